Background: an optimization exercise with open tools, aiming at small area. Do not read the settings as production practice. RTL that was checked went through simulation tests only; none was proved equivalent to the original. The runs stand in the order in which they began. Some may have run side by side, so a run need not build on the results above it, and the first need not be the original design. The series may have gaps, and a smaller design here may also do less where the tests do not look. Only the layout flow was run in runs 2 to 4; the RTL was not checked for function there.

===== flow/config.mk =====
export PLATFORM = sky130hd
export DESIGN_NAME = cpu16
export DESIGN_NICKNAME = cpu16
export VERILOG_FILES = /design/flow/design.v
export SDC_FILE = /design/flow/constraint.sdc
export NUM_CORES = 4
export LEC_CHECK = 0
export CAP_MARGIN = 20
export CORE_MARGIN = 2
export CORE_UTILIZATION = 40
export SLEW_MARGIN = 20

===== flow/constraint.sdc =====
create_clock -name core_clock -period 15.0 [get_ports {clk}]
set_input_delay 3.0000 -clock core_clock [delete_from_list [all_inputs] [get_ports {clk}]]
set_output_delay 3.0000 -clock core_clock [all_outputs]
set_load 0.01 [all_outputs]

===== flow/design.v =====
module Control (ins,controlcode);
	input[15:0] ins;
	output[20:0] controlcode;
	reg[20:0] controlcode;
	always@(*) 
		begin
			 case(ins[15:11])
				5'b00000:		controlcode<={5'b00000,	ins[7:0],8'b00000000};
				5'b00001:	   controlcode<={5'b00001,	ins[7:0],8'b00000000};
				5'b01000:		controlcode<={5'b01000,	ins[7:0],8'b00000000};
				5'b01001:		controlcode<={5'b01001,	ins[7:0],8'b00000000};
				5'b01010:		controlcode<={5'b01010,	ins[7:0],8'b00000000};
				5'b01011:		controlcode<={5'b01011,	ins[7:0],8'b00000000};
				5'b01100:		controlcode<={5'b01100,	ins[7:0],8'b00000000};
				5'b01101:		controlcode<={5'b01101,	ins[7:0],8'b00000000};
				5'b01110:		controlcode<={5'b01110,	ins[7:0],8'b00000000};
				5'b10000:		controlcode<={5'b10000,	ins[7:0],8'b00000000};
				5'b10100:	controlcode<={5'b10100,ins[7:4],8'b00000000,ins[3:0]};
				5'b10110:	controlcode<={5'b10110,8'b00000000,ins[7:0]};
				5'b10001:	controlcode<={5'b10001,	ins[7:0],8'b00000000};
				5'b10010:		controlcode<={5'b10010,	ins[7:0],8'b00000000};
				5'b10101:	controlcode<={5'b10101,ins[7:4],8'b00000000,ins[3:0]};
				5'b10111:	controlcode<={5'b10111,8'b00000000,ins[7:0]};
				5'b10011:	controlcode<={5'b10011,	ins[7:0],8'b00000000};
				5'b00100:		controlcode<={5'b00100,	ins[7:0],8'b00000000};
				5'b00110:	  	controlcode<={5'b00110,	ins[7:4],8'b00000000,ins[3:0]};
				5'b00101:	controlcode<={5'b00101,	8'b00000000,ins[7:0]};
				default:	controlcode<={ins[15:11],16'b0}; 
			 endcase
		end
endmodule
module regGroup(clk,regwr,r_addrA,r_addrB,w_addr,result,rdA,rdB,i_d1,i_d2);
	input clk;
	input regwr; 
	input[15:0] result; 
	input[3:0] w_addr;	 
	input[3:0] r_addrA;	 
	input[3:0] r_addrB;
	input[3:0] i_d1;		 
	input[3:0] i_d2;
	output[15:0] rdA;
	output[15:0] rdB;
	reg[15:0] regData[15:0];
	reg[15:0] regComA,regComB;
	assign rdA = regComA;
	assign rdB = regComB;
	always@(*) 
		begin
			if(i_d2 && !i_d1)begin
				regComA = regData[r_addrA];
				regComB = 16'b0;
				regComB[3:0] = i_d2;
			end
			else if(i_d1)begin
				regComA = 16'b0;
				regComB = 16'b0;
				regComA[3:0] = i_d1;
				regComB[3:0] = i_d2;
			end
			else begin
				regComA = regData[r_addrA];
				regComB = regData[r_addrB];
			end		
		end
	always@(posedge clk)
		begin
			if(regwr)
				regData[w_addr]<=result;
		end
endmodule
module ALU(
	input CLK,
	input rst,
	input [4:0] ALUControl,
	input [15:0] SrcA,
	input [15:0] SrcB,
	output reg[15:0] ALUResult,
	output reg[7:0] pc,
	output reg regwr
    );
	reg CF_temp;
	reg CF_next;
	always@(*) 
	begin
		ALUResult = 16'b0;
		regwr = 1'b0;
		CF_next = CF_temp;
		case(ALUControl)
			5'b00000:	   begin ALUResult = ( SrcA + 1 ); regwr = 1'b1; end
			5'b00001:		begin ALUResult = ( SrcA - 1 ); regwr = 1'b1; end
			5'b01000:		begin ALUResult = ( SrcA & SrcB );regwr = 1'b1; end
			5'b01001:		begin ALUResult = ( SrcA | SrcB );regwr = 1'b1; end
			5'b01010:		begin ALUResult = ( SrcA ^ SrcB );regwr = 1'b1; end
			5'b01011:		begin ALUResult = ( SrcA << SrcB );regwr = 1'b1; end
			5'b01100:		begin ALUResult = ( SrcA >> SrcB );regwr = 1'b1; end
			5'b01101:		begin ALUResult = ( SrcA <<< SrcB );regwr = 1'b1; end
			5'b01110:		begin ALUResult = ( SrcA >>> SrcB );regwr = 1'b1; end
			5'b10000:		begin {CF_next, ALUResult} = {1'b0, SrcA} + {1'b0, SrcB};regwr = 1'b1; end
			5'b10100:	begin {CF_next, ALUResult} = {1'b0, SrcA} + {1'b0, SrcB};regwr = 1'b1; end
			5'b10110:	begin {CF_next, ALUResult} = {1'b0, SrcA} + {1'b0, SrcB};regwr = 1'b0; end
			5'b10001:	begin ALUResult = ( SrcA + SrcB + CF_temp);regwr = 1'b1; end
			5'b10010:		begin ALUResult = ( SrcA - SrcB );regwr = 1'b1; end
			5'b10101:	begin ALUResult = ( SrcA - SrcB );regwr = 1'b1; end
			5'b10111:	begin ALUResult = ( SrcA - SrcB );regwr = 1'b0; end
			5'b10011:	begin ALUResult = ( SrcA - SrcB - CF_temp);regwr = 1'b1; end
			5'b00100:		begin ALUResult = ( SrcA - SrcB );regwr = 1'b0; end
			5'b00110:	   begin ALUResult = SrcB;regwr = 1'b1; end
			5'b00101:	begin ALUResult = 16'b0;regwr = 1'b0; end
			default:	begin ALUResult = 16'b0;regwr = 1'b0; end
		endcase
	end
	always@(posedge CLK)
	begin
		if(rst)
			CF_temp <= 1'b0;
		else
			CF_temp <= CF_next;
	end
	always@(posedge CLK)
	begin
		if(rst)
			pc <= 8'b0;
		else
		case(ALUControl)
			5'b00101:	pc <= {SrcA[3:0],SrcB[3:0]}; 
			default:	pc <= pc+1; 
		endcase
	end
endmodule
module cpu16(
	input clk,
	input rst,
	input [15:0] instr,
	output [7:0] pc,
	output wb_en,
	output [3:0] wb_addr,
	output [15:0] wb_data
    );
	wire [20:0] controlcode;
	wire [15:0] rdA, rdB, result;
	wire regwr;
	wire we = regwr & ~rst;
	Control u_control(
		.ins(instr),
		.controlcode(controlcode)
	);
	regGroup u_regs(
		.clk(clk),
		.regwr(we),
		.r_addrA(controlcode[15:12]),
		.r_addrB(controlcode[11:8]),
		.w_addr(controlcode[15:12]),
		.result(result),
		.rdA(rdA),
		.rdB(rdB),
		.i_d1(controlcode[7:4]),
		.i_d2(controlcode[3:0])
	);
	ALU u_alu(
		.CLK(clk),
		.rst(rst),
		.ALUControl(controlcode[20:16]),
		.SrcA(rdA),
		.SrcB(rdB),
		.ALUResult(result),
		.pc(pc),
		.regwr(regwr)
	);
	assign wb_en = we;
	assign wb_addr = controlcode[15:12];
	assign wb_data = result;
endmodule

===== flow/run.sh =====
#!/bin/bash
# synth_recipe.tcl (not shown) runs the flow's synth.tcl, then flattens the netlist and writes it again
# the make line also repeats each setting of config.mk as NAME=value (left out here)
make -C /OpenROAD-flow-scripts/flow DESIGN_CONFIG=/design/flow/config.mk WORK_HOME=/design/flow/orfs CLKGATE_MAP_FILE= SYNTH_SCRIPT=/design/flow/synth_recipe.tcl finish

==> results of run 1 <==
==> layer usage <==
metal / global-route usage [%] / up-vias / routed length (um)
met5: 0 / - / 18
met4: 19.35 / 2 / 6016
met3: 6.922 / 373 / 10120
met2: 50.69 / 1517 / 37130
met1: 42.46 / 9429 / 32300
li1: - / 8150 / -
==> metrics by stage <==
| stage | instances | hold slack [ns] | utilization [%] |
|---|---|---|---|
| finish | 2789 | 0.5098 | 45.27 |
| global route | 2789 | 0.5563 | 45.27 |
| CTS | 2788 | 0.5072 | 45.24 |
| detailed placement | 2733 | 0.4987 | 43.32 |
| global placement | 2733 | 0.4910 | 43.32 |
| floorplan | 2077 | 0.5109 | - |
==> how the worst max path moves through the flow <==
| stage | to | slack [ns] | cells past startpoint |
|---|---|---|---|
| CTS | wb_data[12] | 0.71 | 22 |
| finish | wb_data[12] | 0.65 | 22 |
| global placement | wb_data[12] | 0.98 | 22 |
| detailed placement | wb_data[12] | 0.73 | 22 |
| floorplan | wb_data[12] | 3.84 | 22 |
| global route | wb_data[12] | 0.53 | 20 |
==> worst max-delay path: stages <==
cell and delay (ns):
clkdlybuf4s50_1 0.86, and3_4 0.40, o21a_4 0.32, buf_4 0.29, nor2_1 0.71, o221ai_1 0.27, o211ai_1 0.54, nand2_1 0.41
inv_1 0.35, fa_1 0.27, nor2b_1 0.06, o21a_1 0.20, o21a_1 0.23, o41a_1 0.40, or4_1 0.51, o311ai_0 0.32
o221a_2 0.35, o21ai_0 0.12, a31oi_1 0.20, o311ai_0 0.18, or3_1 0.72, clkdlybuf4s50_1 0.60
==> flip-flops by register name, indices dropped and copies added (netlist names) <==
| name | flops |
|---|---|
| u_alu.CF_temp | 1 |
| u_regs.regData | 256 |
| u_alu.pc | 8 |
==> final cells by class <==
class / instances / area share (%)
multi-input combinational: 1596 / 49.87
sequential: 265 / 35.65
timing repair buffer: 141 / 5.307
tap: 664 / 3.765
clock buffer: 36 / 3.600
inverter: 68 / 1.157
clock inverter: 19 / 0.6520
==> Yosys cell counts (41+ instances only) <==
| cell | n | area share, % |
|---|---|---|
| edfxtp_1 | 256 | 39 |
| o21ai_0 | 83 | 2.1 |
| mux2i_1 | 108 | 5.5 |
| o22ai_1 | 74 | 2.3 |
| ha_1 | 64 | 4.1 |
| clkbuf_1 | 71 | 1.4 |
| nor2_1 | 218 | 4.2 |
| nor3_1 | 67 | 1.7 |
| nand3_1 | 45 | 1.1 |
| nand2_1 | 136 | 2.6 |
| inv_1 | 59 | 1.1 |
| a21oi_1 | 139 | 3.5 |
| a211oi_1 | 41 | 1.6 |
==> placed cells by master, fill, tap and decap left out, types with 23 or more instances in the layout <==
cell type        Yosys  final
edfxtp_1           256    256
o211ai_1            27     27
xnor2_1             27     27
or3_1               23     23
nor4_1              28     25
clkdlybuf4s50_1      0     41
mux2i_1            108    108
o31ai_1             39     39
o221ai_1            28     28
nor2_1             218    202
ha_1                64     64
buf_4               13     98
nor3_1              67     65
o22ai_1             74     74
a211oi_1            41     39
nand3_1             45     45
a21oi_1            139    139
inv_1               59     59
clkbuf_16            0     31
o21ai_0             83     82
nand2b_1            26     26
nand2_1            136    136
a31oi_1             31     31
==> cells by family (layout without fill, tap and decap cells) <==
| kind of cell | Yosys count | in the layout | share of synthesized area (%) |
|---|---|---|---|
| AND/OR/NAND/NOR | 654 | 654 | 16.14 |
| XOR/XNOR | 40 | 40 | 1.778 |
| AO/OA/AOI/OAI | 697 | 697 | 25.22 |
| multiplexers | 136 | 136 | 7.332 |
| buffers and inverters | 216 | 264 | 5.047 |
| adder cells (fa/ha/maj) | 69 | 69 | 4.571 |
| flip-flops | 265 | 265 | 39.92 |
==> impl_metrics.toml, run 1 <==
[clock_network]
clkTransAtPathRegs_ns = 0.06
clock_sinks = 265
htree_levels = 1
cts_resized = 0
clkLatencyLatePin_ns = 0.60
ctsHoldBuffers = 0
cts_setup_buffers = 0
cts_tree = "done"
clockRootBuffer = "clkbuf_16"
ctsLongestPathBuffers = 3
cts_buffers = 30

[run_status]
status = "finished clean"

[timing]
finalSetupViolations = 0
setup-tns-final_ns = 0
final.setup.worst_slack_ns = 0.6483
min_period_over_period_pct = 95.68
drv_slew = 0
fmax_mhz = 69.68
finalHoldViolCount = 0
slew_headroom_pct = 10.98
rsz0062_at_grt = "no"
clock_skew_ns = 0.04128
min_period_ns = 14.35
tightestPinTransition_ns = 1.333

[placed_design]
dp_hpwl_um = 59390
io_buffers = 43
preCtsSetupSlack_ns = 0.7277
gp_congestion = 0.9635
post_dp_cell_area_um2 = 21120

[finish]
fill_cells = 4642
diodes = 0
multi_input_area_um2 = 11000
nets = 2189
area_growth_pct = 11.97
final_area_um2 = 22070
drive_above_1_share_pct = 11.76
seq_area_um2 = 7868

[worst_setup_path]
cp-start-kind = "input port"
critPathRequiredTime_ns = 12.00
worstReg2RegStart = "u_regs.regData[1][0]"
crit_fanout = 27
reg2reg_depth = 19
r2r-end = "u_regs.regData[14][12]"
r2r_slack_ns = 8.28
critPathArrivalTime_ns = 11.35
crit_start = "instr[11]"
path_class = "in2out"
crit_path_end_kind = "output port"

[hold_path]
hp-start = "u_alu.pc[0]"
whs_endpoint = "u_alu.pc[0]"
whs_path_depth = 1
holdCritPathClass = "reg2reg"

[route]
wl_per_cell_um = 30.69
drtAntennaViolNets = 0
drtIter0Drc = 3009
vias_per_cell = 6.981
drcViolationCount = 0
wirelength_um = 85580
vias = 19470
drt_pass1_iterations = 6

[floorplan]
initial_core_util_pct = 40.43
coreArea_um2 = 48750
die_h_um = 226.0
ios = 47
fp-row-count = 81
dieArea_um2 = 51060
die_width_um = 226.0

[synthesis]
yosysSeqAreaShare_pct = 39.92
synth_nets = 2164
synth_seq_cells = 265
async_flop_share_pct = 0
ys_types = 117
synth_ff_type = "edfxtp_1"
synth_edf_count = 256
synth_warnings = 3
syn_area_um2 = 19710
netlist_instances = 2077
avgSynthCellArea_um2 = 9.489

[global_route]
antenna_found_initial = 1
grtUsageTotal_pct = 32.84
grt_pass1_vias = 18120
grt.overflow.total = 0
grt_max_degree = 51
grt_pass1_wl_um = 123100

[run]
cap_violations = 0
Power of run 1 is not shown: the default activity estimate is doubtful for this run.
==> run 2, diff against run 1 <==
==> flow/design.v (replaced) <==
module g_a22o(input a1, a2, b1, b2, output y);
	assign y = (a1 & a2) | (b1 & b2);
endmodule
module g_a222oi(input a1, a2, b1, b2, c1, c2, output y);
	assign y = ~((a1 & a2) | (b1 & b2) | (c1 & c2));
endmodule
module g_nand2(input a, b, output y);
	assign y = ~(a & b);
endmodule
module g_and3(input a, b, c, output y);
	assign y = a & b & c;
endmodule
module g_nand4(input a, b, c, d, output y);
	assign y = ~(a & b & c & d);
endmodule
module rdbit(input [15:0] d, input [15:0] s, output y);
	wire l0, l1, l2, l3, l4, l5, t;
	g_a222oi u0(d[0], s[0], d[1], s[1], d[2], s[2], l0);
	g_a222oi u1(d[3], s[3], d[4], s[4], d[5], s[5], l1);
	g_a222oi u2(d[6], s[6], d[7], s[7], d[8], s[8], l2);
	g_a222oi u3(d[9], s[9], d[10], s[10], d[11], s[11], l3);
	g_a222oi u4(d[12], s[12], d[13], s[13], d[14], s[14], l4);
	g_nand2 u5(d[15], s[15], l5);
	g_and3 u6(l0, l1, l2, t);
	g_nand4 u7(t, l3, l4, l5, y);
endmodule
module dec16(input [3:0] a, input en, output [15:0] y);
	assign y = en ? (16'b1 << a) : 16'b0;
endmodule
module fadd(input a, b, ci, output s, co);
	assign s = a ^ b ^ ci;
	assign co = (a & b) | (a & ci) | (b & ci);
endmodule
module shl16(input [15:0] a, input [3:0] n, output [15:0] y);
	assign y = a << n;
endmodule
module resbit(input sum, a, b, shl, shr, es, ca, cx, sl, sr, output y);
	assign y = (sum & es) | (a & b & ca) | ((a ^ b) & cx) | (shl & sl) | (shr & sr);
endmodule
module ctrl(
	input [4:0] op,
	input [3:0] x,
	input [3:0] y,
	input cf,
	input rst,
	output wr, ena, enb, immb, binv, cin, es, ca, cx, shl_op, shr_op,
	output cf_upd, cf_x0, jump
	);
	wire op_ins  = op == 5'b00000;
	wire op_des  = op == 5'b00001;
	wire op_and  = op == 5'b01000;
	wire op_or   = op == 5'b01001;
	wire op_xor  = op == 5'b01010;
	wire op_sll  = op == 5'b01011 || op == 5'b01101;
	wire op_srl  = op == 5'b01100 || op == 5'b01110;
	wire op_add  = op == 5'b10000 || op == 5'b10100;
	wire op_addc = op == 5'b10001;
	wire op_sub  = op == 5'b10010 || op == 5'b10101;
	wire op_subc = op == 5'b10011;
	wire op_addi2 = op == 5'b10110;
	wire op_mov  = op == 5'b00110;
	wire iform  = op == 5'b10100 || op == 5'b10101 || op == 5'b00110;
	wire iiform = op == 5'b10110 || op == 5'b10111 || op == 5'b00101;
	wire xnz = |x;
	wire ynz = |y;
	assign immb = (iform & ynz) | (iiform & (xnz | ynz));
	assign wr = (op_ins | op_des | op_and | op_or | op_xor | op_sll | op_srl |
	             op_add | op_addc | op_sub | op_subc | op_mov) & ~rst;
	assign ena = ~op_mov;
	assign enb = ~(immb | op_ins | op_des);
	assign binv = op_des | op_sub | op_subc;
	assign cin = op_ins | op_sub | (op_addc & cf) | (op_subc & ~cf);
	assign es = op_ins | op_des | op_add | op_addc | op_sub | op_subc | op_mov;
	assign ca = op_and | op_or;
	assign cx = op_xor | op_or;
	assign shl_op = op_sll;
	assign shr_op = op_srl;
	assign cf_upd = op_add | op_addi2;
	assign cf_x0 = op_addi2 & xnz;
	assign jump = op == 5'b00101;
endmodule
module cpu16(
	input clk,
	input rst,
	input [15:0] instr,
	output [7:0] pc,
	output wb_en,
	output [3:0] wb_addr,
	output [15:0] wb_data
    );
	wire [4:0] op = instr[15:11];
	wire [3:0] x = instr[7:4];
	wire [3:0] y = instr[3:0];
	reg [255:0] rf;
	reg [7:0] pc_q;
	reg cf;
	wire wr, ena, enb, immb, binv, cin, es, ca, cx, shl_op, shr_op;
	wire cf_upd, cf_x0, jump;
	ctrl u_ctrl(.op(op), .x(x), .y(y), .cf(cf), .rst(rst),
		.wr(wr), .ena(ena), .enb(enb), .immb(immb), .binv(binv), .cin(cin),
		.es(es), .ca(ca), .cx(cx), .shl_op(shl_op), .shr_op(shr_op),
		.cf_upd(cf_upd), .cf_x0(cf_x0), .jump(jump));
	wire [15:0] sa, sb, sw;
	dec16 u_deca(.a(x), .en(ena), .y(sa));
	dec16 u_decb(.a(y), .en(enb), .y(sb));
	dec16 u_decw(.a(x), .en(wr), .y(sw));
	wire [15:0] a, rb;
	genvar i, j;
	generate
		for (i = 0; i < 16; i = i + 1) begin : rd
			wire [15:0] col;
			for (j = 0; j < 16; j = j + 1) begin : c
				assign col[j] = rf[16*j + i];
			end
			rdbit ua(.d(col), .s(sa), .y(a[i]));
			rdbit ub(.d(col), .s(sb), .y(rb[i]));
		end
	endgenerate
	wire [15:0] b = {rb[15:4], rb[3:0] | (y & {4{immb}})};
	wire [15:0] bx = b ^ {16{binv}};
	wire [16:0] c;
	wire [15:0] sum;
	assign c[0] = cin;
	generate
		for (i = 0; i < 16; i = i + 1) begin : add
			fadd u(.a(a[i]), .b(bx[i]), .ci(c[i]), .s(sum[i]), .co(c[i+1]));
		end
	endgenerate
	wire big = |b[15:4];
	wire [15:0] arev;
	wire [15:0] shin, sh;
	generate
		for (i = 0; i < 16; i = i + 1) begin : rv
			assign arev[i] = a[15-i];
		end
	endgenerate
	assign shin = shr_op ? arev : a;
	shl16 u_shl(.a(shin), .n(b[3:0]), .y(sh));
	wire sl = shl_op & ~big;
	wire sr = shr_op & ~big;
	wire [15:0] result;
	generate
		for (i = 0; i < 16; i = i + 1) begin : res
			resbit u(.sum(sum[i]), .a(a[i]), .b(b[i]), .shl(sh[i]), .shr(sh[15-i]),
				.es(es), .ca(ca), .cx(cx), .sl(sl), .sr(sr), .y(result[i]));
		end
	endgenerate
	wire [255:0] rf_d;
	generate
		for (j = 0; j < 16; j = j + 1) begin : wrow
			wire nw = ~sw[j];
			for (i = 0; i < 16; i = i + 1) begin : wb
				g_a22o u(.a1(sw[j]), .a2(result[i]), .b1(nw), .b2(rf[16*j + i]), .y(rf_d[16*j + i]));
			end
		end
	endgenerate
	always @(posedge clk)
		rf <= rf_d;
	always @(posedge clk) begin
		if (rst)
			pc_q <= 8'b0;
		else if (jump)
			pc_q <= {(|x) ? x : a[3:0], b[3:0]};
		else
			pc_q <= pc_q + 8'd1;
	end
	always @(posedge clk) begin
		if (rst)
			cf <= 1'b0;
		else if (cf_upd)
			cf <= c[16] & ~cf_x0;
	end
	assign wb_en = wr;
	assign wb_addr = x;
	assign wb_data = result;
	assign pc = pc_q;
endmodule
--- a/flow/config.mk
+++ b/flow/config.mk
@@ -11 +11,2 @@
 export SLEW_MARGIN = 20
+export SYNTH_HIERARCHICAL = 1
==> impl_metrics.toml, run 2 <==
[global_route]
grt_max_degree = 26
grt.overflow.total = 0
grtUsageTotal_pct = 29.61
grt_pass1_vias = 12000
antenna_found_initial = 0
grt_pass1_wl_um = 75610

[clock_network]
cts_tree = "done"
htree_levels = 1
ctsLongestPathBuffers = 3
clkTransAtPathRegs_ns = 0.07
ctsHoldBuffers = 0
clock_sinks = 265
clockRootBuffer = "clkbuf_16"
clkLatencyLatePin_ns = 0.57
cts_buffers = 28

[finish]
drive_above_1_share_pct = 19.86
final_area_um2 = 15670
layout.cells.non_filler = 1782
reg_top3 = "rf (256), pc_q (8), cf (1)"
largest-register = "rf"
area_growth_pct = 22.93
final_common_cell = "dfxtp_1"
nets = 1413
final_cell_mix = "dfxtp_1 (265), a22o_1 (256), a222oi_1 (176)"
diodes = 0
largest_reg_flops = 256

[timing]
fmax_mhz = 67.52
min_period_ns = 14.81
slew_headroom_pct = 33.31
clock_skew_ns = 0.02565
drv_slew = 0
min_period_over_period_pct = 98.73
tightestPinTransition_ns = 0.9967
finalSetupViolations = 0
rsz0062_at_grt = "no"
finalHoldViolCount = 0
setup-tns-final_ns = 0

[floorplan]
dieArea_um2 = 33310
initial_core_util_pct = 40.50
fp-row-count = 65
ios = 47
die_width_um = 182.5
die_h_um = 182.5
coreArea_um2 = 31470

[synthesis]
ys_types = 51
syn_area_um2 = 12750
synthTopCellsByArea = "dfxtp_1 (42%), a22o_1 (18%), a222oi_1 (14%)"
synth_nets = 1218
async_flop_share_pct = 0
synth_warnings = 7
synth_seq_cells = 265
synth_edf_count = 0
avgSynthCellArea_um2 = 10.92
yosysTopAreaCell = "dfxtp_1"
synth_ff_type = "dfxtp_1"
yosysSeqAreaShare_pct = 41.62
yosys-top-cells-count = "dfxtp_1 (265), a22o_1 (256), a222oi_1 (176)"
synth.top_cell.area_share_pct = 41.62
netlist_instances = 1167
synth_most_common_cell = "dfxtp_1"

[route]
wirelength_um = 50830
wl_per_cell_um = 28.52
vias_per_cell = 7.155
drcViolationCount = 0
drt_pass1_iterations = 13
drtIter0Drc = 2479
drtAntennaViolNets = 0
vias = 12750

[placed_design]
io_buffers = 43
dp_cells = 1728
post_dp_cell_area_um2 = 14660
gp_congestion = 0.8919
dp_hpwl_um = 33270

[hold_path]
holdCritPathClass = "reg2reg"

[worst_setup_path]
critPathArrivalTime_ns = 11.81
max_stage_delay_ns = 0.45
cp-start-kind = "input port"
path_class = "in2out"
crit_path_end_kind = "output port"
critPathRequiredTime_ns = 12.00
crit_fanout = 4
slowest_stage = "or3b_4"
path_common_cell = "fa_2"

[run]
cap_violations = 0

[run_status]
status = "finished clean"
==> run 2: critical path, delay by kind of cell <==
| kind | cells | cell delay (ns) |
|---|---|---|
| fa+ha+maj | 16 | 5.75 |
| simple gates | 6 | 1.42 |
| compound gates | 6 | 1.02 |
| buf+inv | 2 | 0.47 |
| xor+xnor | 1 | 0.14 |
==> run 2: final timing paths <==
path	from	to	slack (ns)	cells after the start
worst min register to register	cf	cf	0.49	2
worst max register to register	rf[96]	rf[223]	6.58	25
worst max-delay path	instr[7]	wb_data[15]	0.19	31
worst min-delay path	cf	cf	0.49	2
==> run 2: what timing repair did <==
| action | in CTS | in global routing |
|---|---|---|
| buffers inserted | 2 | 3 |
| pin swaps | 7 | 13 |
| endpoints found under the setup margin | 3 | 2 |
| gates resized for setup | 26 | 21 |
==> run 2: layer usage <==
layer,global-route usage [%],share of wire (%)
met1,41.34,41
met2,44.90,43
met3,4.590,11
met4,13.84,4.8
met5,0,0
==> run 2: kinds of logic (layout without fill, tap and decap cells) <==
logic type                 count (synthesis)  after routing  share of synthesized area, %
and+or+nand+nor                          260            260                         11.07
muxes                                     52             52                         5.536
DFF                                      265            265                         41.62
AOI/OAI and AO/OA                        487            487                         34.28
xor gates and xnor gates                  22             22                         1.512
adders and majority gates                 33             33                         4.181
buffers and inverters                     48            261                         1.806
==> run 2: per-stage QoR <==
| stage | utilization, % | setup slack (ns) | hold slack [ns] |
|---|---|---|---|
| floorplan | - | 0.04175 | 0.4587 |
| global placement | 46.57 | -0.9682 | 0.4741 |
| detailed placement | 46.57 | -1.159 | 0.4791 |
| CTS | 49.47 | 0.002474 | 0.4963 |
| global route | 49.79 | 0.004076 | 0.5101 |
| finish | 49.79 | 0.1903 | 0.4883 |
==> run 2: area by class of cell <==
type                       count  area, um2
fill                        2804      15800
tap                          402      503.0
multi-input combinational    854       7360
timing repair buffer         189       1549
clock inverter                11      88.84
clock buffer                  37      774.5
sequential                   265       5305
inverter                      24      90.09
==> run 2: per-module statistics from Yosys, one instance, submodules excluded, excerpt <==
module / times used / flip-flops and latches / cell area, um2 / cells
cpu16: 1 / 265 / 6090 / 379
ctrl: 1 / 0 / 312.8 / 48
dec16: 3 / 0 / 120.1 / 23
fadd: 16 / 0 / 20.02 / 1
g_a222oi: 160 / 0 / 10.01 / 1
g_a22o: 256 / 0 / 8.758 / 1
g_and3: 32 / 0 / 6.256 / 1
g_nand2: 32 / 0 / 3.754 / 1
g_nand4: 32 / 0 / 6.256 / 1
resbit: 16 / 0 / 33.78 / 4
shl16: 1 / 0 / 759.5 / 79
Power of run 2 is not shown: the default activity estimate is doubtful for this run.
==> run 3, diff against run 2 <==
--- a/flow/config.mk
+++ b/flow/config.mk
@@ -9,3 +9,4 @@
 export CORE_MARGIN = 2
-export CORE_UTILIZATION = 40
+export CORE_UTILIZATION = 70
+export PLACE_DENSITY = 0.8
 export SLEW_MARGIN = 20
==> impl_metrics.toml, run 3 <==
[run_status]
status = "finished clean"

[route]
vias = 13470
vias_per_cell = 8.485
drtIter0Drc = 3189
drtAntennaViolNets = 0
drt_pass1_iterations = 15
wirelength_um = 49750
drcViolationCount = 0
wl_per_cell_um = 31.35

[global_route]
grtUsageTotal_pct = 48.80
grt_pass1_wl_um = 73890
grt_max_degree = 26
antenna_found_initial = 1
grt.overflow.total = 0
grt_pass1_vias = 12710

[synthesis]
synth_warnings = 7
synth_edf_count = 0
ys_types = 51
syn_area_um2 = 12750
yosysSeqAreaShare_pct = 41.62
synth_most_common_cell = "dfxtp_1"
synth.top_cell.area_share_pct = 41.62
yosys-top-cells-count = "dfxtp_1 (265), a22o_1 (256), a222oi_1 (176)"
synthTopCellsByArea = "dfxtp_1 (42%), a22o_1 (18%), a222oi_1 (14%)"
synth_seq_cells = 265
yosysTopAreaCell = "dfxtp_1"
netlist_instances = 1167
async_flop_share_pct = 0
synth_ff_type = "dfxtp_1"
synth_nets = 1218
avgSynthCellArea_um2 = 10.92

[timing]
tightestPinTransition_ns = 1.126
holdWs_ns = 0.5000
finalHoldViolCount = 0
min_period_ns = 14.75
setup-tns-final_ns = 0
clock_skew_ns = 0.01020
slew_headroom_pct = 24.92
min_period_over_period_pct = 98.31
finalSetupViolations = 0
rsz0062_at_grt = "no"
fmax_mhz = 67.81
drv_slew = 0

[finish]
fill_cells = 982
diodes = 0
largest-register = "rf"
fin_util_pct = 85.28
drive_above_1_share_pct = 18.41
final_cell_mix = "dfxtp_1 (265), a22o_1 (256), a222oi_1 (176)"
nets = 1389
final_common_cell = "dfxtp_1"
reg_top3 = "rf (256), pc_q (8), cf (1)"
area_growth_pct = 19.77
largest_reg_flops = 256
final_area_um2 = 15270

[worst_setup_path]
critPathArrivalTime_ns = 11.75
crit_path_end_kind = "output port"
path_class = "in2out"
slowest_stage = "a222oi_1"
crit_fanout = 3
cp-start-kind = "input port"
max_stage_delay_ns = 0.48
critPathRequiredTime_ns = 12.00
path_common_cell = "fa_2"

[clock_network]
clock_sinks = 265
htree_levels = 1
clkLatencyLatePin_ns = 0.54
clockRootBuffer = "clkbuf_16"
ctsLongestPathBuffers = 3
clkTransAtPathRegs_ns = 0.07
cts_buffers = 26
cts_tree = "done"
ctsHoldBuffers = 0

[floorplan]
ios = 47
coreArea_um2 = 17900
fp-row-count = 49
die_width_um = 138.9
initial_core_util_pct = 71.20
dieArea_um2 = 19310
die_h_um = 138.9

[hold_path]
holdCritPathClass = "reg2reg"

[placed_design]
post_dp_cell_area_um2 = 14200
gp_congestion = 0.9367
io_buffers = 43
dp_hpwl_um = 30370

[run]
cap_violations = 0
==> run 3: cell counts after synthesis <==
Identical to the previous run, type by type.
==> run 3: cell type report <==
type,count,area (um2),area share [%]
multi-input combinational,854,7343,48.10
sequential,265,5305,34.75
timing repair buffer,167,1338,8.761
clock buffer,36,738.2,4.835
tap,229,286.5,1.877
clock inverter,12,166.4,1.090
inverter,24,90.09,0.5901
==> run 3: metal layers <==
metal	vias up	share of wire (%)	global-route usage, %
met1	6327	34	63.97
met5	-	0.032	0
met4	2	7.7	28.92
met3	281	16	13.02
met2	1419	42	72.83
li1	5436	-	-
==> run 3: repair_timing <==
item | in CTS | in global routing
endpoints found under the setup margin | 3 | 3
pin swaps | 27 | 20
resized for setup | 51 | 6
setup buffers | 12 | 2
==> run 3: worst paths after layout <==
check / startpoint / endpoint / slack (ns) / cells past startpoint
max: instr[12] / wb_data[15] / 0.25 / 33
max reg2reg: rf[48] / rf[159] / 6.47 / 27
min reg2reg: cf / cf / 0.50 / 2
min: cf / cf / 0.50 / 2
==> run 3: cells by family after synthesis <==
logic type                 Yosys count  synth area share (%)
DFF                                265                 41.62
buffers and inverters               48                 1.806
adders and majority gates           33                 4.181
and+or+nand+nor                    260                 11.07
xor gates and xnor gates            22                 1.512
AOI/OAI and AO/OA                  487                 34.28
muxes                               52                 5.536
==> run 3: per-module statistics from Yosys (local to each module, per instance), a selection <==
| module | cells inside | cell area, um2 | copies in the design | flops+latches |
|---|---|---|---|---|
| g_a22o | 1 | 8.758 | 256 | 0 |
| g_a222oi | 1 | 10.01 | 160 | 0 |
| g_nand4 | 1 | 6.256 | 32 | 0 |
| shl16 | 79 | 759.5 | 1 | 0 |
| fadd | 1 | 20.02 | 16 | 0 |
| g_and3 | 1 | 6.256 | 32 | 0 |
| dec16 | 23 | 120.1 | 3 | 0 |
| resbit | 4 | 33.78 | 16 | 0 |
| g_nand2 | 1 | 3.754 | 32 | 0 |
| cpu16 | 379 | 6090 | 1 | 265 |
| ctrl | 48 | 312.8 | 1 | 0 |
==> run 3: metrics by stage <==
| stage | worst slack [ns] | instances |
|---|---|---|
| 3_3_place_gp | -0.7831 | 1525 |
| 4_1_cts | 0.002871 | 1585 |
| 2_1_floorplan | 0.04175 | 1167 |
| 6_report | 0.2536 | 1587 |
| 3_5_place_dp | -0.9594 | 1525 |
| 5_1_grt | 0.007532 | 1587 |
==> run 3: worst max-delay path: cells and delay by family <==
| kind | cells | cell delay, ns |
|---|---|---|
| fa+ha+maj | 16 | 5.82 |
| xor+xnor | 2 | 0.28 |
| simple gates | 4 | 0.48 |
| buf+inv | 5 | 0.71 |
| compound gates | 6 | 1.47 |
Power of run 3 is not shown: the default activity estimate is doubtful for this run.
==> run 4, diff against run 3 <==
==> flow/design.v (replaced) <==
module g_a22o(input a1, a2, b1, b2, output y);
	assign y = (a1 & a2) | (b1 & b2);
endmodule
module g_a222oi(input a1, a2, b1, b2, c1, c2, output y);
	assign y = ~((a1 & a2) | (b1 & b2) | (c1 & c2));
endmodule
module g_a22oi(input a1, a2, b1, b2, output y);
	assign y = ~((a1 & a2) | (b1 & b2));
endmodule
module g_o22a(input a1, a2, b1, b2, output y);
	assign y = (a1 | a2) & (b1 | b2);
endmodule
module g_a21oi(input a1, a2, b1, output y);
	assign y = ~((a1 & a2) | b1);
endmodule
module g_o21ai(input a1, a2, b1, output y);
	assign y = ~((a1 | a2) & b1);
endmodule
module g_nand2(input a, b, output y);
	assign y = ~(a & b);
endmodule
module g_nor2(input a, b, output y);
	assign y = ~(a | b);
endmodule
module g_and2(input a, b, output y);
	assign y = a & b;
endmodule
module g_xor2(input a, b, output y);
	assign y = a ^ b;
endmodule
module g_xnor2(input a, b, output y);
	assign y = ~(a ^ b);
endmodule
module g_and3(input a, b, c, output y);
	assign y = a & b & c;
endmodule
module g_nand3(input a, b, c, output y);
	assign y = ~(a & b & c);
endmodule
module g_nand4(input a, b, c, d, output y);
	assign y = ~(a & b & c & d);
endmodule
module g_mux2(input a0, a1, s, output y);
	assign y = s ? a1 : a0;
endmodule
module g_mux2i(input a0, a1, s, output y);
	assign y = ~(s ? a1 : a0);
endmodule
module g_inv(input a, output y);
	assign y = ~a;
endmodule
module rdbit(input [15:0] d, input [15:0] s, output y);
	wire l0, l1, l2, l3, l4, l5, t;
	g_a222oi u0(d[0], s[0], d[1], s[1], d[2], s[2], l0);
	g_a222oi u1(d[3], s[3], d[4], s[4], d[5], s[5], l1);
	g_a222oi u2(d[6], s[6], d[7], s[7], d[8], s[8], l2);
	g_a222oi u3(d[9], s[9], d[10], s[10], d[11], s[11], l3);
	g_a222oi u4(d[12], s[12], d[13], s[13], d[14], s[14], l4);
	g_nand2 u5(d[15], s[15], l5);
	g_and3 u6(l0, l1, l2, t);
	g_nand4 u7(t, l3, l4, l5, y);
endmodule
module dec16(input [3:0] a, input en, output [15:0] y);
	wire [3:0] an;
	wire [3:0] lo_n, hi_n;
	genvar k;
	generate
		for (k = 0; k < 4; k = k + 1) begin : iv
			g_inv u(a[k], an[k]);
		end
		for (k = 0; k < 4; k = k + 1) begin : pd
			g_nand3 ul(en, k[0] ? a[0] : an[0], k[1] ? a[1] : an[1], lo_n[k]);
			g_nand2 uh(k[0] ? a[2] : an[2], k[1] ? a[3] : an[3], hi_n[k]);
		end
		for (k = 0; k < 16; k = k + 1) begin : o
			g_nor2 u(lo_n[k % 4], hi_n[k / 4], y[k]);
		end
	endgenerate
endmodule
module decw(input [3:0] a, input en, output [15:0] y, output [15:0] yn);
	dec16 u(.a(a), .en(en), .y(y));
	genvar k;
	generate
		for (k = 0; k < 16; k = k + 1) begin : iv
			g_inv ui(y[k], yn[k]);
		end
	endgenerate
endmodule
module resmux(input l2, s, shl, shr, es, sl, sr, output y);
	wire l1 = ~((s & es) | (shl & sl) | (shr & sr));
	assign y = ~(l1 & l2);
endmodule
module alu2(input [1:0] a, input [1:0] bx, input c, input es, ca, cx, can, cxn,
	input [1:0] shl, input [1:0] shr, input sl, sr, output c2, output [1:0] res);
	wire p0, g0, cn1, s0, l20;
	wire pn1, gn1, s1, l21;
	g_xor2 u0(a[0], bx[0], p0);
	g_and2 u1(a[0], bx[0], g0);
	g_a21oi u2(p0, c, g0, cn1);
	g_xor2 u3(p0, c, s0);
	g_a22oi u4(g0, ca, p0, cx, l20);
	resmux u5(l20, s0, shl[0], shr[0], es, sl, sr, res[0]);
	g_xnor2 v0(a[1], bx[1], pn1);
	g_nand2 v1(a[1], bx[1], gn1);
	g_o21ai v2(pn1, cn1, gn1, c2);
	g_xor2 v3(pn1, cn1, s1);
	g_o22a v4(gn1, can, pn1, cxn, l21);
	resmux v5(l21, s1, shl[1], shr[1], es, sl, sr, res[1]);
endmodule
module shifter(input [15:0] a, input rev, revn, input [3:0] n, input [3:0] nn, output [15:0] y);
	wire [15:0] s0, s1, s2, s3;
	genvar i;
	generate
		for (i = 0; i < 16; i = i + 1) begin : st
			g_a22o ur(a[i], revn, a[15-i], rev, s0[i]);
			if (i >= 1) begin : a1
				g_a22o u(s0[i], nn[0], s0[i-1], n[0], s1[i]);
			end else begin : b1
				g_and2 u(s0[i], nn[0], s1[i]);
			end
			if (i >= 2) begin : a2
				g_a22o u(s1[i], nn[1], s1[i-2], n[1], s2[i]);
			end else begin : b2
				g_and2 u(s1[i], nn[1], s2[i]);
			end
			if (i >= 4) begin : a3
				g_a22o u(s2[i], nn[2], s2[i-4], n[2], s3[i]);
			end else begin : b3
				g_and2 u(s2[i], nn[2], s3[i]);
			end
			if (i >= 8) begin : a4
				g_a22o u(s3[i], nn[3], s3[i-8], n[3], y[i]);
			end else begin : b4
				g_and2 u(s3[i], nn[3], y[i]);
			end
		end
	endgenerate
endmodule
module ctrl(
	input [4:0] op,
	input [3:0] x,
	input [3:0] y,
	input cf,
	input rst,
	output wr, ena, enb, immb, binv, cin, es, ca, cx, can, cxn, shl_op, shr_op, rev, revn,
	output cf_upd, cf_mask, jump
	);
	wire o4 = op[4], o3 = op[3], o2 = op[2], o1 = op[1], o0 = op[0];
	wire xnz = |x;
	wire ynz = |y;
	assign wr = ~rst & ((~o4 & ~o3 & ((~o2 & ~o1) | (o2 & o1 & ~o0))) |
	                    (~o4 & o3 & ~(o2 & o1 & o0)) |
	                    (o4 & ~o3 & ~(o2 & o1)));
	assign ena = ~(~o4 & ~o3 & o1 & ~o0);
	wire imm_x = o4 ? o1 : o0;
	assign immb = ~o3 & o2 & (ynz | (imm_x & xnz));
	assign enb = ~immb & (o4 | o3 | o2);
	assign binv = o4 ? (o2 ? o0 : o1) : (o0 & ~o3 & ~o1);
	assign cin = o4 ? (o2 ? o0 : (o1 ^ (o0 & cf))) : (~o1 & ~o0);
	assign es = ~o3;
	assign ca = o3 & ~o2 & ~o1;
	assign cx = o3 & ~o2 & (o1 ^ o0);
	assign can = ~ca;
	assign cxn = ~cx;
	assign shl_op = o3 & o0 & (o2 | o1);
	assign shr_op = o3 & o2 & ~o0;
	assign rev = o2 & ~o0;
	assign revn = ~rev;
	assign cf_upd = o4 & ~o3 & ~o0 & (~o1 | o2);
	assign cf_mask = o1 & xnz;
	assign jump = ~o4 & ~o3 & o2 & ~o1 & o0;
endmodule
module cpu16(
	input clk,
	input rst,
	input [15:0] instr,
	output [7:0] pc,
	output wb_en,
	output [3:0] wb_addr,
	output [15:0] wb_data
    );
	wire [4:0] op = instr[15:11];
	wire [3:0] x = instr[7:4];
	wire [3:0] y = instr[3:0];
	reg [255:0] rf;
	reg [7:0] pc_q;
	reg cf;
	wire wr, ena, enb, immb, binv, cin, es, ca, cx, can, cxn, shl_op, shr_op, rev, revn;
	wire cf_upd, cf_mask, jump;
	ctrl u_ctrl(.op(op), .x(x), .y(y), .cf(cf), .rst(rst),
		.wr(wr), .ena(ena), .enb(enb), .immb(immb), .binv(binv), .cin(cin),
		.es(es), .ca(ca), .cx(cx), .can(can), .cxn(cxn),
		.shl_op(shl_op), .shr_op(shr_op), .rev(rev), .revn(revn),
		.cf_upd(cf_upd), .cf_mask(cf_mask), .jump(jump));
	wire [15:0] sa, sb, sw, swn;
	dec16 u_deca(.a(x), .en(ena), .y(sa));
	dec16 u_decb(.a(y), .en(enb), .y(sb));
	decw u_decw(.a(x), .en(wr), .y(sw), .yn(swn));
	wire [15:0] a, rb;
	genvar i, j;
	generate
		for (i = 0; i < 16; i = i + 1) begin : rd
			wire [15:0] col;
			for (j = 0; j < 16; j = j + 1) begin : c
				assign col[j] = rf[16*j + i];
			end
			rdbit ua(.d(col), .s(sa), .y(a[i]));
			rdbit ub(.d(col), .s(sb), .y(rb[i]));
		end
	endgenerate
	wire [15:0] b = {rb[15:4], rb[3:0] | (y & {4{immb}})};
	wire [15:0] bx = b ^ {16{binv}};
	wire big = |b[15:4];
	wire sl = shl_op & ~big;
	wire sr = shr_op & ~big;
	wire [15:0] sh;
	shifter u_sh(.a(a), .rev(rev), .revn(revn), .n(b[3:0]), .nn(~b[3:0]), .y(sh));
	wire [16:0] c;
	wire [15:0] result;
	assign c[0] = cin;
	generate
		for (i = 0; i < 16; i = i + 2) begin : alu
			alu2 u(.a(a[i+1:i]), .bx(bx[i+1:i]), .c(c[i]), .es(es), .ca(ca), .cx(cx),
				.can(can), .cxn(cxn), .shl(sh[i+1:i]), .shr({sh[14-i], sh[15-i]}),
				.sl(sl), .sr(sr), .c2(c[i+2]), .res(result[i+1:i]));
		end
	endgenerate
	wire [255:0] rf_d;
	generate
		for (j = 0; j < 16; j = j + 1) begin : wrow
			for (i = 0; i < 16; i = i + 1) begin : wb
				g_a22o u(.a1(sw[j]), .a2(result[i]), .b1(swn[j]), .b2(rf[16*j + i]), .y(rf_d[16*j + i]));
			end
		end
	endgenerate
	always @(posedge clk)
		rf <= rf_d;
	always @(posedge clk) begin
		if (rst)
			pc_q <= 8'b0;
		else if (jump)
			pc_q <= {(|x) ? x : a[3:0], b[3:0]};
		else
			pc_q <= pc_q + 8'd1;
	end
	always @(posedge clk) begin
		if (rst)
			cf <= 1'b0;
		else if (cf_upd)
			cf <= c[16] & ~cf_mask;
	end
	assign wb_en = wr;
	assign wb_addr = x;
	assign wb_data = result;
	assign pc = pc_q;
endmodule
--- a/flow/config.mk
+++ b/flow/config.mk
@@ -7,7 +7,8 @@
 export LEC_CHECK = 0
-export CAP_MARGIN = 20
+export CAP_MARGIN = 0
 export CORE_MARGIN = 2
-export CORE_UTILIZATION = 70
-export PLACE_DENSITY = 0.8
-export SLEW_MARGIN = 20
+export CORE_UTILIZATION = 60
+export CTS_BUF_LIST = sky130_fd_sc_hd__clkbuf_4
+export PLACE_DENSITY = 0.75
+export SLEW_MARGIN = 0
 export SYNTH_HIERARCHICAL = 1
==> impl_metrics.toml, run 4 <==
[run_status]
status = "finished clean"

[worst_setup_path]
crit_path_end_kind = "output port"
critPathRequiredTime_ns = 12.00
cp-start-kind = "input port"
path_class = "in2out"
critPathArrivalTime_ns = 10.61
slowest_stage = "clkdlybuf4s50_1"
max_stage_delay_ns = 0.63
crit_fanout = 19

[floorplan]
dieArea_um2 = 21870
initial_core_util_pct = 61.21
coreArea_um2 = 20300
fp-row-count = 52
ios = 47
die_width_um = 147.9
die_h_um = 147.9

[global_route]
grt_pass1_wl_um = 69770
grt_max_degree = 20
grt_pass1_vias = 11720
grt.overflow.total = 0
antenna_found_initial = 1
grtUsageTotal_pct = 41.59

[route]
drtAntennaViolNets = 0
drtIter0Drc = 2665
drt_pass1_iterations = 13
wirelength_um = 46810
vias = 13000
wl_per_cell_um = 27.73
drcViolationCount = 0
vias_per_cell = 7.700

[timing]
rsz0062_at_grt = "no"
slew_headroom_pct = 22.73
drv_slew = 0
setup-tns-final_ns = 0
tightestPinTransition_ns = 1.156
min_period_over_period_pct = 90.73
clock_skew_ns = 0.04915
finalSetupViolations = 0
finalHoldViolCount = 0
min_period_ns = 13.61
fmax_mhz = 73.48

[synthesis]
netlist_instances = 1207
yosysTopAreaCell = "dfxtp_1"
synth_simple_gate_area_share_pct = 11.17
synth_warnings = 7
synth_seq_cells = 265
synth_compound_area_share_pct = 40.23
synth_edf_count = 0
synthAdderAreaFrac_pct = 0.2014
yosysSeqAreaShare_pct = 42.70
yosys-top-cells-count = "a22o_1 (321), dfxtp_1 (265), a222oi_1 (160)"
synth_nets = 1227
synthTopCellsByArea = "dfxtp_1 (43%), a22o_1 (23%), a222oi_1 (13%)"
synth_mux_area_share_pct = 0.08056
synth_most_common_cell = "a22o_1"
synth_xor_area_share_pct = 3.666
synth_top_family_by_area = "compound AO/OA/AOI/OAI gates"
synth.top_cell.area_share_pct = 42.70
syn_area_um2 = 12420
synth_ff_type = "dfxtp_1"
avgSynthCellArea_um2 = 10.29
async_flop_share_pct = 0
ys_types = 44

[clock_network]
cts_resized = 0
cts_tree = "done"
htree_levels = 3
clock_sinks = 265
cts_buffers = 69
ctsHoldBuffers = 0
clkLatencyLatePin_ns = 0.67
ctsLongestPathBuffers = 3
clkTransAtPathRegs_ns = 0.05
cts_setup_buffers = 0
clockRootBuffer = "clkbuf_4"

[finish]
reg_top3 = "rf (256), pc_q (8), cf (1)"
area_growth_pct = 15.75
nets = 1393
final_cell_mix = "a22o_1 (321), dfxtp_1 (265), a222oi_1 (160)"
final_common_cell = "a22o_1"
largest-register = "rf"
largest_reg_flops = 256
drive_above_1_share_pct = 12.70

[run]
cap_violations = 0

[placed_design]
dp_hpwl_um = 30140
io_buffers = 43
gp_congestion = 1.073

[hold_path]
holdCritPathClass = "reg2reg"
-- run 4: cell count changes in the layout (fill, tap and decap cells not counted), sizes merged, moves of 15 or more --
cell	change
xor2	+21
clkbuf	+49
nand3	+26
fa	-16
and2	+23
mux2i	-20
a22o	+65
buf	-62
inv	+22
nor3	-16
mux2	-19
a222oi	-16
ha	-15
-- run 4: logic make-up after synthesis --
| logic type | count (synthesis) |
|---|---|
| flip-flops | 265 |
| AND/OR/NAND/NOR | 274 |
| multiplexers | 1 |
| AO/OA/AOI/OAI | 557 |
| buffers and inverters | 56 |
| XOR/XNOR | 52 |
| adder cells (fa/ha/maj) | 2 |
-- run 4: layout make-up --
type	count	area (um2)
multi-input combinational	886	6877
clock buffer	88	660.6
sequential	265	5305
inverter	43	163.9
tap	270	337.8
timing repair buffer	108	918.4
antenna	1	2.502
clock inverter	27	116.4
fill	1620	5918
-- run 4: metal layers --
layer / part of all wire (%) / global-route usage [%]
met1: 40 / 59.35
met2: 39 / 54.98
met3: 15 / 11.70
met4: 6.7 / 25.71
met5: 0 / 0
-- run 4: metrics by stage --
stage / setup slack [ns] / utilization (%) / instances / hold slack (ns) / area [um2]
after floorplan: 3.397 / - / 1207 / 0.4596 / 12420
after global placement: 1.780 / 67.01 / 1572 / 0.4737 / 13600
after detailed placement: 1.643 / 67.01 / 1572 / 0.4781 / 13600
after CTS: 1.615 / 70.83 / 1687 / 0.4903 / 14380
after global routing: 0.9646 / 70.85 / 1688 / 0.5106 / 14380
final: 1.391 / 70.85 / 1688 / 0.4914 / 14380
-- run 4: path summary, 6_finish.rpt --
check | startpoint | endpoint | slack [ns] | cells after the start
worst max-delay path | instr[4] | wb_data[15] | 1.39 | 34
worst min-delay path | cf | cf | 0.49 | 2
worst max register to register | rf[128] | rf[143] | 9.25 | 27
worst min register to register | cf | cf | 0.49 | 2
-- run 4: per-module statistics from Yosys (local to each module, per instance), excerpt --
module / cells / area (um2) / copies in the design / flip-flops and latches
g_a22o: 1 / 8.758 / 321 / 0
g_a222oi: 1 / 10.01 / 160 / 0
ctrl: 42 / 266.5 / 1 / 0
g_nand2: 1 / 3.754 / 52 / 0
g_nand4: 1 / 6.256 / 32 / 0
g_nand3: 1 / 5.005 / 12 / 0
g_and2: 1 / 6.256 / 23 / 0
resmux: 3 / 16.27 / 16 / 0
g_inv: 1 / 3.754 / 28 / 0
g_a22oi: 1 / 12.51 / 8 / 0
g_nor2: 1 / 3.754 / 48 / 0
g_a21oi: 1 / 8.758 / 8 / 0
g_xnor2: 1 / 8.758 / 8 / 0
-- run 4: worst max-delay path: cells and delay by family --
family,cells,cell delay [ns]
AO/OA/AOI/OAI,19,3.45
buffers and inverters,5,1.92
XOR/XNOR,3,0.72
AND/OR/NAND/NOR,7,1.49
Power of run 4 is not shown: the default activity estimate is doubtful for this run.
==> run 5, diff against run 4 <==
--- a/flow/design.v
+++ b/flow/design.v
@@ -62,5 +62,4 @@
 endmodule
-module dec16(input [3:0] a, input en, output [15:0] y);
+module predec(input [3:0] a, input en, output [3:0] lo, output [3:0] hi);
 	wire [3:0] an;
-	wire [3:0] lo_n, hi_n;
 	genvar k;
@@ -71,7 +70,16 @@
 		for (k = 0; k < 4; k = k + 1) begin : pd
-			g_nand3 ul(en, k[0] ? a[0] : an[0], k[1] ? a[1] : an[1], lo_n[k]);
-			g_nand2 uh(k[0] ? a[2] : an[2], k[1] ? a[3] : an[3], hi_n[k]);
-		end
+			g_and3 ul(en, k[0] ? a[0] : an[0], k[1] ? a[1] : an[1], lo[k]);
+			g_nor2 uh(k[0] ? an[2] : a[2], k[1] ? an[3] : a[3], hi[k]);
+		end
+	endgenerate
+endmodule
+module dec16(input [3:0] a, input en, output [15:0] y);
+	wire [3:0] lo, hi;
+	wire [15:0] yn;
+	predec u(.a(a), .en(en), .lo(lo), .hi(hi));
+	genvar k;
+	generate
 		for (k = 0; k < 16; k = k + 1) begin : o
-			g_nor2 u(lo_n[k % 4], hi_n[k / 4], y[k]);
+			g_nand2 un(lo[k % 4], hi[k / 4], yn[k]);
+			g_inv ui(yn[k], y[k]);
 		end
@@ -80,13 +88,23 @@
 module decw(input [3:0] a, input en, output [15:0] y, output [15:0] yn);
-	dec16 u(.a(a), .en(en), .y(y));
+	wire [3:0] lo, hi;
+	wire [15:0] t;
+	predec u(.a(a), .en(en), .lo(lo), .hi(hi));
 	genvar k;
 	generate
-		for (k = 0; k < 16; k = k + 1) begin : iv
-			g_inv ui(y[k], yn[k]);
-		end
-	endgenerate
-endmodule
-module resmux(input l2, s, shl, shr, es, sl, sr, output y);
+		for (k = 0; k < 16; k = k + 1) begin : o
+			g_nand2 un(lo[k % 4], hi[k / 4], t[k]);
+			g_inv ui(t[k], y[k]);
+			g_inv uj(y[k], yn[k]);
+		end
+	endgenerate
+endmodule
+module resmux(input l2, s, shl, shr, es, sl, sr, output yn);
+	wire l1;
+	g_a222oi u0(s, es, shl, sl, shr, sr, l1);
+	g_and2 u1(l1, l2, yn);
+endmodule
+module resmux_e(input g, p, s, shl, shr, es, ca, cx, sl, sr, output yn);
 	wire l1 = ~((s & es) | (shl & sl) | (shr & sr));
-	assign y = ~(l1 & l2);
+	wire l2 = ~((g & ca) | (p & cx));
+	assign yn = l1 & l2;
 endmodule
@@ -94,4 +112,5 @@
 	input [1:0] shl, input [1:0] shr, input sl, sr, output c2, output [1:0] res);
-	wire p0, g0, cn1, s0, l20;
+	wire p0, g0, cn1, s0;
 	wire pn1, gn1, s1, l21;
+	wire [1:0] rn;
 	g_xor2 u0(a[0], bx[0], p0);
@@ -100,4 +119,4 @@
 	g_xor2 u3(p0, c, s0);
-	g_a22oi u4(g0, ca, p0, cx, l20);
-	resmux u5(l20, s0, shl[0], shr[0], es, sl, sr, res[0]);
+	resmux_e u5(g0, p0, s0, shl[0], shr[0], es, ca, cx, sl, sr, rn[0]);
+	g_inv u6(rn[0], res[0]);
 	g_xnor2 v0(a[1], bx[1], pn1);
@@ -107,8 +126,14 @@
 	g_o22a v4(gn1, can, pn1, cxn, l21);
-	resmux v5(l21, s1, shl[1], shr[1], es, sl, sr, res[1]);
-endmodule
-module shifter(input [15:0] a, input rev, revn, input [3:0] n, input [3:0] nn, output [15:0] y);
+	resmux v5(l21, s1, shl[1], shr[1], es, sl, sr, rn[1]);
+	g_inv v6(rn[1], res[1]);
+endmodule
+module shifter(input [15:0] a, input rev, revn, input [3:0] nb, output [15:0] y);
 	wire [15:0] s0, s1, s2, s3;
+	wire [3:0] n, nn;
 	genvar i;
 	generate
+		for (i = 0; i < 4; i = i + 1) begin : sel
+			g_inv u0(nb[i], nn[i]);
+			g_inv u1(nn[i], n[i]);
+		end
 		for (i = 0; i < 16; i = i + 1) begin : st
@@ -216,3 +241,3 @@
 	wire [15:0] sh;
-	shifter u_sh(.a(a), .rev(rev), .revn(revn), .n(b[3:0]), .nn(~b[3:0]), .y(sh));
+	shifter u_sh(.a(a), .rev(rev), .revn(revn), .nb(b[3:0]), .y(sh));
 	wire [16:0] c;
--- a/flow/config.mk
+++ b/flow/config.mk
@@ -10,3 +10,5 @@
 export CORE_UTILIZATION = 60
-export CTS_BUF_LIST = sky130_fd_sc_hd__clkbuf_4
+export CTS_BUF_LIST = sky130_fd_sc_hd__clkbuf_8
+export CTS_CLUSTER_DIAMETER = 80
+export CTS_CLUSTER_SIZE = 16
 export PLACE_DENSITY = 0.75
==> impl_metrics.toml, run 5 <==
[timing]
min_period_over_period_pct = 91.26
clock_skew_ns = 0.03317
min_period_ns = 13.69
finalHoldViolCount = 0
drv_slew = 0
fmax_mhz = 73.05
tightestPinTransition_ns = 1.110
finalSetupViolations = 0
slew_headroom_pct = 25.71
rsz0062_at_grt = "no"
setup-tns-final_ns = 0

[finish]
seq_area_um2 = 5305
diodes = 0
final_cell_mix = "a22o_1 (321), dfxtp_1 (265), a222oi_1 (176)"
fill_cells = 1762
nets = 1358
multi_input_area_um2 = 6852
largest-register = "rf"
drive_above_1_share_pct = 3.731
largest_reg_flops = 256
area_growth_pct = 8.918
reg_top3 = "rf (256), pc_q (8), cf (1)"
final_common_cell = "a22o_1"

[synthesis]
synth_seq_cells = 265
yosys-top-cells-count = "a22o_1 (321), dfxtp_1 (265), a222oi_1 (176)"
yosysTopAreaCell = "dfxtp_1"
synth.top_cell.area_share_pct = 41.87
ys_types = 42
synth_ff_type = "dfxtp_1"
synth_nets = 1291
syn_area_um2 = 12670
synthTopCellsByArea = "dfxtp_1 (42%), a22o_1 (22%), a222oi_1 (14%)"
async_flop_share_pct = 0
netlist_instances = 1271
synth_warnings = 7
synth_most_common_cell = "a22o_1"
synth_edf_count = 0
yosysSeqAreaShare_pct = 41.87
avgSynthCellArea_um2 = 9.968

[clock_network]
ctsHoldBuffers = 0
cts_resized = 0
cts_setup_buffers = 0
clkTransAtPathRegs_ns = 0.09
htree_levels = 1
ctsLongestPathBuffers = 3
cts_tree = "done"
clockRootBuffer = "clkbuf_8"
clock_sinks = 265
clkLatencyLatePin_ns = 0.58
cts_buffers = 21

[worst_setup_path]
critPathArrivalTime_ns = 10.69
crit_path_end_kind = "output port"
critPathRequiredTime_ns = 12.00
crit_fanout = 16
cp-start-kind = "input port"
path_delay_family = "compound AO/OA/AOI/OAI gates"
path_class = "in2out"
slowest_stage = "clkdlybuf4s50_1"
path_buf_inv = 4
max_stage_delay_ns = 0.65

[run_status]
status = "finished clean"

[floorplan]
initial_core_util_pct = 60.65
coreArea_um2 = 20890
die_width_um = 149.3
dieArea_um2 = 22300
ios = 47
die_h_um = 149.3
fp-row-count = 53

[global_route]
grt_pass1_vias = 11270
grtUsageTotal_pct = 40.86
grt_max_degree = 20
antenna_found_initial = 6
grt.overflow.total = 0
grt_pass1_wl_um = 69430

[hold_path]
holdCritPathClass = "reg2reg"

[route]
wirelength_um = 46920
drcViolationCount = 0
drtAntennaViolNets = 0
vias_per_cell = 7.753
drtIter0Drc = 2468
vias = 12520
wl_per_cell_um = 29.05
drt_pass1_iterations = 12

[run]
cap_violations = 0

[placed_design]
dp_hpwl_um = 30270
gp_congestion = 1.061
io_buffers = 43
## run 5: changes by cell type after synthesis
cell,before,now
nand3_1,32,4
nand2_1,70,106
a22oi_1,16,0
and2_1,24,32
inv_1,42,114
a22oi_2,8,0
nor2_1,54,18
a222oi_1,160,176
and3_1,34,54
## run 5: routing by layer
metal | track usage, % | share of wire, % | vias up
met5 | 2.273 | 0.19 | -
met4 | 21.57 | 6.2 | 6
met3 | 10.24 | 14 | 132
met1 | 57.50 | 39 | 6004
li1 | - | - | 5436
met2 | 57.28 | 40 | 943
## run 5: final timing paths
kind | start | endpoint | slack [ns] | depth (start not counted)
worst max-delay path | instr[7] | wb_data[15] | 1.31 | 33
worst min-delay path | cf | cf | 0.50 | 2
worst max register to register | rf[97] | rf[15] | 8.86 | 26
worst min register to register | cf | cf | 0.50 | 2
## run 5: cell type report
class / count / share of cell area [%]
Clock buffer: 21 / 2.094
Clock inverter: 4 / 0.2901
Inverter: 115 / 3.146
Multi-Input combinational cell: 878 / 49.65
Sequential cell: 265 / 38.44
Tap cell: 275 / 2.493
Timing Repair Buffer: 57 / 3.881
## run 5: per-stage QoR
step	cell area [um2]	cells	setup WS (ns)	hold WS [ns]	util (%)
floorplan	12670	1271	3.797	0.4596	-
global placement	13470	1590	1.593	0.4742	64.49
detailed placement	13470	1590	1.504	0.4768	64.49
CTS	13800	1615	1.473	0.4971	66.06
global route	13800	1615	0.8681	0.5153	66.06
finish	13800	1615	1.310	0.4994	66.06
## run 5: kinds of logic (layout without fill, tap and decap cells)
logic type / after synthesis / in the layout / share of synthesized area [%]
AO/OA/AOI/OAI: 549 / 549 / 38.98
AND/OR/NAND/NOR: 274 / 274 / 11.23
flip-flops: 265 / 265 / 41.87
buffers and inverters: 128 / 197 / 4.049
XOR/XNOR: 52 / 52 / 3.595
adder cells (fa/ha/maj): 2 / 2 / 0.1975
multiplexers: 1 / 1 / 0.07901
## run 5: per-module statistics from Yosys (local to each module, per instance), excerpt
module / flops+latches / cells inside
cpu16: 265 / 345
ctrl: 0 / 42
g_a21oi: 0 / 1
g_a222oi: 0 / 1
g_a22o: 0 / 1
g_and2: 0 / 1
g_and3: 0 / 1
g_inv: 0 / 1
g_nand2: 0 / 1
g_nand4: 0 / 1
g_nor2: 0 / 1
g_o22a: 0 / 1
resmux_e: 0 / 4
## run 5: tightest hold or removal path, stage by stage, from the launching register on
cell and delay (ns):
dfxtp_1 0.34, nand2b_1 0.07, a21oi_1 0.05
Power of run 5 is not shown: the default activity estimate is doubtful for this run.
==> run 6, diff against run 5 <==
==> flow/flow/run.sh (new file) <==
#!/bin/bash
# Standard layout flow, with smaller port buffers and area recovery after
# global routing. Each tool's output is logged by standard.sh under orfs/logs.
set -e
cp standard.sh standard_sh.txt
export BUFFER_PORTS_ARGS="-buffer_cell sky130_fd_sc_hd__buf_1"
export RECOVER_POWER=100
bash standard.sh > standard_run.log 2>&1
==> flow/standard.sh (new file) <==
#!/bin/bash
# synth_recipe.tcl (not shown) runs the flow's synth.tcl, then flattens the netlist and writes it again
# the make line also repeats each setting of config.mk as NAME=value (left out here)
make -C /OpenROAD-flow-scripts/flow DESIGN_CONFIG=/design/flow/config.mk WORK_HOME=/design/flow/orfs CLKGATE_MAP_FILE= SYNTH_SCRIPT=/design/flow/synth_recipe.tcl "${@:-finish}"
removed: flow/run.sh
==> impl_metrics.toml, run 6 <==
[hold_path]
holdCritPathClass = "reg2reg"
hp-start = "rf[254]"

[timing]
slew_headroom_pct = 17.17
min_period_ns = 13.73
finalHoldViolCount = 0
min_period_over_period_pct = 91.54
setup-tns-final_ns = 0
fmax_mhz = 72.83
clock_skew_ns = 0.04680
drv_slew = 0
finalSetupViolations = 0
rsz0062_at_grt = "no"
tightestPinTransition_ns = 1.242

[synthesis]
synth.top_cell.area_share_pct = 41.87
synthTopCellsByArea = "dfxtp_1 (42%), a22o_1 (22%), a222oi_1 (14%)"
async_flop_share_pct = 0
synth_nets = 1291
yosys-top-cells-count = "a22o_1 (321), dfxtp_1 (265), a222oi_1 (176)"
yosysSeqAreaShare_pct = 41.87
netlist_instances = 1271
ys_types = 42
synth_warnings = 7
synth_edf_count = 0
avgSynthCellArea_um2 = 9.968
syn_area_um2 = 12670
synth_seq_cells = 265
yosysTopAreaCell = "dfxtp_1"
synth_ff_type = "dfxtp_1"
synth_most_common_cell = "a22o_1"

[floorplan]
fp-row-count = 53
initial_core_util_pct = 60.65
dieArea_um2 = 22300
ios = 47
coreArea_um2 = 20890
die_width_um = 149.3
die_h_um = 149.3

[route]
wirelength_um = 46280
wl_per_cell_um = 28.74
drtAntennaViolNets = 0
vias = 12550
drt_pass1_iterations = 13
drcViolationCount = 0
drtIter0Drc = 2511
vias_per_cell = 7.794

[run_status]
status = "finished clean"

[clock_network]
clockRootBuffer = "clkbuf_8"
cts_setup_buffers = 0
ctsLongestPathBuffers = 3
htree_levels = 1
cts_tree = "done"
clock_sinks = 265
clkLatencyLatePin_ns = 0.58
ctsHoldBuffers = 0
clkTransAtPathRegs_ns = 0.10
cts_resized = 0
cts_buffers = 20

[global_route]
grt.overflow.total = 0
grt_pass1_vias = 11270
grt_max_degree = 20
grt_pass1_wl_um = 68660
antenna_found_initial = 1
grtUsageTotal_pct = 40.43

[worst_setup_path]
worstReg2RegStart = "rf[97]"
path_class = "in2out"
path_common_cell = "o21ai_0"
crit_path_end_kind = "output port"
crit_fanout = 17
crit_start = "instr[6]"
max_stage_delay_ns = 0.71
critPathArrivalTime_ns = 10.73
r2r_slack_ns = 8.00
cp-start-kind = "input port"
critPathRequiredTime_ns = 12.00
slowest_stage = "a222oi_1"

[finish]
largest-register = "rf"
final_common_cell = "a22o_1"
final_cell_mix = "a22o_1 (321), dfxtp_1 (265), a222oi_1 (176)"
area_growth_pct = 6.143
fill_cells = 1812
seq_area_um2 = 5305
multi_input_area_um2 = 6837
reg_top3 = "rf (256), pc_q (8), cf (1)"
largest_reg_flops = 256
diodes = 0
nets = 1355
fin_util_pct = 64.38
drive_above_1_share_pct = 2.622

[placed_design]
gp_congestion = 1.053
io_buffers = 43
dp_hpwl_um = 29850

[run]
cap_violations = 0
-- run 6: changes by cell type in the layout (fill, tap and decap cells not counted), moves of 2 or more --
cell and delta:
o21ai_0 +6, buf_4 -8, o21ai_1 -6, clkdlybuf4s50_1 -43
clkinvlp_4 -2, and2_1 -11, buf_1 +37, a21oi_2 -3
a21oi_1 +3, clkbuf_1 +12, and2_0 +11
-- run 6: metal layers --
layer	wire length (um)	vias up	GRT usage, %
met5	14	-	0
met4	2719	2	19.05
met3	6646	119	11.19
met2	18870	982	57.95
met1	18020	6010	56.29
li1	-	5435	-
-- run 6: kinds of logic (layout without fill, tap and decap cells) --
| group | count (synthesis) | count (layout) | share of synthesized area, % |
|---|---|---|---|
| AO/OA/AOI/OAI | 549 | 549 | 38.98 |
| XOR/XNOR | 52 | 52 | 3.595 |
| AND/OR/NAND/NOR | 274 | 274 | 11.23 |
| flip-flops | 265 | 265 | 41.87 |
| multiplexers | 1 | 1 | 0.07901 |
| buffers and inverters | 128 | 192 | 4.049 |
| adder cells (fa/ha/maj) | 2 | 2 | 0.1975 |
-- run 6: modules after synthesis (local to each module, per instance), excerpt --
| module | cell area, um2 | copies in the design | flops+latches | cells inside |
|---|---|---|---|---|
| g_and3 | 6.256 | 44 | 0 | 1 |
| g_a222oi | 10.01 | 168 | 0 | 1 |
| ctrl | 266.5 | 1 | 0 | 42 |
| g_a21oi | 8.758 | 8 | 0 | 1 |
| g_xnor2 | 8.758 | 8 | 0 | 1 |
| g_xor2 | 8.758 | 24 | 0 | 1 |
| g_nand4 | 6.256 | 32 | 0 | 1 |
| g_nand2 | 3.754 | 88 | 0 | 1 |
| g_nor2 | 3.754 | 12 | 0 | 1 |
| g_inv | 3.754 | 100 | 0 | 1 |
| g_o21ai | 5.005 | 8 | 0 | 1 |
| g_a22o | 8.758 | 321 | 0 | 1 |
-- run 6: stage by stage --
stage          hold WS, ns  cell area [um2]  setup WS [ns]  std cells
6_report            0.5048            13450          1.269       1610
5_1_grt             0.5243            13450         0.7290       1610
4_1_cts             0.5049            13490          2.119       1610
3_5_place_dp        0.4769            13190          2.127       1588
3_3_place_gp        0.4739            13190          2.249       1588
2_1_floorplan       0.4596            12670          3.797       1271
-- run 6: path summary, 6_finish.rpt --
check / cells after the start / end
setup / recovery: 33 / wb_data[15]
hold / removal: 1 / rf[254]
setup reg to reg: 25 / rf[110]
hold reg to reg: 1 / rf[254]
-- run 6: final cells by class --
type	count	area share, %
clock buffers	20	2.047
clock inverters	2	0.1861
inverters	115	3.219
multi-input cells	878	50.84
flip-flops and latches	265	39.45
well taps	275	2.559
repair buffers	55	1.703
-- run 6: critical path: cells and delay by family --
| kind | cells | cell delay [ns] |
|---|---|---|
| AO/OA/AOI/OAI | 19 | 4.81 |
| buffers and inverters | 5 | 1.13 |
| XOR/XNOR | 3 | 0.54 |
| AND/OR/NAND/NOR | 6 | 1.20 |
Power of run 6 is not shown: the default activity estimate is doubtful for this run.
==> run 7, diff against run 6 <==
--- a/flow/design.v
+++ b/flow/design.v
@@ -75,2 +75,26 @@
 endmodule
+module predec2(input [3:0] a, input en0, en1, output [3:0] lo0, output [3:0] lo1, output [3:0] hi);
+	wire [3:0] an;
+	genvar k;
+	generate
+		for (k = 0; k < 4; k = k + 1) begin : iv
+			g_inv u(a[k], an[k]);
+		end
+		for (k = 0; k < 4; k = k + 1) begin : pd
+			g_and3 ul0(en0, k[0] ? a[0] : an[0], k[1] ? a[1] : an[1], lo0[k]);
+			g_and3 ul1(en1, k[0] ? a[0] : an[0], k[1] ? a[1] : an[1], lo1[k]);
+			g_nor2 uh(k[0] ? an[2] : a[2], k[1] ? an[3] : a[3], hi[k]);
+		end
+	endgenerate
+endmodule
+module sel16(input [3:0] lo, input [3:0] hi, output [15:0] y);
+	wire [15:0] yn;
+	genvar k;
+	generate
+		for (k = 0; k < 16; k = k + 1) begin : o
+			g_nand2 un(lo[k % 4], hi[k / 4], yn[k]);
+			g_inv ui(yn[k], y[k]);
+		end
+	endgenerate
+endmodule
 module dec16(input [3:0] a, input en, output [15:0] y);
@@ -87,6 +111,4 @@
 endmodule
-module decw(input [3:0] a, input en, output [15:0] y, output [15:0] yn);
-	wire [3:0] lo, hi;
+module selw(input [3:0] lo, input [3:0] hi, output [15:0] y, output [15:0] yn);
 	wire [15:0] t;
-	predec u(.a(a), .en(en), .lo(lo), .hi(hi));
 	genvar k;
@@ -169,24 +191,33 @@
 	input rst,
-	output wr, ena, enb, immb, binv, cin, es, ca, cx, can, cxn, shl_op, shr_op, rev, revn,
-	output cf_upd, cf_mask, jump
+	output wr, addr_en, ena, aimm, enb, immb, binv, cin, es, ca, cx, can, cxn,
+	output shl_op, shr_op, rev, revn, cf_upd, jump
 	);
 	wire o4 = op[4], o3 = op[3], o2 = op[2], o1 = op[1], o0 = op[0];
+	wire x02, x10, x21, x1c;
+	g_xor2 ux0(o0, o2, x02);
+	g_xor2 ux1(o1, o0, x10);
+	g_xor2 ux2(o2, o1, x21);
+	g_xor2 ux3(o1, o0 & cf, x1c);
 	wire xnz = |x;
 	wire ynz = |y;
-	assign wr = ~rst & ((~o4 & ~o3 & ((~o2 & ~o1) | (o2 & o1 & ~o0))) |
-	                    (~o4 & o3 & ~(o2 & o1 & o0)) |
-	                    (o4 & ~o3 & ~(o2 & o1)));
-	assign ena = ~(~o4 & ~o3 & o1 & ~o0);
+	wire wrop = (~o4 & ~o3 & ((~o2 & ~o1) | (o2 & o1 & ~o0))) |
+	            (~o4 & o3 & ~(o2 & o1 & o0)) |
+	            (o4 & ~o3 & ~(o2 & o1));
+	assign wr = wrop & ~rst;
+	assign addr_en = wrop | (~o4 & ~o3 & o2 & ~o1 & ~o0);
+	wire iiform = ~o3 & o2 & (o4 ? o1 : (~o1 & o0));
+	assign aimm = iiform & xnz;
+	assign ena = ~(aimm | (~o4 & ~o3 & o1 & ~o0));
 	wire imm_x = o4 ? o1 : o0;
-	assign immb = ~o3 & o2 & (ynz | (imm_x & xnz));
+	assign immb = ~o3 & o2 & (o4 | o1 | o0) & (ynz | (imm_x & xnz));
 	assign enb = ~immb & (o4 | o3 | o2);
-	assign binv = o4 ? (o2 ? o0 : o1) : (o0 & ~o3 & ~o1);
-	assign cin = o4 ? (o2 ? o0 : (o1 ^ (o0 & cf))) : (~o1 & ~o0);
-	assign es = ~o3;
-	assign ca = o3 & ~o2 & ~o1;
-	assign cx = o3 & ~o2 & (o1 ^ o0);
+	assign binv = o4 ? (o2 ? o0 : o1) : (~o3 & ~o1 & x02);
+	assign cin = o4 ? (o2 ? o0 : x1c) : (~o1 & ~o0);
+	assign es = ~o3 & (o4 | (~o1 & ~(o2 & o0)) | (o2 & o1 & ~o0));
+	assign ca = ~o4 & o3 & ~o2 & ~o1;
+	assign cx = ~o4 & o3 & ~o2 & x10;
 	assign can = ~ca;
 	assign cxn = ~cx;
-	assign shl_op = o3 & o0 & (o2 | o1);
-	assign shr_op = o3 & o2 & ~o0;
+	assign shl_op = ~o4 & o3 & o0 & x21;
+	assign shr_op = ~o4 & o3 & o2 & ~o0;
 	assign rev = o2 & ~o0;
@@ -194,3 +225,2 @@
 	assign cf_upd = o4 & ~o3 & ~o0 & (~o1 | o2);
-	assign cf_mask = o1 & xnz;
 	assign jump = ~o4 & ~o3 & o2 & ~o1 & o0;
@@ -212,14 +242,16 @@
 	reg cf;
-	wire wr, ena, enb, immb, binv, cin, es, ca, cx, can, cxn, shl_op, shr_op, rev, revn;
-	wire cf_upd, cf_mask, jump;
+	wire wr, addr_en, ena, aimm, enb, immb, binv, cin, es, ca, cx, can, cxn;
+	wire shl_op, shr_op, rev, revn, cf_upd, jump;
 	ctrl u_ctrl(.op(op), .x(x), .y(y), .cf(cf), .rst(rst),
-		.wr(wr), .ena(ena), .enb(enb), .immb(immb), .binv(binv), .cin(cin),
+		.wr(wr), .addr_en(addr_en), .ena(ena), .aimm(aimm), .enb(enb), .immb(immb), .binv(binv), .cin(cin),
 		.es(es), .ca(ca), .cx(cx), .can(can), .cxn(cxn),
 		.shl_op(shl_op), .shr_op(shr_op), .rev(rev), .revn(revn),
-		.cf_upd(cf_upd), .cf_mask(cf_mask), .jump(jump));
+		.cf_upd(cf_upd), .jump(jump));
 	wire [15:0] sa, sb, sw, swn;
-	dec16 u_deca(.a(x), .en(ena), .y(sa));
+	wire [3:0] lo_a, lo_w, hi_x;
+	predec2 u_pdx(.a(x), .en0(ena), .en1(wr), .lo0(lo_a), .lo1(lo_w), .hi(hi_x));
+	sel16 u_sela(.lo(lo_a), .hi(hi_x), .y(sa));
+	selw u_selw(.lo(lo_w), .hi(hi_x), .y(sw), .yn(swn));
 	dec16 u_decb(.a(y), .en(enb), .y(sb));
-	decw u_decw(.a(x), .en(wr), .y(sw), .yn(swn));
-	wire [15:0] a, rb;
+	wire [15:0] ra, rb;
 	genvar i, j;
@@ -231,3 +263,3 @@
 			end
-			rdbit ua(.d(col), .s(sa), .y(a[i]));
+			rdbit ua(.d(col), .s(sa), .y(ra[i]));
 			rdbit ub(.d(col), .s(sb), .y(rb[i]));
@@ -235,2 +267,3 @@
 	endgenerate
+	wire [15:0] a = {ra[15:4], ra[3:0] | (x & {4{aimm}})};
 	wire [15:0] b = {rb[15:4], rb[3:0] | (y & {4{immb}})};
@@ -266,3 +299,3 @@
 		else if (jump)
-			pc_q <= {(|x) ? x : a[3:0], b[3:0]};
+			pc_q <= {a[3:0], b[3:0]};
 		else
@@ -274,6 +307,6 @@
 		else if (cf_upd)
-			cf <= c[16] & ~cf_mask;
+			cf <= c[16];
 	end
 	assign wb_en = wr;
-	assign wb_addr = x;
+	assign wb_addr = x & {4{addr_en}};
 	assign wb_data = result;
==> impl_metrics.toml, run 7 <==
[run_status]
status = "finished clean"

[synthesis]
async_flop_share_pct = 0
yosys-top-cells-count = "a22o_1 (321), dfxtp_1 (265), a222oi_1 (176)"
synthTopCellsByArea = "dfxtp_1 (42%), a22o_1 (22%), a222oi_1 (14%)"
synth_ff_type = "dfxtp_1"
avgSynthCellArea_um2 = 9.972
synth_warnings = 7
yosysSeqAreaShare_pct = 41.69
syn_area_um2 = 12720
ys_types = 45
netlist_instances = 1276
synth.top_cell.area_share_pct = 41.69
synth_nets = 1295
synth_edf_count = 0
synth_most_common_cell = "a22o_1"
synth_seq_cells = 265
yosysTopAreaCell = "dfxtp_1"

[worst_setup_path]
crit_start = "instr[12]"
cp-start-kind = "input port"
path_delay_family = "compound AO/OA/AOI/OAI gates"
path_buf_inv = 5
crit_path_end_kind = "output port"
slowest_stage = "clkbuf_1"
crit_fanout = 17
max_stage_delay_ns = 0.89
critPathRequiredTime_ns = 12.00
worstReg2RegStart = "rf[0]"
path_class = "in2out"
r2r_slack_ns = 8.18
reg2reg_depth = 26
r2r-end = "rf[207]"
path_common_cell = "a21oi_1"
critPathArrivalTime_ns = 11.13

[timing]
clock_skew_ns = 0.05194
slew_headroom_pct = 16.45
drv_slew = 0
tightestPinTransition_ns = 1.253
rsz0062_at_grt = "no"
setup-tns-final_ns = 0
final.setup.worst_slack_ns = 0.8698
fmax_mhz = 70.77
min_period_ns = 14.13
finalSetupViolations = 0
min_period_over_period_pct = 94.20
finalHoldViolCount = 0

[placed_design]
dp_hpwl_um = 29900
dp_cells = 1600
gp_congestion = 1.070
io_buffers = 43
preCtsSetupSlack_ns = 1.619

[clock_network]
clock_sinks = 265
clkTransAtPathRegs_ns = 0.10
cts_buffers = 20
cts_setup_buffers = 0
ctsLongestPathBuffers = 3
cts_resized = 0
htree_levels = 1
clockRootBuffer = "clkbuf_8"
cts_tree = "done"
clkLatencyLatePin_ns = 0.58
ctsHoldBuffers = 0

[floorplan]
coreArea_um2 = 20890
die_width_um = 149.6
ios = 47
fp-row-count = 53
die_h_um = 149.6
initial_core_util_pct = 60.92
dieArea_um2 = 22390

[route]
drt_pass1_iterations = 11
drtAntennaViolNets = 0
wirelength_um = 46010
wl_per_cell_um = 28.35
vias = 12660
drcViolationCount = 0
drtIter0Drc = 2374
vias_per_cell = 7.800

[finish]
layout.cells.non_filler = 1623
final_cell_mix = "a22o_1 (321), dfxtp_1 (265), a222oi_1 (176)"
diodes = 0
largest_reg_flops = 256
area_growth_pct = 6.421
fill_cells = 1804
largest-register = "rf"
nets = 1366
final_common_cell = "a22o_1"
drive_above_1_share_pct = 2.893
reg_top3 = "rf (256), pc_q (8), cf (1)"

[global_route]
grt_pass1_wl_um = 67470
antenna_found_initial = 0
grt_max_degree = 19
grtUsageTotal_pct = 39.49
grt_pass1_vias = 11040
grt.overflow.total = 0

[run]
cap_violations = 0

[hold_path]
hp-start = "rf[202]"
whs_path_depth = 1
whs_endpoint = "rf[202]"
holdCritPathClass = "reg2reg"
[run 7: changes by cell type after synthesis, moves of 3 or more]
cell / delta
and2_1: +6
nor4b_1: -5
xor2_1: +5
o21bai_1: +3
a21oi_1: +3
buf_2: -3
a311oi_1: -3
inv_1: -3
[run 7: how the worst max path moves through the flow]
stage,end,cells past startpoint
4_1_cts,wb_data[15],33
3_3_place_gp,wb_data[15],33
2_1_floorplan,wb_data[15],31
5_1_grt,wb_data[15],33
3_5_place_dp,wb_data[15],33
6_report,wb_data[13],32
[run 7: metrics by stage]
| stage | utilization (%) | area [um2] | hold WS (ns) |
|---|---|---|---|
| floorplan | - | 12720 | 0.4522 |
| global placement | 63.61 | 13290 | 0.4667 |
| detailed placement | 63.61 | 13290 | 0.4757 |
| CTS | 65.07 | 13590 | 0.5051 |
| global route | 64.83 | 13540 | 0.5230 |
| finish | 64.83 | 13540 | 0.5093 |
[run 7: final cells by class]
cell class              count  area [um2]  share of cell area (%)
repair buffers             57       236.5                   1.746
inverters                 111       416.7                   3.077
flip-flops and latches    265        5305                   39.18
clock buffers              21       289.0                   2.134
multi-input cells         892        6934                   51.21
clock inverters             2       16.27                  0.1201
well taps                 275       344.1                   2.541
[run 7: kinds of logic (layout without fill, tap and decap cells)]
logic type,Yosys count,after routing,share of synthesized area [%]
multiplexers,2,2,0.1573
XOR/XNOR,56,56,3.854
AO/OA/AOI/OAI,559,559,39.39
adder cells (fa/ha/maj),1,1,0.09831
flip-flops,265,265,41.69
AND/OR/NAND/NOR,274,274,11.15
buffers and inverters,119,191,3.658
[run 7: worst register-to-register path, stage by stage, from the launching register on]
cell	delay, ns
dfxtp_1	0.33
a222oi_1	0.55
and3_1	0.33
nand4_1	0.12
a21oi_1	0.38
xnor2_1	0.21
xor2_1	0.29
a21oi_1	0.16
o21ai_0	0.31
a21oi_1	0.16
o21ai_0	0.37
a21oi_2	0.12
o21ai_0	0.32
a21oi_1	0.17
o21ai_1	0.27
a21oi_2	0.11
o21ai_1	0.25
a21oi_2	0.11
o21ai_1	0.24
a21oi_1	0.14
o21ai_1	0.25
a21oi_2	0.10
xor2_1	0.18
a222oi_1	0.38
and2_1	0.18
inv_1	0.34
a22o_1	0.36
[run 7: modules after synthesis, one instance, submodules excluded, a selection]
| module | flip-flops and latches | cells | copies in the design | area (um2) |
|---|---|---|---|---|
| cpu16 | 265 | 346 | 1 | 5826 |
| ctrl | 0 | 50 | 1 | 330.3 |
| g_a21oi | 0 | 1 | 8 | 8.758 |
| g_a222oi | 0 | 1 | 168 | 10.01 |
| g_a22o | 0 | 1 | 321 | 8.758 |
| g_and2 | 0 | 1 | 31 | 6.256 |
| g_inv | 0 | 1 | 96 | 3.754 |
| g_nand2 | 0 | 1 | 88 | 3.754 |
| g_nand4 | 0 | 1 | 32 | 6.256 |
| g_nor2 | 0 | 1 | 8 | 3.754 |
| g_o21ai | 0 | 1 | 8 | 5.005 |
| g_o22a | 0 | 1 | 8 | 8.758 |
| g_xnor2 | 0 | 1 | 8 | 8.758 |
| g_xor2 | 0 | 1 | 28 | 8.758 |
| resmux_e | 0 | 4 | 8 | 23.77 |
[run 7: routing by layer]
| layer | part of all wire, % | GRT usage [%] | wire (um) |
|---|---|---|---|
| met1 | 40 | 59.53 | 18620 |
| met2 | 39 | 52.89 | 18130 |
| met3 | 15 | 9.299 | 6975 |
| met4 | 4.9 | 17.38 | 2276 |
| met5 | 0 | 0 | 0 |
Power of run 7 is not shown: the default activity estimate is doubtful for this run.
==> run 8, diff against run 7 <==
--- a/flow/config.mk
+++ b/flow/config.mk
@@ -9,3 +9,3 @@
 export CORE_MARGIN = 2
-export CORE_UTILIZATION = 60
+export CORE_UTILIZATION = 66
 export CTS_BUF_LIST = sky130_fd_sc_hd__clkbuf_8
@@ -13,3 +13,3 @@
 export CTS_CLUSTER_SIZE = 16
-export PLACE_DENSITY = 0.75
+export PLACE_DENSITY = 0.8
 export SLEW_MARGIN = 0
==> impl_metrics.toml, run 8 <==
[run_status]
status = "finished clean"

[global_route]
grt.overflow.total = 0
grt_pass1_vias = 11080
grt_max_degree = 19
grt_pass1_wl_um = 66540
grtUsageTotal_pct = 42.59
antenna_found_initial = 1
grt_busiest_layer = "met1"
grtUsageMet3_pct = 10.97
met2_usage_pct = 59.19
use_met1_pct = 62.03

[finish]
multi_input_area_um2 = 6930
final_common_cell = "a22o_1"
drive_above_1_share_pct = 2.530
reg_top3 = "rf (256), pc_q (8), cf (1)"
nets = 1362
area_growth_pct = 6.136
fill_cells = 1496
final_area_um2 = 13510
final_cell_mix = "a22o_1 (321), dfxtp_1 (265), a222oi_1 (176)"
largest_reg_flops = 256
seq_area_um2 = 5305
largest-register = "rf"

[timing]
drv_slew = 0
final.setup.worst_slack_ns = 1.063
setup-tns-final_ns = 0
clock_skew_ns = 0.04487
fmax_mhz = 71.75
tightestPinTransition_ns = 1.308
min_period_ns = 13.94
min_period_over_period_pct = 92.92
rsz0062_at_grt = "no"
holdWs_ns = 0.5107
finalSetupViolations = 0
finalHoldViolCount = 0
slew_headroom_pct = 12.78

[worst_setup_path]
critPathRequiredTime_ns = 12.00
cp-start-kind = "input port"
critPathArrivalTime_ns = 10.94
max_stage_delay_ns = 0.86
crit_path_end_kind = "output port"
path_common_cell = "a21oi_1"
path_class = "in2out"
crit_fanout = 17
r2r_slack_ns = 8.19
slowest_stage = "clkbuf_1"

[floorplan]
coreArea_um2 = 18830
initial_core_util_pct = 67.57
fp-row-count = 50
dieArea_um2 = 20410
die_h_um = 142.9
die_width_um = 142.9
ios = 47

[synthesis]
synth_seq_cells = 265
async_flop_share_pct = 0
synth_ff_type = "dfxtp_1"
synth_nets = 1295
synth_most_common_cell = "a22o_1"
synthTopCellsByArea = "dfxtp_1 (42%), a22o_1 (22%), a222oi_1 (14%)"
yosysSeqAreaShare_pct = 41.69
yosys-top-cells-count = "a22o_1 (321), dfxtp_1 (265), a222oi_1 (176)"
syn_area_um2 = 12720
avgSynthCellArea_um2 = 9.972
yosysTopAreaCell = "dfxtp_1"
synth_edf_count = 0
netlist_instances = 1276
synth.top_cell.area_share_pct = 41.69
synth_warnings = 7
ys_types = 45

[route]
drtIter0Drc = 2727
wirelength_um = 45010
drcViolationCount = 0
wl_per_cell_um = 28.04
vias = 12700
drtAntennaViolNets = 0
vias_per_cell = 7.915
drt_pass1_iterations = 13

[clock_network]
clock_sinks = 265
ctsHoldBuffers = 0
clockRootBuffer = "clkbuf_8"
clkLatencyLatePin_ns = 0.57
cts_buffers = 20
ctsLongestPathBuffers = 3
cts_resized = 0
clkTransAtPathRegs_ns = 0.10
cts_setup_buffers = 0
htree_levels = 1
cts_tree = "done"

[placed_design]
io_buffers = 43
gp_congestion = 0.9825
post_dp_cell_area_um2 = 13240
preCtsSetupSlack_ns = 1.883
dp_hpwl_um = 29530

[run]
cap_violations = 0

[hold_path]
holdCritPathClass = "reg2reg"
==> run 8: layout make-up <==
| class | count | share of cell area, % |
|---|---|---|
| inverter | 111 | 3.085 |
| timing repair buffer | 53 | 1.529 |
| antenna | 1 | 0.01853 |
| multi-input combinational | 892 | 51.32 |
| clock buffer | 20 | 2.038 |
| sequential | 265 | 39.28 |
| tap | 260 | 2.409 |
| clock inverter | 3 | 0.3243 |
==> run 8: through the flow <==
step           cells  util (%)
2_1_floorplan   1276         -
3_3_place_gp    1581     70.30
3_5_place_dp    1581     70.30
4_1_cts         1604     71.99
5_1_grt         1604     71.71
6_report        1605     71.72
==> run 8: cell families (layout without fill, tap and decap cells) <==
| group | after synthesis | count (layout) | synth area share [%] |
|---|---|---|---|
| buffers and inverters | 119 | 187 | 3.658 |
| AOI/OAI and AO/OA | 559 | 559 | 39.39 |
| DFF | 265 | 265 | 41.69 |
| xor gates and xnor gates | 56 | 56 | 3.854 |
| other | 0 | 1 | 0 |
| muxes | 2 | 2 | 0.1573 |
| adders and majority gates | 1 | 1 | 0.09831 |
| and+or+nand+nor | 274 | 274 | 11.15 |
==> run 8: modules after synthesis (local to each module, per instance), a selection <==
| module | cell area, um2 | times used |
|---|---|---|
| g_inv | 3.754 | 96 |
| g_and2 | 6.256 | 31 |
| cpu16 | 5826 | 1 |
| g_a222oi | 10.01 | 168 |
| g_and3 | 6.256 | 44 |
| resmux_e | 23.77 | 8 |
| g_nand4 | 6.256 | 32 |
| g_a22o | 8.758 | 321 |
| g_xor2 | 8.758 | 28 |
| g_a21oi | 8.758 | 8 |
| g_nand2 | 3.754 | 88 |
| g_xnor2 | 8.758 | 8 |
| g_nor2 | 3.754 | 8 |
| g_o21ai | 5.005 | 8 |
==> run 8: worst paths after layout <==
path,depth (start not counted),start,to
worst max-delay path,31,instr[12],wb_data[13]
worst min-delay path,1,rf[120],rf[120]
worst max register to register,25,rf[97],rf[254]
worst min register to register,1,rf[120],rf[120]
==> run 8: layer usage <==
layer | vias to the layer above | wire length, um
met4 | 0 | 2514
li1 | 5459 | -
met1 | 6059 | 17720
met5 | - | 0
met2 | 1056 | 17770
met3 | 130 | 7008
==> run 8: worst max-delay path, delay by kind of cell <==
kind	cells	cell delay, ns
xor+xnor	3	0.57
simple gates	5	1.08
mux	1	0.16
buf+inv	5	1.94
compound gates	17	4.12
Power of run 8 is not shown: the default activity estimate is doubtful for this run.
==> run 9, diff against run 8 <==
==> flow/run.sh (new file) <==
#!/bin/bash
# synth_recipe.tcl (not shown) runs the flow's synth.tcl, then flattens the netlist and writes it again
# the make line also repeats each setting of config.mk as NAME=value (left out here)
make -C /OpenROAD-flow-scripts/flow DESIGN_CONFIG=/design/flow/config.mk WORK_HOME=/design/flow/orfs CLKGATE_MAP_FILE= SYNTH_SCRIPT=/design/flow/synth_recipe.tcl finish
--- a/flow/config.mk
+++ b/flow/config.mk
@@ -9,3 +9,3 @@
 export CORE_MARGIN = 2
-export CORE_UTILIZATION = 66
+export CORE_UTILIZATION = 60
 export CTS_BUF_LIST = sky130_fd_sc_hd__clkbuf_8
@@ -13,3 +13,3 @@
 export CTS_CLUSTER_SIZE = 16
-export PLACE_DENSITY = 0.8
+export PLACE_DENSITY = 0.75
 export SLEW_MARGIN = 0
removed: flow/flow/run.sh
removed: flow/standard.sh
==> impl_metrics.toml, run 9 <==
[run_status]
status = "finished clean"

[clock_network]
clkLatencyLatePin_ns = 0.58
ctsHoldBuffers = 0
cts_tree = "done"
cts_resized = 0
clock_sinks = 265
clkTransAtPathRegs_ns = 0.09
htree_levels = 1
ctsLongestPathBuffers = 3
clockRootBuffer = "clkbuf_8"
cts_buffers = 20
cts_setup_buffers = 0

[global_route]
grtUsageTotal_pct = 40.99
use_met1_pct = 59.00
antenna_found_initial = 3
grt_max_degree = 19
grt_pass1_vias = 11340
grtUsageMet3_pct = 9.360
met2_usage_pct = 56.70
grt_pass1_wl_um = 69950
grt_busiest_layer = "met1"
grt.overflow.total = 0

[floorplan]
ios = 47
coreArea_um2 = 20890
die_h_um = 149.6
initial_core_util_pct = 60.92
die_width_um = 149.6
fp-row-count = 53
dieArea_um2 = 22390

[route]
wirelength_um = 47210
drtIter0Drc = 2432
vias = 12690
drtAntennaViolNets = 0
drcViolationCount = 0
vias_per_cell = 7.754
drt_pass1_iterations = 13
wl_per_cell_um = 28.84

[worst_setup_path]
crit_fanout = 17
path_buf_inv = 5
critPathRequiredTime_ns = 12.00
max_stage_delay_ns = 0.89
path_class = "in2out"
cp-start-kind = "input port"
crit_path_end_kind = "output port"
critPathArrivalTime_ns = 11.39
slowest_stage = "clkdlybuf4s50_1"
path_delay_family = "compound AO/OA/AOI/OAI gates"

[finish]
reg_top3 = "rf (256), pc_q (8), cf (1)"
largest-register = "rf"
largest_reg_flops = 256
nets = 1381
area_growth_pct = 9.774
diodes = 0
final_common_cell = "a22o_1"
drive_above_1_share_pct = 4.846
final_cell_mix = "a22o_1 (321), dfxtp_1 (265), a222oi_1 (176)"
fill_cells = 1794

[timing]
finalSetupViolations = 0
finalHoldViolCount = 0
setup-tns-final_ns = 0
min_period_ns = 14.39
tightestPinTransition_ns = 1.079
fmax_mhz = 69.51
slew_headroom_pct = 27.78
drv_slew = 0
min_period_over_period_pct = 95.91
rsz0062_at_grt = "no"
clock_skew_ns = 0.04030

[synthesis]
synth_warnings = 7
synth_edf_count = 0
synthTopCellsByArea = "dfxtp_1 (42%), a22o_1 (22%), a222oi_1 (14%)"
yosysSeqAreaShare_pct = 41.69
avgSynthCellArea_um2 = 9.972
synth_nets = 1295
synth_seq_cells = 265
yosysTopAreaCell = "dfxtp_1"
syn_area_um2 = 12720
synth.top_cell.area_share_pct = 41.69
ys_types = 45
synth_ff_type = "dfxtp_1"
async_flop_share_pct = 0
netlist_instances = 1276
yosys-top-cells-count = "a22o_1 (321), dfxtp_1 (265), a222oi_1 (176)"
synth_most_common_cell = "a22o_1"

[placed_design]
gp_congestion = 1.080
io_buffers = 43
dp_hpwl_um = 30760

[run]
cap_violations = 0

[hold_path]
holdCritPathClass = "reg2reg"
[run 9: metal layers]
metal	vias to the layer above	routed length [um]
li1	5500	-
met1	6130	18930
met2	930	19110
met3	131	6227
met4	2	2918
met5	-	13
[run 9: cell type report]
type | count | area, um2 | share of cell area (%)
Multi-Input combinational cell | 892 | 6954 | 49.79
Clock inverter | 2 | 25.02 | 0.1791
Tap cell | 275 | 344.1 | 2.463
Timing Repair Buffer | 72 | 648.1 | 4.640
Inverter | 111 | 416.7 | 2.983
Clock buffer | 20 | 275.3 | 1.971
Sequential cell | 265 | 5305 | 37.98
[run 9: worst paths after layout]
kind              from     endpoint  slack [ns]  cells after the start
max          instr[12]  wb_data[15]        0.61                     34
min            rf[250]      rf[250]        0.51                      1
max reg2reg     rf[97]      rf[127]        8.72                     25
min reg2reg    rf[250]      rf[250]        0.51                      1
[run 9: per-module statistics from Yosys (local to each module, per instance), a selection]
module	cells	flip-flops and latches	cell area, um2
ctrl	50	0	330.3
g_a222oi	1	0	10.01
g_a21oi	1	0	8.758
g_o22a	1	0	8.758
g_xnor2	1	0	8.758
g_xor2	1	0	8.758
g_nand4	1	0	6.256
g_inv	1	0	3.754
g_nor2	1	0	3.754
g_nand2	1	0	3.754
[run 9: cells by family (layout without fill, tap and decap cells)]
kind of cell | Yosys count | in the layout | synth area share [%]
adder cells (fa/ha/maj) | 1 | 1 | 0.09831
XOR/XNOR | 56 | 56 | 3.854
AO/OA/AOI/OAI | 559 | 559 | 39.39
flip-flops | 265 | 265 | 41.69
multiplexers | 2 | 2 | 0.1573
buffers and inverters | 119 | 205 | 3.658
AND/OR/NAND/NOR | 274 | 274 | 11.15
[run 9: worst reg2reg max path: cells and delay by family (launching register included)]
family | cells | cell delay (ns)
and+or+nand+nor | 3 | 0.66
AOI/OAI and AO/OA | 18 | 4.32
xor gates and xnor gates | 3 | 0.56
DFF | 1 | 0.34
buffers and inverters | 1 | 0.31
[run 9: metrics by stage]
| step | utilization, % | area [um2] | hold slack, ns | cells | setup slack, ns |
|---|---|---|---|---|---|
| detailed placement | 65.43 | 13670 | 0.4767 | 1615 | 0.9430 |
| floorplan | - | 12720 | 0.4522 | 1276 | 3.822 |
| global route | 66.87 | 13970 | 0.5221 | 1637 | 0.1603 |
| CTS | 66.87 | 13970 | 0.5065 | 1637 | 0.9213 |
| finish | 66.87 | 13970 | 0.5077 | 1637 | 0.6131 |
| global placement | 65.43 | 13670 | 0.4742 | 1615 | 1.107 |
Power of run 9 is not shown: the default activity estimate is doubtful for this run.
==> run 10, diff against run 9 <==
==> flow/flow/run.sh (new file) <==
#!/bin/bash
# Standard layout flow, with smaller port buffers and area recovery after
# global routing. Each tool's output is logged by standard.sh under orfs/logs.
set -e
cp standard.sh standard_sh.txt
export BUFFER_PORTS_ARGS="-buffer_cell sky130_fd_sc_hd__buf_1"
export RECOVER_POWER=100
bash standard.sh > standard_run.log 2>&1
==> flow/standard.sh (new file) <==
#!/bin/bash
# synth_recipe.tcl (not shown) runs the flow's synth.tcl, then flattens the netlist and writes it again
# the make line also repeats each setting of config.mk as NAME=value (left out here)
make -C /OpenROAD-flow-scripts/flow DESIGN_CONFIG=/design/flow/config.mk WORK_HOME=/design/flow/orfs CLKGATE_MAP_FILE= SYNTH_SCRIPT=/design/flow/synth_recipe.tcl "${@:-finish}"
--- a/flow/config.mk
+++ b/flow/config.mk
@@ -9,7 +9,7 @@
 export CORE_MARGIN = 2
-export CORE_UTILIZATION = 60
+export CORE_UTILIZATION = 66
 export CTS_BUF_LIST = sky130_fd_sc_hd__clkbuf_8
 export CTS_CLUSTER_DIAMETER = 80
-export CTS_CLUSTER_SIZE = 16
-export PLACE_DENSITY = 0.75
+export CTS_CLUSTER_SIZE = 18
+export PLACE_DENSITY = 0.8
 export SLEW_MARGIN = 0
removed: flow/run.sh
==> impl_metrics.toml, run 10 <==
[synthesis]
synth_most_common_cell = "a22o_1"
yosys-top-cells-count = "a22o_1 (321), dfxtp_1 (265), a222oi_1 (176)"
syn_area_um2 = 12720
synth_compound_area_share_pct = 39.39
synth_ff_type = "dfxtp_1"
synth_seq_cells = 265
synth_mux_area_share_pct = 0.1573
synthTopCellsByArea = "dfxtp_1 (42%), a22o_1 (22%), a222oi_1 (14%)"
synth.top_cell.area_share_pct = 41.69
synth_edf_count = 0
synth_nets = 1295
synth_xor_area_share_pct = 3.854
synthAdderAreaFrac_pct = 0.09833
synth_top_family_by_area = "compound AO/OA/AOI/OAI gates"
yosysSeqAreaShare_pct = 41.69
netlist_instances = 1276
synth_simple_gate_area_share_pct = 11.15
avgSynthCellArea_um2 = 9.972
synth_warnings = 7
ys_types = 45
async_flop_share_pct = 0
yosysTopAreaCell = "dfxtp_1"

[route]
drt_pass1_iterations = 15
drtIter0Drc = 2723
wl_per_cell_um = 28.16
vias_per_cell = 7.989
wirelength_um = 45120
drcViolationCount = 0
drtAntennaViolNets = 0
vias = 12800

[worst_setup_path]
worstReg2RegStart = "rf[0]"
critPathRequiredTime_ns = 12.00
crit_fanout = 17
path_class = "in2out"
reg2reg_depth = 26
crit_path_end_kind = "output port"
slowest_stage = "clkbuf_1"
cp-start-kind = "input port"
critPathArrivalTime_ns = 10.85
max_stage_delay_ns = 0.85
path_common_cell = "a21oi_1"
crit_start = "instr[12]"

[hold_path]
holdCritPathClass = "reg2reg"
whs_path_depth = 1
hp-start = "rf[45]"

[clock_network]
ctsLongestPathBuffers = 3
clkLatencyLatePin_ns = 0.58
clockRootBuffer = "clkbuf_8"
htree_levels = 1
cts_resized = 0
cts_setup_buffers = 0
cts_buffers = 18
ctsHoldBuffers = 0
cts_tree = "done"
clkTransAtPathRegs_ns = 0.11
clock_sinks = 265

[floorplan]
fp-row-count = 50
die_width_um = 142.9
initial_core_util_pct = 67.57
dieArea_um2 = 20410
die_h_um = 142.9
coreArea_um2 = 18830
ios = 47

[finish]
drive_above_1_share_pct = 2.385
fin_util_pct = 71.48
layout.cells.non_filler = 1602
area_growth_pct = 5.772
multi_input_area_um2 = 6930
reg_top3 = "rf (256), pc_q (8), cf (1)"
largest-register = "rf"
largest_reg_flops = 256
fill_cells = 1501
final_cell_mix = "a22o_1 (321), dfxtp_1 (265), a222oi_1 (176)"
final_common_cell = "a22o_1"
diodes = 0
seq_area_um2 = 5305
nets = 1360

[timing]
min_period_over_period_pct = 92.34
setup-tns-final_ns = 0
drv_slew = 0
fmax_mhz = 72.20
clock_skew_ns = 0.04683
rsz0062_at_grt = "no"
min_period_ns = 13.85
slew_headroom_pct = 13.08
tightestPinTransition_ns = 1.304
finalSetupViolations = 0
finalHoldViolCount = 0

[placed_design]
gp_congestion = 0.9825
io_buffers = 43
dp_hpwl_um = 29530
dp_cells = 1581

[run]
cap_violations = 0

[run_status]
status = "finished clean"

[global_route]
grt_pass1_wl_um = 66610
grtUsageTotal_pct = 42.59
antenna_found_initial = 0
grt_pass1_vias = 11080
grt_max_degree = 19
grt.overflow.total = 0
## run 10: stage by stage
step	cell area [um2]	hold WS, ns	setup WS [ns]
4_1_cts	13510	0.5100	1.861
3_3_place_gp	13240	0.4739	1.990
5_1_grt	13460	0.5234	0.5841
6_report	13460	0.5103	1.149
3_5_place_dp	13240	0.4769	1.883
2_1_floorplan	12720	0.4522	3.822
## run 10: worst paths after layout
kind	endpoint	slack [ns]
worst min register to register	rf[45]	0.51
worst min-delay path	rf[45]	0.51
worst max-delay path	wb_data[13]	1.15
worst max register to register	rf[110]	8.27
## run 10: cell families after synthesis
logic type,count (synthesis)
muxes,2
adders and majority gates,1
and+or+nand+nor,274
AOI/OAI and AO/OA,559
xor gates and xnor gates,56
buffers and inverters,119
DFF,265
## run 10: per-module statistics from Yosys, one instance, submodules excluded, excerpt
module	cells inside	copies in the design	flip-flops and latches	area, um2
cpu16	346	1	265	5826
ctrl	50	1	0	330.3
g_a21oi	1	8	0	8.758
g_a222oi	1	168	0	10.01
g_a22o	1	321	0	8.758
g_and2	1	31	0	6.256
g_and3	1	44	0	6.256
g_inv	1	96	0	3.754
g_nand2	1	88	0	3.754
g_nand4	1	32	0	6.256
g_nor2	1	8	0	3.754
g_o21ai	1	8	0	5.005
g_o22a	1	8	0	8.758
g_xnor2	1	8	0	8.758
g_xor2	1	28	0	8.758
resmux_e	4	8	0	23.77
## run 10: layer usage
metal	vias up	global-route usage [%]	part of all wire (%)
met5	-	0	0
met4	0	18.39	5.3
met3	132	9.490	16
met2	1098	60.10	40
met1	6111	62.31	39
li1	5458	-	-
## run 10: critical path: cells and delay by family
family,cells,cell delay [ns]
xor gates and xnor gates,3,0.57
buffers and inverters,5,1.95
and+or+nand+nor,5,1.08
AOI/OAI and AO/OA,17,4.05
muxes,1,0.16
## run 10: area by class of cell
cell class | instances | area share (%)
multi-input cells | 892 | 51.49
flip-flops and latches | 265 | 39.42
inverters | 111 | 3.096
well taps | 260 | 2.417
clock buffers | 19 | 1.943
repair buffers | 53 | 1.534
clock inverters | 2 | 0.1023
Power of run 10 is not shown: the default activity estimate is doubtful for this run.
==> run 11, diff against run 10 <==
--- a/flow/config.mk
+++ b/flow/config.mk
@@ -13,2 +13,3 @@
 export CTS_CLUSTER_SIZE = 18
+export GPL_TIMING_DRIVEN = 0
 export PLACE_DENSITY = 0.8
==> impl_metrics.toml, run 11 <==
[run_status]
status = "finished clean"

[finish]
final_cell_mix = "a22o_1 (321), dfxtp_1 (265), a222oi_1 (176)"
nets = 1358
final_area_um2 = 13490
diodes = 0
largest-register = "rf"
drive_above_1_share_pct = 2.687
fin_util_pct = 71.61
area_growth_pct = 5.978
largest_reg_flops = 256
reg_top3 = "rf (256), pc_q (8), cf (1)"
fill_cells = 1469
final_common_cell = "a22o_1"

[clock_network]
cts_setup_buffers = 0
clkTransAtPathRegs_ns = 0.11
cts_resized = 0
htree_levels = 1
clkLatencyLatePin_ns = 0.56
ctsHoldBuffers = 0
ctsLongestPathBuffers = 3
clockRootBuffer = "clkbuf_8"
clock_sinks = 265
cts_tree = "done"
cts_buffers = 18

[timing]
tightestPinTransition_ns = 1.323
min_period_over_period_pct = 93.16
finalSetupViolations = 0
clock_skew_ns = 0.03207
final.setup.worst_slack_ns = 1.026
drv_slew = 0
slew_headroom_pct = 11.82
setup-tns-final_ns = 0
rsz0062_at_grt = "no"
fmax_mhz = 71.56
min_period_ns = 13.97
finalHoldViolCount = 0

[route]
wl_per_cell_um = 28.52
drtIter0Drc = 2808
vias = 12650
drt_pass1_iterations = 15
vias_per_cell = 7.904
drcViolationCount = 0
wirelength_um = 45630
drtAntennaViolNets = 0

[synthesis]
synth_ff_type = "dfxtp_1"
synth_most_common_cell = "a22o_1"
synth_warnings = 7
synth_edf_count = 0
yosysTopAreaCell = "dfxtp_1"
synth_nets = 1295
async_flop_share_pct = 0
synth.top_cell.area_share_pct = 41.69
syn_area_um2 = 12720
synthTopCellsByArea = "dfxtp_1 (42%), a22o_1 (22%), a222oi_1 (14%)"
avgSynthCellArea_um2 = 9.972
yosys-top-cells-count = "a22o_1 (321), dfxtp_1 (265), a222oi_1 (176)"
yosysSeqAreaShare_pct = 41.69
netlist_instances = 1276
synth_seq_cells = 265
ys_types = 45

[floorplan]
fp-row-count = 50
dieArea_um2 = 20410
ios = 47
initial_core_util_pct = 67.57
die_h_um = 142.9
die_width_um = 142.9
coreArea_um2 = 18830

[placed_design]
dp_hpwl_um = 29440
gp_congestion = 1.017
post_dp_cell_area_um2 = 13210
preCtsSetupSlack_ns = 1.743
io_buffers = 43

[global_route]
grt_pass1_vias = 11320
grt.overflow.total = 0
grt_pass1_wl_um = 67020
grt_max_degree = 19
grtUsageTotal_pct = 42.93
antenna_found_initial = 2

[worst_setup_path]
max_stage_delay_ns = 0.64
critPathArrivalTime_ns = 10.97
path_class = "in2out"
crit_fanout = 17
cp-start-kind = "input port"
slowest_stage = "a222oi_1"
critPathRequiredTime_ns = 12.00
crit_path_end_kind = "output port"
path_common_cell = "a21oi_2"

[hold_path]
holdCritPathClass = "reg2reg"

[run]
cap_violations = 0
## run 11: changes by cell type in the layout (fill, tap and decap cells not counted), moves of 2 or more
cell,previous run,this run
a21oi_2,3,6
buf_2,0,2
a21oi_1,16,13
clkbuf_1,9,3
## run 11: layout make-up
cell class	instances	area [um2]	area share (%)
Multi-Input combinational cell	892	6939	51.46
Sequential cell	265	5305	39.34
Inverter	111	416.7	3.090
Tap cell	260	325.3	2.412
Clock buffer	18	247.7	1.837
Timing Repair Buffer	43	161.4	1.197
Buffer	8	47.55	0.3526
Clock inverter	3	42.54	0.3155
## run 11: worst paths after layout
path / start / endpoint / slack [ns] / cells past startpoint
max: instr[11] / wb_data[15] / 1.03 / 34
min: rf[13] / rf[13] / 0.51 / 1
max reg2reg: rf[96] / rf[207] / 8.30 / 26
min reg2reg: rf[13] / rf[13] / 0.51 / 1
## run 11: modules after synthesis (local to each module, per instance), excerpt
module	flip-flops and latches	copies in the design
g_xnor2	0	8
g_nor2	0	8
g_inv	0	96
g_o22a	0	8
g_a21oi	0	8
g_o21ai	0	8
g_a222oi	0	168
g_and3	0	44
g_nand4	0	32
resmux_e	0	8
g_nand2	0	88
## run 11: logic make-up after synthesis
| kind of cell | count (synthesis) | share of synthesized area, % |
|---|---|---|
| compound gates | 559 | 39.39 |
| simple gates | 274 | 11.15 |
| flops | 265 | 41.69 |
| buf+inv | 119 | 3.658 |
| xor+xnor | 56 | 3.854 |
| mux | 2 | 0.1573 |
| fa+ha+maj | 1 | 0.09831 |
## run 11: worst max-delay path, delay by kind of cell
family / cells / cell delay [ns]
buffers and inverters: 5 / 1.54
AOI/OAI and AO/OA: 20 / 4.54
and+or+nand+nor: 5 / 1.08
xor gates and xnor gates: 3 / 0.67
muxes: 1 / 0.12
## run 11: layer usage
metal | wire length [um] | track usage (%)
met1 | 17730 | 62.31
met2 | 18420 | 58.96
met3 | 7268 | 12.64
met4 | 2184 | 18.39
met5 | 27 | 0
## run 11: through the flow
stage               hold WS, ns  std cells
detailed placement       0.4777       1579
global route             0.5261       1600
global placement         0.4737       1579
finish                   0.5104       1600
floorplan                0.4522       1276
CTS                      0.5100       1600
Power of run 11 is not shown: the default activity estimate is doubtful for this run.

-- static timing again, ports no longer ideal --
No port has a modelled driver above. Below, the same layouts with a new extraction and two added sets of constraints. Step 1, drivers: a clkbuf_16 drives clk and a buf_2 each remaining input, both assumed. Step 2 times the ports against the registers' clock, not the clock port: input delays grow and output delays shrink by t, the midpoint of the rising clock arrivals with the driver on. a / b / c = ideal / step 1 / step 2; a / b = the first two.
| run | t (ns) | slack for setup (ns) | worst slew at a driven data input, ns |
|---|---|---|---|
| run 1 | 0.633 | 0.648 / 0.614 / 0.614 | 0.05 |
| run 2 | 0.613 | 0.190 / 0.167 / 0.167 | 0.04 |
| run 3 | 0.589 | 0.254 / 0.226 / 0.226 | 0.05 |
| run 4 | 0.692 | 1.391 / 1.364 / 1.364 | 0.04 |
| run 5 | 0.609 | 1.310 / 1.282 / 1.282 | 0.04 |
| run 6 | 0.603 | 1.269 / 1.245 / 1.245 | 0.04 |
| run 7 | 0.605 | 0.870 / 0.843 / 0.843 | 0.04 |
| run 8 | 0.599 | 1.063 / 1.039 / 1.039 | 0.04 |
| run 9 | 0.612 | 0.613 / 0.580 / 0.580 | 0.04 |
| run 10 | 0.601 | 1.149 / 1.126 / 1.126 | 0.04 |
| run 11 | 0.585 | 1.026 / 1.004 / 1.004 | 0.03 |
After both steps every run listed still meets setup and hold. The setup slack of run 1, which loses most, moves by -0.034 ns with the drivers and by -0.034 ns with both steps.
